What follows belongs to an exercise in optimizing a design on an open flow for small area, a short achievable clock period and few clock cycles; a production flow would make more cautious choices.
RTL that was checked went through simulation tests only; none was proved equivalent to the original.
Order is by start time. A run may have started before the one above it ended, and the first run may already hold edits.
Some runs may be left out. An edit can pass the tests and still lose a function that they never use.
Function not checked in runs 1 to 4: the RTL went through the layout flow alone.

==> config.mk <==
export PLATFORM = sky130hd
export DESIGN_NAME = sha256
export DESIGN_NICKNAME = sha256
export VERILOG_FILES = /design/flow/design.v
export SDC_FILE = /design/flow/constraint.sdc
export NUM_CORES = 4
export LEC_CHECK = 0
export CAP_MARGIN = 20
export CORE_MARGIN = 2
export CORE_UTILIZATION = 40
export SETUP_SLACK_MARGIN = 4.5
export SLEW_MARGIN = 20
export TNS_END_PERCENT = 100
==> design.v <==
module sha256(
    input clk,
    input reset_n,
    input cs,
    input we,
    input [7:0] address,
    input [31:0] write_data,
    output [31:0] read_data
);
localparam ADDR_CTRL   = 8'h08;
localparam ADDR_STATUS = 8'h09;
localparam [31:0] IV0 = 32'h6a09e667;
localparam [31:0] IV1 = 32'hbb67ae85;
localparam [31:0] IV2 = 32'h3c6ef372;
localparam [31:0] IV3 = 32'ha54ff53a;
localparam [31:0] IV4 = 32'h510e527f;
localparam [31:0] IV5 = 32'h9b05688c;
localparam [31:0] IV6 = 32'h1f83d9ab;
localparam [31:0] IV7 = 32'h5be0cd19;
function [31:0] kfun(input [5:0] i);
    case (i)
        6'd00: kfun = 32'h428a2f98;
        6'd01: kfun = 32'h71374491;
        6'd02: kfun = 32'hb5c0fbcf;
        6'd03: kfun = 32'he9b5dba5;
        6'd04: kfun = 32'h3956c25b;
        6'd05: kfun = 32'h59f111f1;
        6'd06: kfun = 32'h923f82a4;
        6'd07: kfun = 32'hab1c5ed5;
        6'd08: kfun = 32'hd807aa98;
        6'd09: kfun = 32'h12835b01;
        6'd10: kfun = 32'h243185be;
        6'd11: kfun = 32'h550c7dc3;
        6'd12: kfun = 32'h72be5d74;
        6'd13: kfun = 32'h80deb1fe;
        6'd14: kfun = 32'h9bdc06a7;
        6'd15: kfun = 32'hc19bf174;
        6'd16: kfun = 32'he49b69c1;
        6'd17: kfun = 32'hefbe4786;
        6'd18: kfun = 32'h0fc19dc6;
        6'd19: kfun = 32'h240ca1cc;
        6'd20: kfun = 32'h2de92c6f;
        6'd21: kfun = 32'h4a7484aa;
        6'd22: kfun = 32'h5cb0a9dc;
        6'd23: kfun = 32'h76f988da;
        6'd24: kfun = 32'h983e5152;
        6'd25: kfun = 32'ha831c66d;
        6'd26: kfun = 32'hb00327c8;
        6'd27: kfun = 32'hbf597fc7;
        6'd28: kfun = 32'hc6e00bf3;
        6'd29: kfun = 32'hd5a79147;
        6'd30: kfun = 32'h06ca6351;
        6'd31: kfun = 32'h14292967;
        6'd32: kfun = 32'h27b70a85;
        6'd33: kfun = 32'h2e1b2138;
        6'd34: kfun = 32'h4d2c6dfc;
        6'd35: kfun = 32'h53380d13;
        6'd36: kfun = 32'h650a7354;
        6'd37: kfun = 32'h766a0abb;
        6'd38: kfun = 32'h81c2c92e;
        6'd39: kfun = 32'h92722c85;
        6'd40: kfun = 32'ha2bfe8a1;
        6'd41: kfun = 32'ha81a664b;
        6'd42: kfun = 32'hc24b8b70;
        6'd43: kfun = 32'hc76c51a3;
        6'd44: kfun = 32'hd192e819;
        6'd45: kfun = 32'hd6990624;
        6'd46: kfun = 32'hf40e3585;
        6'd47: kfun = 32'h106aa070;
        6'd48: kfun = 32'h19a4c116;
        6'd49: kfun = 32'h1e376c08;
        6'd50: kfun = 32'h2748774c;
        6'd51: kfun = 32'h34b0bcb5;
        6'd52: kfun = 32'h391c0cb3;
        6'd53: kfun = 32'h4ed8aa4a;
        6'd54: kfun = 32'h5b9cca4f;
        6'd55: kfun = 32'h682e6ff3;
        6'd56: kfun = 32'h748f82ee;
        6'd57: kfun = 32'h78a5636f;
        6'd58: kfun = 32'h84c87814;
        6'd59: kfun = 32'h8cc70208;
        6'd60: kfun = 32'h90befffa;
        6'd61: kfun = 32'ha4506ceb;
        6'd62: kfun = 32'hbef9a3f7;
        default: kfun = 32'hc67178f2;
    endcase
endfunction
function [31:0] ch(input [31:0] x, input [31:0] y, input [31:0] z);
    ch = (x & y) ^ ((~x) & z);
endfunction
function [31:0] maj(input [31:0] x, input [31:0] y, input [31:0] z);
    maj = (x & y) | (x & z) | (y & z);
endfunction
function [31:0] sum0(input [31:0] x);
    sum0 = {x[1:0], x[31:2]} ^ {x[12:0], x[31:13]} ^ {x[21:0], x[31:22]};
endfunction
function [31:0] sum1(input [31:0] x);
    sum1 = {x[5:0], x[31:6]} ^ {x[10:0], x[31:11]} ^ {x[24:0], x[31:25]};
endfunction
function [31:0] sig0(input [31:0] x);
    sig0 = {x[6:0], x[31:7]} ^ {x[17:0], x[31:18]} ^ {3'h0, x[31:3]};
endfunction
function [31:0] sig1(input [31:0] x);
    sig1 = {x[16:0], x[31:17]} ^ {x[18:0], x[31:19]} ^ {10'h0, x[31:10]};
endfunction
reg        busy;        
reg [5:0]  u;           
reg [31:0] w [0:15];    
reg [31:0] H [0:7];     
reg [31:0] a, b, c, d, e, f, g, h;
reg [31:0] pkw;         
reg        load_iv;     
wire wr       = cs && we;
wire ctrl_wr  = wr && (address == ADDR_CTRL) && !busy;
wire start    = ctrl_wr && (write_data[0] || write_data[1]);
wire init     = write_data[0];
wire blk_wr   = wr && (address[7:4] == 4'h1);
wire last     = (u == 6'd0);
wire [31:0] hsel = H[address[2:0]];
assign read_data =
    (address == ADDR_STATUS)      ? {31'h0, !busy || last} :
    (address[7:3] == 5'b00100)    ? hsel :
    32'h0;
function [63:0] csa(input [31:0] x, input [31:0] y, input [31:0] z);
    csa = {((x & y) | (x & z) | (y & z)) << 1, x ^ y ^ z};
endfunction
wire [63:0] x1  = csa(pkw, sum1(e), ch(e, f, g));               
wire [63:0] xe  = csa(x1[31:0], x1[63:32], d);                  
wire [63:0] x2  = csa(sum0(a), maj(a, b, c), x1[31:0]);
wire [63:0] xa  = csa(x2[31:0], x2[63:32], x1[63:32]);          
wire [31:0] an  = xa[31:0] + xa[63:32];
wire [31:0] en  = xe[31:0] + xe[63:32];
wire [63:0] ya  = csa(xa[31:0], xa[63:32], H[3]);
wire [63:0] ye  = csa(xe[31:0], xe[63:32], H[7]);
wire [31:0] han = ya[31:0] + ya[63:32];
wire [31:0] hen = ye[31:0] + ye[63:32];
wire [63:0] m0  = csa(sig1(w[14]), w[9], sig0(w[1]));
wire [63:0] m1  = csa(m0[31:0], m0[63:32], w[0]);
wire [31:0] wn  = m1[31:0] + m1[63:32];
wire [31:0] s7  = init ? IV7 : H[7];
wire [63:0] q   = csa(busy ? g : s7, busy ? w[1] : w[0], kfun(u));
wire [31:0] pn  = q[31:0] + q[63:32];
wire [31:0] wdg = {32{!busy}} & write_data;
integer i;
always @(posedge clk) begin
    if (!reset_n)
        busy <= 1'b0;
    else if (start)
        busy <= 1'b1;
    else if (last)
        busy <= 1'b0;
    if (!reset_n)
        u <= 6'd0;
    else if (start)
        u <= 6'd1;
    else if (busy && !last)
        u <= u + 6'd1;
    pkw <= pn;
    for (i = 0; i < 15; i = i + 1)
        if (busy || (blk_wr && address[3:0] == i))
            w[i] <= ({32{busy}} & w[i + 1]) | wdg;
    if (busy || (blk_wr && address[3:0] == 4'd15))
        w[15] <= ({32{busy}} & wn) | wdg;
    if (start) begin
        if (init) begin
            a <= IV0; b <= IV1; c <= IV2; d <= IV3;
            e <= IV4; f <= IV5; g <= IV6; h <= IV7;
        end else begin
            a <= H[0]; b <= H[1]; c <= H[2]; d <= H[3];
            e <= H[4]; f <= H[5]; g <= H[6]; h <= H[7];
        end
    end else begin
        a <= an; b <= a; c <= b; d <= c;
        e <= en; f <= e; g <= f; h <= g;
    end
    load_iv <= start && init;
    if (load_iv) begin
        H[0] <= IV0; H[1] <= IV1; H[2] <= IV2; H[3] <= IV3;
        H[4] <= IV4; H[5] <= IV5; H[6] <= IV6; H[7] <= IV7;
    end else if (busy && (u[5:0] > 6'd60 || last)) begin
        H[0] <= han; H[1] <= H[0]; H[2] <= H[1]; H[3] <= H[2];
        H[4] <= hen; H[5] <= H[4]; H[6] <= H[5]; H[7] <= H[6];
    end
end
endmodule
==> run.sh <==
#!/bin/bash
# synth_recipe.tcl (not shown) runs the flow's synth.tcl, then flattens the netlist and writes it again
# the make line also repeats each setting of config.mk as NAME=value (left out here)
make -C /OpenROAD-flow-scripts/flow DESIGN_CONFIG=/design/flow/config.mk WORK_HOME=/design/flow/orfs CLKGATE_MAP_FILE= SYNTH_SCRIPT=/design/flow/synth_recipe.tcl finish
==> constraint.sdc <==
create_clock -name core_clock -period 10.0 [get_ports {clk}]
set_input_delay 2.0000 -clock core_clock [delete_from_list [all_inputs] [get_ports {clk}]]
set_output_delay 2.0000 -clock core_clock [all_outputs]
set_load 0.01 [all_outputs]
==> reports/metrics.cfg, run 1 <==
[clocking]
h-tree-depth=3
clk_latency_ns=0.77
holdBufCountCts=0
path_clk_slew_ns=0.06
cts.sinks=1032
cts_root_buffer=clkbuf_16
clk_path_buf_depth=3
cts_buffers=114
cts_tree=built

[global_route]
grt_use_total=0.271
grt_pass1_wl_mm=313
antenna_found_initial=2
grt_pass1_vias=46800
grt_overflow=0
grt_max_degree=168

[routing]
drtPass1Iterations=7
wl_mm=213
vias_per_cell=5.72
ant_nets=0
drtIter0Drc=5762
wl_per_cell_um=24.5
drc=0
route.vias.total=49800

[flow_run]
maxCapViolCount=0

[critical_path]
crit_fanout=3
critical_path_required_ns=8.00
timing.reg2reg.setup_slack_ns=4.60
endpoint_kind=output pin
path_class=input port to output pin
critPathArrivalTime_ns=3.52
start_kind=input port

[logic_synthesis]
ys_seq_area_frac=0.425
yosys_most_used_dff=dfxtp_1
synth.area.top_cells=edfxtp_1 25%, dfxtp_1 17%, nand2_1 11%
syn_nets=7250
synth.most_common_cell=nand2_1
synth.distinct_cells=92
ys_ff_latch=1032
synth_top_area_share=0.254
syn-cell-area_um2=60600
yosysWarnings=3
yosys.area.top_type=edfxtp_1
yosys-top-cells-count=1796 x nand2_1, 520 x dfxtp_1, 512 x edfxtp_1
synth_edf_count=512
syn_area_per_cell_um2=9.02
synthCells=6717
async_flop_share=0

[sta]
slew_headroom=0.257
drv_slew=0
finalHoldViolCount=0
finalCriticalPeriod_ns=5.52
finalWorstSetupSlack_ns=4.48
finalSetupTns_ns=0
rsz0062_at_grt=true
finalSetupViolations=0
finalCritPeriodShare=0.552
worst_pin_slew_ns=1.11
fmax_ghz=0.181
fin_worst_skew_ns=0.0885

[floorplan]
die-height_um=393
pin_count=76
rows=142
core_um2=150000
start_util=0.404
dieWidth_um=393
fp.dieArea_um2=155000

[placement]
io_buffers=75
post_dp_cell_area_um2=62900
gp_congestion=0.983
place_ws_ns=2.98
hpwlAfterDp_mm=151

[status]
status=no timing/DRC/antenna violations

[final_layout]
n_fill_cell=14300
layout-drive-gt1-share=0.0883
synthToLayoutAreaGrowth_pct=13.0
fin_util=0.456
final_nets=7130
final_area_um2=68500

[min_path]
hold_class=flop to flop

## kinds of logic after synthesis
group | after synthesis | share of synthesized area
and+or+nand+nor | 2719 | 0.185
buffers and inverters | 684 | 0.0432
muxes | 65 | 0.0134
DFF | 1032 | 0.425
AOI/OAI and AO/OA | 1296 | 0.135
adders and majority gates | 517 | 0.140
xor gates and xnor gates | 404 | 0.0584
## layout make-up
type	count	area (µm²)	share of cell area
antenna	1	2.50	0.0000365
clock buffer	159	3220	0.0471
clock inverter	50	688	0.0101
inverter	236	910	0.0133
multi-input combinational	5001	33100	0.483
sequential	1032	25800	0.377
tap	2016	2520	0.0368
timing repair buffer	212	2190	0.0320
## worst max-delay path: stages
cell             delay [ns]
clkdlybuf4s15_1        0.22
or4_4                  0.55
o31ai_4                0.51
buf_2                  0.22
## cells in the final DEF (no fill, tap or decap), types with 95 or more instances in the layout
cell       netlist  routed
o21ai_0        347     319
xnor2_1        298     291
edfxtp_1       512     512
nor2_1         385     377
dfxtp_1        520     494
nand3_1        184     184
clkbuf_16        0     119
nor3_1         159     158
fa_1           279     274
nand2_1       1796    1781
a21oi_1        381     373
inv_1          234     224
buf_4            0      95
ha_1           210     201
xor2_1         106     104
## worst paths after layout
| path | depth (start not counted) | end | from |
|---|---|---|---|
| worst max-delay path | 4 | read_data[0] | address[6] |
| worst min register to register | 2 | g[19] | f[19] |
| worst min-delay path | 2 | g[19] | f[19] |
| worst max register to register | 19 | H[4][27] | e[1] |
## what timing repair did
action / 4_1_cts / 5_1_grt
endpoints found under the setup margin: 85 / 61
pin swaps: 27 / 35
buffers inserted: 27 / 15
gates cloned: 9 / 3
gates resized for setup: 313 / 106
## routing by layer
layer  global-route usage  wire [µm]  share of wire  vias up
met3               0.0479      18900          0.089      399
met1                0.394      94200           0.44    24500
met4                0.108       8960          0.042        0
met5                    0          0              0        -
li1                     -          -              -    22600
met2                0.399      91100           0.43     2380
## registers in the layout, indices dropped and copies added, names as in the netlist, 6 cells and up
signal and cells:
a 32, u 6, d 32, H 256
b 32, pkw 32, e 32, c 32
w 512, g 32, f 32
## metrics by stage
stage | std cells | hold slack [ns]
final | 8707 | 0.380
after global routing | 8706 | 0.442
after detailed placement | 8443 | 0.442
after global placement | 8443 | 0.433
after CTS | 8688 | 0.382
after floorplan | 6717 | 0.420
Power of run 1 is not shown: default switching activity piles up to over one toggle a cycle in this logic, so the estimate is an artifact.
==> run 2, diff against run 1 <==
--- a/design.v
+++ b/design.v
@@ -104,10 +104,30 @@
     sig1 = {x[16:0], x[31:17]} ^ {x[18:0], x[31:19]} ^ {10'h0, x[31:10]};
 endfunction
+function [31:0] addbk(input [31:0] x, input [31:0] y);
+    reg [31:0] gg, pp;
+    integer i, l;
+    begin
+        gg = x & y;
+        pp = x ^ y;
+        for (l = 1; l < 32; l = l * 2)
+            for (i = 2 * l - 1; i < 32; i = i + 2 * l) begin
+                gg[i] = gg[i] | (pp[i] & gg[i - l]);
+                pp[i] = pp[i] & pp[i - l];
+            end
+        for (l = 8; l >= 1; l = l / 2)
+            for (i = 3 * l - 1; i < 32; i = i + 2 * l) begin
+                gg[i] = gg[i] | (pp[i] & gg[i - l]);
+                pp[i] = pp[i] & pp[i - l];
+            end
+        addbk = x ^ y ^ {gg[30:0], 1'b0};
+    end
+endfunction
 reg        busy;        
+reg        fin;         
 reg [5:0]  u;           
 reg [31:0] w [0:15];    
 reg [31:0] H [0:7];     
 reg [31:0] a, b, c, d, e, f, g, h;
-reg [31:0] pkw;         
+reg [31:0] kr;           
 reg        load_iv;     
 wire wr       = cs && we;
@@ -119,5 +139,5 @@
 wire [31:0] hsel = H[address[2:0]];
 assign read_data =
-    (address == ADDR_STATUS)      ? {31'h0, !busy || last} :
+    (address == ADDR_STATUS)      ? {31'h0, !busy} :
     (address[7:3] == 5'b00100)    ? hsel :
     32'h0;
@@ -125,23 +145,24 @@
     csa = {((x & y) | (x & z) | (y & z)) << 1, x ^ y ^ z};
 endfunction
-wire [63:0] x1  = csa(pkw, sum1(e), ch(e, f, g));               
-wire [63:0] xe  = csa(x1[31:0], x1[63:32], d);                  
-wire [63:0] x2  = csa(sum0(a), maj(a, b, c), x1[31:0]);
-wire [63:0] xa  = csa(x2[31:0], x2[63:32], x1[63:32]);          
+wire [31:0] s1e = sum1(e);
+wire [31:0] che = ch(e, f, g);
+wire [63:0] x0  = csa(h, w[0], kr);                             
+wire [63:0] x1  = csa(s1e, che, x0[31:0]);                      
+wire [63:0] xe  = csa(x1[31:0], x1[63:32], x0[63:32]);
+wire [63:0] ye  = csa(xe[31:0], xe[63:32], d);                  
+wire [63:0] x2  = csa(sum0(a), maj(a, b, c), x0[63:32]);
+wire [63:0] x3  = csa(x1[31:0], x1[63:32], x2[31:0]);
+wire [63:0] xa  = csa(x3[31:0], x3[63:32], x2[63:32]);          
 wire [31:0] an  = xa[31:0] + xa[63:32];
-wire [31:0] en  = xe[31:0] + xe[63:32];
-wire [63:0] ya  = csa(xa[31:0], xa[63:32], H[3]);
-wire [63:0] ye  = csa(xe[31:0], xe[63:32], H[7]);
-wire [31:0] han = ya[31:0] + ya[63:32];
-wire [31:0] hen = ye[31:0] + ye[63:32];
+wire [31:0] en  = ye[31:0] + ye[63:32];
+wire [31:0] han = addbk(H[3], a);
+wire [31:0] hen = addbk(H[7], e);
 wire [63:0] m0  = csa(sig1(w[14]), w[9], sig0(w[1]));
 wire [63:0] m1  = csa(m0[31:0], m0[63:32], w[0]);
-wire [31:0] wn  = m1[31:0] + m1[63:32];
-wire [31:0] s7  = init ? IV7 : H[7];
-wire [63:0] q   = csa(busy ? g : s7, busy ? w[1] : w[0], kfun(u));
-wire [31:0] pn  = q[31:0] + q[63:32];
+wire [31:0] wn  = addbk(m1[31:0], m1[63:32]);
 wire [31:0] wdg = {32{!busy}} & write_data;
 integer i;
 always @(posedge clk) begin
+    fin <= reset_n && busy && last;
     if (!reset_n)
         busy <= 1'b0;
@@ -156,5 +177,5 @@
     else if (busy && !last)
         u <= u + 6'd1;
-    pkw <= pn;
+    kr  <= busy && !last ? kfun(u) : kfun(6'd0);
     for (i = 0; i < 15; i = i + 1)
         if (busy || (blk_wr && address[3:0] == i))
@@ -178,5 +199,5 @@
         H[0] <= IV0; H[1] <= IV1; H[2] <= IV2; H[3] <= IV3;
         H[4] <= IV4; H[5] <= IV5; H[6] <= IV6; H[7] <= IV7;
-    end else if (busy && (u[5:0] > 6'd60 || last)) begin
+    end else if ((busy && (u[5:0] > 6'd61 || last)) || fin) begin
         H[0] <= han; H[1] <= H[0]; H[2] <= H[1]; H[3] <= H[2];
         H[4] <= hen; H[5] <= H[4]; H[6] <= H[5]; H[7] <= H[6];
--- a/config.mk
+++ b/config.mk
@@ -9,5 +9,5 @@
 export CORE_MARGIN = 2
 export CORE_UTILIZATION = 40
-export SETUP_SLACK_MARGIN = 4.5
+export SETUP_SLACK_MARGIN = 5
 export SLEW_MARGIN = 20
 export TNS_END_PERCENT = 100
==> reports/metrics.cfg, run 2 <==
[logic_synthesis]
yosys-top-cells-count=1976 x nand2_1, 553 x dfxtp_1, 512 x edfxtp_1
synth.most_common_cell=nand2_1
async_flop_share=0
synth_top_area_share=0.261
synth.area.top_cells=edfxtp_1 26%, dfxtp_1 19%, nand2_1 13%
yosys_most_used_dff=dfxtp_1
synth_edf_count=512
syn-cell-area_um2=58800
syn_area_per_cell_um2=9.25
yosys.area.top_type=edfxtp_1
synthCells=6358
ys_ff_latch=1065
synth.distinct_cells=83
yosysWarnings=3
syn_nets=6891
ys_seq_area_frac=0.450

[global_route]
grt_overflow=0
antenna_found_initial=3
grt_pass1_vias=45400
grt_use_total=0.281
use_met2=0.425
use_met3=0.0566
grt_max_degree=213
grtUsageMet1=0.380
grt_pass1_wl_mm=312
grt_busiest_layer=met2

[sta]
rsz0062_at_grt=true
finalSetupViolations=0
worst_pin_slew_ns=1.33
finalSetupTns_ns=0
finalCritPeriodShare=0.566
finalCriticalPeriod_ns=5.66
slew_headroom=0.111
fin_worst_skew_ns=0.0546
fmax_ghz=0.177
drv_slew=0
finalHoldViolCount=0

[floorplan]
fp.dieArea_um2=150000
rows=140
dieWidth_um=387
core_um2=146000
start_util=0.404
die-height_um=387
pin_count=76

[routing]
drtPass1Iterations=7
drtIter0Drc=5698
route.vias.total=47500
wl_mm=216
vias_per_cell=5.70
ant_nets=0
wl_per_cell_um=25.9
drc=0

[critical_path]
crit_fanout=5
endpoint_kind=output pin
start_kind=input port
critPathArrivalTime_ns=3.66
critical_path_required_ns=8.00
path_class=input port to output pin

[final_layout]
largestRegisters=w x512, H x256
layout-drive-gt1-share=0.121
final_nets=6862
final_common_cell=nand2_1
layout_common_cells=1958 x nand2_1, 512 x edfxtp_1, 506 x dfxtp_1
synthToLayoutAreaGrowth_pct=15.5
largest_reg_flops=512
n_fill_cell=13600
top_register=w

[flow_run]
maxCapViolCount=0

[clocking]
cts_tree=built
clk_path_buf_depth=3
cts_root_buffer=clkbuf_16
cts.sinks=1065
path_clk_slew_ns=0.06
h-tree-depth=3
cts_buffers=111
clk_latency_ns=0.76

[placement]
hpwlAfterDp_mm=151
io_buffers=75
gp_congestion=0.988

[min_path]
hold_class=flop to flop

[status]
status=no timing/DRC/antenna violations

==> run 2: changes by cell type after synthesis, moves of 20 or more <==
cell / before / now
a21oi_1: 381 / 330
ha_1: 210 / 168
dfxtp_1: 520 / 553
fa_1: 279 / 321
o211ai_1: 45 / 65
nand2_1: 1796 / 1976
xor2_1: 106 / 74
o22a_1: 26 / 0
nor2_1: 385 / 182
o21bai_1: 30 / 7
nor3_1: 159 / 48
nand3_1: 184 / 247
nor2b_1: 54 / 19
==> run 2: metrics by stage <==
step | util | hold WS [ns] | setup slack (ns) | cell area, µm² | cells
after floorplan | - | 0.410 | 4.91 | 59000 | 6358
after global placement | 0.418 | 0.422 | 2.79 | 60900 | 7968
after detailed placement | 0.418 | 0.430 | 2.73 | 60900 | 7968
after CTS | 0.460 | 0.412 | 4.45 | 67000 | 8298
after global routing | 0.466 | 0.420 | 4.31 | 67900 | 8341
final | 0.466 | 0.407 | 4.34 | 67900 | 8342
==> run 2: area by class of cell <==
type / instances / area, µm² / area share
Multi-Input combinational cell: 4617 / 31300 / 0.461
Sequential cell: 1065 / 26500 / 0.390
Clock buffer: 147 / 3170 / 0.0466
Timing Repair Buffer: 288 / 2870 / 0.0423
Tap cell: 1917 / 2400 / 0.0353
Inverter: 246 / 945 / 0.0139
Clock inverter: 60 / 744 / 0.0110
Antenna cell: 2 / 5.00 / 0.0000737
==> run 2: timing repair <==
action	in CTS	in global routing
setup buffers	110	39
setup endpoints to repair	100	149
cloned	13	2
pin swaps	155	98
gates resized for setup	432	121
hold buffers	0	0
==> run 2: cells by family (layout without fill, tap and decap cells) <==
group,Yosys count,after routing,share of synthesized area
compound gates,1104,1104,0.114
xor+xnor,361,361,0.0538
fa+ha+maj,519,519,0.150
buf+inv,680,741,0.0443
flops,1065,1065,0.450
mux,69,69,0.0137
other cells,0,2,0
simple gates,2560,2564,0.175
==> run 2: final timing paths <==
check | cells past startpoint | slack (ns) | endpoint | start
min reg2reg | 2 | 0.41 | h[29] | g[29]
max reg2reg | 21 | 4.60 | w[15][31] | w[14][18]
max | 13 | 4.34 | read_data[28] | address[0]
min | 2 | 0.41 | h[29] | g[29]
==> run 2: metal layers <==
layer  up-vias  wire [µm]
met5         -         58
met4         2      12900
met3       491      18900
met2      2111      94900
met1     23600      89400
li1      21300          -
==> run 2: worst max-delay path, stage by stage <==
cell and delay, ns:
buf_8 0.08, buf_12 0.12, clkinvlp_4 0.11, buf_4 0.15
buf_6 0.11, buf_6 0.11, buf_12 0.14, buf_16 0.15
a21oi_1 0.15, o22ai_1 0.11, a21oi_1 0.18, nor2_2 0.10
buf_2 0.15
Power of run 2 is left out for the same reason.
==> run 3, diff against run 2 <==
--- a/design.v
+++ b/design.v
@@ -123,4 +123,24 @@
     end
 endfunction
+function [31:0] addsk(input [31:0] x, input [31:0] y);
+    reg [31:0] gg, pp, g2, p2;
+    integer i, l;
+    begin
+        gg = x & y;
+        pp = x ^ y;
+        for (l = 1; l < 32; l = l * 2) begin
+            g2 = gg;
+            p2 = pp;
+            for (i = 0; i < 32; i = i + 1)
+                if (i % (2 * l) >= l) begin
+                    g2[i] = gg[i] | (pp[i] & gg[(i / (2 * l)) * (2 * l) + l - 1]);
+                    p2[i] = pp[i] & pp[(i / (2 * l)) * (2 * l) + l - 1];
+                end
+            gg = g2;
+            pp = p2;
+        end
+        addsk = x ^ y ^ {gg[30:0], 1'b0};
+    end
+endfunction
 reg        busy;        
 reg        fin;         
@@ -129,43 +149,51 @@
 reg [31:0] H [0:7];     
 reg [31:0] a, b, c, d, e, f, g, h;
-reg [31:0] kr;           
-reg        load_iv;     
+reg [31:0] pkw;         
+reg [31:0] kr;          
+reg        pre;         
 wire wr       = cs && we;
-wire ctrl_wr  = wr && (address == ADDR_CTRL) && !busy;
+wire ctrl_wr  = wr && (address == ADDR_CTRL) && !busy && !pre;
 wire start    = ctrl_wr && (write_data[0] || write_data[1]);
 wire init     = write_data[0];
+wire go       = (start && !init) || pre;    
 wire blk_wr   = wr && (address[7:4] == 4'h1);
 wire last     = (u == 6'd0);
-wire [31:0] hsel = H[address[2:0]];
-assign read_data =
-    (address == ADDR_STATUS)      ? {31'h0, !busy} :
-    (address[7:3] == 5'b00100)    ? hsel :
-    32'h0;
+wire        hit_h = (address[7:3] == 5'b00100);
+wire [7:0]  sel_h;
+genvar gi;
+generate
+    for (gi = 0; gi < 8; gi = gi + 1) begin : g_sel
+        assign sel_h[gi] = hit_h && (address[2:0] == gi);
+    end
+endgenerate
+wire [31:0] hsel = ({32{sel_h[0]}} & H[0]) | ({32{sel_h[1]}} & H[1]) |
+                   ({32{sel_h[2]}} & H[2]) | ({32{sel_h[3]}} & H[3]) |
+                   ({32{sel_h[4]}} & H[4]) | ({32{sel_h[5]}} & H[5]) |
+                   ({32{sel_h[6]}} & H[6]) | ({32{sel_h[7]}} & H[7]);
+assign read_data = hsel | {31'h0, (address == ADDR_STATUS) && !busy && !pre};
 function [63:0] csa(input [31:0] x, input [31:0] y, input [31:0] z);
     csa = {((x & y) | (x & z) | (y & z)) << 1, x ^ y ^ z};
 endfunction
-wire [31:0] s1e = sum1(e);
-wire [31:0] che = ch(e, f, g);
-wire [63:0] x0  = csa(h, w[0], kr);                             
-wire [63:0] x1  = csa(s1e, che, x0[31:0]);                      
-wire [63:0] xe  = csa(x1[31:0], x1[63:32], x0[63:32]);
-wire [63:0] ye  = csa(xe[31:0], xe[63:32], d);                  
-wire [63:0] x2  = csa(sum0(a), maj(a, b, c), x0[63:32]);
-wire [63:0] x3  = csa(x1[31:0], x1[63:32], x2[31:0]);
-wire [63:0] xa  = csa(x3[31:0], x3[63:32], x2[63:32]);          
+wire [63:0] x1  = csa(pkw, sum1(e), ch(e, f, g));               
+wire [63:0] xe  = csa(x1[31:0], x1[63:32], d);                  
+wire [63:0] x2  = csa(sum0(a), maj(a, b, c), x1[31:0]);
+wire [63:0] xa  = csa(x2[31:0], x2[63:32], x1[63:32]);          
 wire [31:0] an  = xa[31:0] + xa[63:32];
-wire [31:0] en  = ye[31:0] + ye[63:32];
+wire [31:0] en  = xe[31:0] + xe[63:32];
 wire [31:0] han = addbk(H[3], a);
 wire [31:0] hen = addbk(H[7], e);
 wire [63:0] m0  = csa(sig1(w[14]), w[9], sig0(w[1]));
 wire [63:0] m1  = csa(m0[31:0], m0[63:32], w[0]);
-wire [31:0] wn  = addbk(m1[31:0], m1[63:32]);
+wire [31:0] wn  = addsk(m1[31:0], m1[63:32]);
+wire [63:0] q   = csa(busy ? g : H[7], busy ? w[1] : w[0], kr);
+wire [31:0] pn  = q[31:0] + q[63:32];
 wire [31:0] wdg = {32{!busy}} & write_data;
 integer i;
 always @(posedge clk) begin
     fin <= reset_n && busy && last;
+    pre <= reset_n && start && init;
     if (!reset_n)
         busy <= 1'b0;
-    else if (start)
+    else if (go)
         busy <= 1'b1;
     else if (last)
@@ -173,9 +201,10 @@
     if (!reset_n)
         u <= 6'd0;
-    else if (start)
+    else if (go)
         u <= 6'd1;
     else if (busy && !last)
         u <= u + 6'd1;
-    kr  <= busy && !last ? kfun(u) : kfun(6'd0);
+    pkw <= pn;
+    kr  <= (go || (busy && !last)) ? kfun(u + 6'd1) : kfun(6'd0);
     for (i = 0; i < 15; i = i + 1)
         if (busy || (blk_wr && address[3:0] == i))
@@ -183,18 +212,12 @@
     if (busy || (blk_wr && address[3:0] == 4'd15))
         w[15] <= ({32{busy}} & wn) | wdg;
-    if (start) begin
-        if (init) begin
-            a <= IV0; b <= IV1; c <= IV2; d <= IV3;
-            e <= IV4; f <= IV5; g <= IV6; h <= IV7;
-        end else begin
-            a <= H[0]; b <= H[1]; c <= H[2]; d <= H[3];
-            e <= H[4]; f <= H[5]; g <= H[6]; h <= H[7];
-        end
-    end else begin
+    if (busy) begin
         a <= an; b <= a; c <= b; d <= c;
         e <= en; f <= e; g <= f; h <= g;
-    end
-    load_iv <= start && init;
-    if (load_iv) begin
+    end else begin
+        a <= H[0]; b <= H[1]; c <= H[2]; d <= H[3];
+        e <= H[4]; f <= H[5]; g <= H[6]; h <= H[7];
+    end
+    if (start && init) begin
         H[0] <= IV0; H[1] <= IV1; H[2] <= IV2; H[3] <= IV3;
         H[4] <= IV4; H[5] <= IV5; H[6] <= IV6; H[7] <= IV7;
==> reports/metrics.cfg, run 3 <==
[final_layout]
seq_area_um2=26500
largestRegisters=w x512, H x256
layout_common_cells=1637 x nand2_1, 527 x dfxtp_1, 512 x edfxtp_1
multiInputGateArea_um2=30400
synthToLayoutAreaGrowth_pct=14.0
final_common_cell=nand2_1
n_fill_cell=13400
final_nets=6401
top_register=w
largest_reg_flops=512
layout-drive-gt1-share=0.129

[sta]
finalHoldViolCount=0
finalSetupTns_ns=0
worst_pin_slew_ns=1.21
slew_headroom=0.186
rsz0062_at_grt=true
finalCritPeriodShare=0.566
fin_worst_skew_ns=0.0454
fmax_ghz=0.177
drv_slew=0
finalWorstSetupSlack_ns=4.34
finalSetupViolations=0
finalCriticalPeriod_ns=5.66

[routing]
vias_per_cell=5.67
route.vias.total=44900
drc=0
drt-met1-wl_mm=84.0
dr_wl_met3_mm=15.0
drtIter0Drc=4550
wl_mm=195
top_layer_used=met5
drtPass1Iterations=6
dr_wl_met2_mm=87.7
wl_per_cell_um=24.6
ant_nets=0

[logic_synthesis]
yosys_most_used_dff=dfxtp_1
synth-simple-area-share=0.153
yosys.area.top_type=edfxtp_1
synth.area.top_cells=edfxtp_1 27%, dfxtp_1 19%, nand2_1 11%
syn_nets=6431
yosys-top-cells-count=1639 x nand2_1, 553 x dfxtp_1, 512 x edfxtp_1
synth.most_common_cell=nand2_1
synth_xor_area_frac=0.0589
synth_edf_count=512
synthCells=5935
synth_compound_area_frac=0.110
synth_top_family_by_area=simple AND/OR/NAND/NOR gates
ys_ff_latch=1065
async_flop_share=0
synth_top_area_share=0.265
ys_seq_area_frac=0.456
synth.distinct_cells=82
synthMuxAreaShare=0.0511
syn_area_per_cell_um2=9.77
synthAdderAreaFrac=0.135
syn-cell-area_um2=58000
yosysWarnings=3

[critical_path]
start_kind=input port
crit_chain=buf_8, nor2_4, nand4b_1, buf_6, buf_12, nor2_4, clkbuf_16, a222oi_1, nand3_1, buf_2
crit_fanout=8
r2r_end=w[15][31]
path_common_cell=nor2_4
cp-startpoint=address[6]
path_class=input port to output pin
cp_slowest_cell=clkbuf_16
r2r_cells=15
critPathArrivalTime_ns=3.66
endpoint_kind=output pin
cp_slowest_stage_delay_ns=0.24
timing.reg2reg.setup_slack_ns=5.06
critical_path_required_ns=8.00
r2r-start=w[1][21]

[floorplan]
pin_count=76
core_um2=144000
start_util=0.403
die-height_um=385
fp.dieArea_um2=148000
dieWidth_um=385
rows=139

[clocking]
path_clk_slew_ns=0.06
clk_path_buf_depth=3
clk_latency_ns=0.78
h-tree-depth=3
cts.sinks=1065
cts_root_buffer=clkbuf_16
holdBufCountCts=0
cts_buffers=115
cts_tree=built

[min_path]
min_to=H[5][0]
min_path_cells=2
hold_class=flop to flop
min-delay-start=H[5][0]

[global_route]
antenna_found_initial=6
grt_max_degree=167
grt_pass1_wl_mm=285
grt_overflow=0
grt_pass1_vias=42700
grt_use_total=0.258

[placement]
io_buffers=75
place_ws_ns=2.51
hpwlAfterDp_mm=133
gp_congestion=0.985

[status]
status=no timing/DRC/antenna violations

[flow_run]
maxCapViolCount=0

==> run 3: cell count changes after synthesis, sizes merged, moves of 31 or more <==
cell	previous run	this run
o211ai	65	28
nand3	247	185
ha	168	199
a22oi	54	118
inv	240	162
mux2	33	237
buf	69	30
o21ai	344	207
nand2	1976	1639
a31oi	59	20
a21oi	330	293
fa	321	253
==> run 3: cell families (layout without fill, tap and decap cells) <==
group | after synthesis | in the layout
AO/OA/AOI/OAI | 995 | 995
XOR/XNOR | 389 | 389
adder cells (fa/ha/maj) | 481 | 481
buffers and inverters | 545 | 607
flip-flops | 1065 | 1065
multiplexers | 264 | 264
other | 0 | 2
AND/OR/NAND/NOR | 2196 | 2204
==> run 3: cell type report <==
type                    instances  share of cell area
flip-flops and latches       1065               0.401
repair buffers                228              0.0344
clock buffers                 140              0.0460
multi-input cells            4333               0.460
diodes                          2           0.0000757
well taps                    1903              0.0360
clock inverters                77              0.0135
inverters                     162             0.00924
==> run 3: worst max-delay path: cells and delay by family <==
family                 cells  cell delay, ns
buffers and inverters      5            0.79
AOI/OAI and AO/OA          1            0.10
and+or+nand+nor            4            0.75
==> run 3: routing by layer <==
metal	GRT usage	up-vias
met4	0.0943	4
met5	0	-
met3	0.0455	376
li1	-	20300
met2	0.402	1954
met1	0.358	22200
==> run 3: worst max path at each step <==
| stage | end | cells past startpoint |
|---|---|---|
| after floorplan | w[12][0] | 4 |
| after global placement | read_data[0] | 8 |
| after detailed placement | read_data[0] | 7 |
| after CTS | read_data[0] | 10 |
| after global routing | read_data[13] | 10 |
| final | read_data[0] | 10 |
==> run 3: timing repair <==
item,CTS,global route
gates resized for setup,266,85
setup endpoints to repair,162,62
pin swaps,47,51
setup buffers,57,30
cloned,10,2
==> run 3: through the flow <==
stage	hold slack [ns]	std cells	cell area [µm²]	utilization
final	0.458	7910	66100	0.459
after global routing	0.494	7909	66100	0.459
after CTS	0.454	7876	65500	0.455
after detailed placement	0.454	7592	60500	0.421
after global placement	0.443	7592	60500	0.421
after floorplan	0.432	5935	58000	-
Power of run 3 is not shown: the default activity estimate is doubtful for this run.
==> run 4, diff against run 3 <==
--- a/config.mk
+++ b/config.mk
@@ -9,5 +9,6 @@
 export CORE_MARGIN = 2
 export CORE_UTILIZATION = 40
-export SETUP_SLACK_MARGIN = 5
+export CTS_BUF_LIST = sky130_fd_sc_hd__clkbuf_4 sky130_fd_sc_hd__clkbuf_8
+export SETUP_SLACK_MARGIN = 4.6
 export SLEW_MARGIN = 20
 export TNS_END_PERCENT = 100
==> reports/metrics.cfg, run 4 <==
[status]
status=no timing/DRC/antenna violations

[global_route]
grt_use_total=0.260
grt_max_degree=174
grt_pass1_wl_mm=287
grt_pass1_vias=43300
antenna_found_initial=7
grt_overflow=0

[routing]
route.vias.total=44800
vias_per_cell=5.60
drc=0
wl_mm=194
drtIter0Drc=5116
ant_nets=0
drtPass1Iterations=8
wl_per_cell_um=24.3

[placement]
io_buffers=75
gp_congestion=0.966
place_ws_ns=2.35
dpl.cell_count=7592
hpwlAfterDp_mm=133

[logic_synthesis]
syn-cell-area_um2=58000
yosysWarnings=3
yosys-top-cells-count=1639 x nand2_1, 553 x dfxtp_1, 512 x edfxtp_1
synth_top_area_share=0.265
yosys.area.top_type=edfxtp_1
syn_area_per_cell_um2=9.77
synthCells=5935
synth.distinct_cells=82
ys_ff_latch=1065
async_flop_share=0
ys_seq_area_frac=0.456
syn_nets=6431
synth.area.top_cells=edfxtp_1 27%, dfxtp_1 19%, nand2_1 11%
synth_edf_count=512
synth.most_common_cell=nand2_1
yosys_most_used_dff=dfxtp_1

[final_layout]
seq_area_um2=26500
final_common_cell=nand2_1
top_register=w
multiInputGateArea_um2=30200
fin_cells=8000
layout-drive-gt1-share=0.139
final_nets=6446
synthToLayoutAreaGrowth_pct=13.2
largestRegisters=w x512, H x256
n_fill_cell=13500
layout_common_cells=1637 x nand2_1, 541 x dfxtp_1, 512 x edfxtp_1
largest_reg_flops=512

[sta]
finalSetupViolations=0
worst_pin_slew_ns=1.07
drv_slew=0
fmax_ghz=0.174
fin_worst_skew_ns=0.0743
finalSetupTns_ns=0
finalCritPeriodShare=0.576
rsz0062_at_grt=true
finalWorstSetupSlack_ns=4.24
finalCriticalPeriod_ns=5.76
finalHoldViolCount=0
slew_headroom=0.277

[critical_path]
timing.reg2reg.setup_slack_ns=4.73
path_class=input port to output pin
crit_fanout=5
endpoint_kind=output pin
critical_path_required_ns=8.00
start_kind=input port
critPathArrivalTime_ns=3.76

[clocking]
cts_tree=built
clk_path_buf_depth=3
cts_buffers=183
h-tree-depth=4
clk_latency_ns=0.97
cts.sinks=1065
holdBufCountCts=0
cts_root_buffer=clkbuf_8
path_clk_slew_ns=0.06

[floorplan]
rows=139
dieWidth_um=385
fp.dieArea_um2=148000
core_um2=144000
pin_count=76
start_util=0.403
die-height_um=385

[min_path]
hold_class=flop to flop

[flow_run]
maxCapViolCount=0

==> run 4: logic make-up (layout without fill, tap and decap cells) <==
family                     Yosys count  count (layout)  share of synthesized area
adders and majority gates          481             481                      0.135
other                                0               2                          0
DFF                               1065            1065                      0.456
muxes                              264             264                     0.0511
buffers and inverters              545             696                     0.0354
AOI/OAI and AO/OA                  995             996                      0.110
and+or+nand+nor                   2196            2204                      0.153
xor gates and xnor gates           389             389                     0.0589
==> run 4: final timing paths <==
path                            cells past startpoint        from             to
worst max-delay path                               11  address[7]  read_data[12]
worst min-delay path                                1        b[1]           c[1]
worst max register to register                     15        e[5]          a[31]
worst min register to register                      1        b[1]           c[1]
==> run 4: critical path, stage by stage <==
cell and delay, ns:
buf_8 0.10, nor2_4 0.21, nand4_1 0.19, buf_6 0.17
buf_6 0.13, nor2_4 0.20, buf_6 0.14, buf_8 0.13
a22oi_1 0.09, nand4_1 0.21, buf_2 0.18
==> run 4: through the flow <==
| step | instance area [µm²] | utilization | hold WS (ns) |
|---|---|---|---|
| after floorplan | 58000 | - | 0.432 |
| after global placement | 60500 | 0.420 | 0.440 |
| after detailed placement | 60500 | 0.421 | 0.449 |
| after CTS | 65400 | 0.454 | 0.456 |
| after global routing | 65600 | 0.456 | 0.492 |
| final | 65600 | 0.456 | 0.449 |
==> run 4: repair_timing <==
item,CTS,global route
gates cloned,9,2
buffers inserted,60,4
gates resized for setup,237,53
pin swaps,56,21
endpoints found under the hold margin,0,0
setup endpoints to repair,48,113
==> run 4: per-layer routing <==
layer | part of all wire | up-vias | track usage
li1 | - | 20400 | -
met1 | 0.43 | 22000 | 0.358
met2 | 0.45 | 1986 | 0.399
met3 | 0.080 | 390 | 0.0512
met4 | 0.042 | 6 | 0.107
met5 | 0.00021 | - | 0
==> run 4: cell type report <==
class                   count  area share
diodes                      2   0.0000762
clock buffers             274      0.0514
clock inverters            56     0.00835
inverters                 162     0.00930
multi-input cells        4334       0.460
flip-flops and latches   1065       0.403
well taps                1903      0.0363
repair buffers            204      0.0315
Power of run 4 is not shown: the default activity estimate is doubtful for this run.
==> run 5, diff against run 4 <==
--- a/design.v
+++ b/design.v
@@ -151,25 +151,16 @@
 reg [31:0] pkw;         
 reg [31:0] kr;          
-reg        pre;         
+reg        load_iv;     
 wire wr       = cs && we;
-wire ctrl_wr  = wr && (address == ADDR_CTRL) && !busy && !pre;
+wire ctrl_wr  = wr && (address == ADDR_CTRL) && !busy;
 wire start    = ctrl_wr && (write_data[0] || write_data[1]);
 wire init     = write_data[0];
-wire go       = (start && !init) || pre;    
 wire blk_wr   = wr && (address[7:4] == 4'h1);
 wire last     = (u == 6'd0);
-wire        hit_h = (address[7:3] == 5'b00100);
-wire [7:0]  sel_h;
-genvar gi;
-generate
-    for (gi = 0; gi < 8; gi = gi + 1) begin : g_sel
-        assign sel_h[gi] = hit_h && (address[2:0] == gi);
-    end
-endgenerate
-wire [31:0] hsel = ({32{sel_h[0]}} & H[0]) | ({32{sel_h[1]}} & H[1]) |
-                   ({32{sel_h[2]}} & H[2]) | ({32{sel_h[3]}} & H[3]) |
-                   ({32{sel_h[4]}} & H[4]) | ({32{sel_h[5]}} & H[5]) |
-                   ({32{sel_h[6]}} & H[6]) | ({32{sel_h[7]}} & H[7]);
-assign read_data = hsel | {31'h0, (address == ADDR_STATUS) && !busy && !pre};
+wire [31:0] hsel = H[address[2:0]];
+assign read_data =
+    (address == ADDR_STATUS)      ? {31'h0, !busy} :
+    (address[7:3] == 5'b00100)    ? hsel :
+    32'h0;
 function [63:0] csa(input [31:0] x, input [31:0] y, input [31:0] z);
     csa = {((x & y) | (x & z) | (y & z)) << 1, x ^ y ^ z};
@@ -186,5 +177,6 @@
 wire [63:0] m1  = csa(m0[31:0], m0[63:32], w[0]);
 wire [31:0] wn  = addsk(m1[31:0], m1[63:32]);
-wire [63:0] q   = csa(busy ? g : H[7], busy ? w[1] : w[0], kr);
+wire [31:0] s7  = init ? IV7 : H[7];
+wire [63:0] q   = csa(busy ? g : s7, busy ? w[1] : w[0], kr);
 wire [31:0] pn  = q[31:0] + q[63:32];
 wire [31:0] wdg = {32{!busy}} & write_data;
@@ -192,8 +184,7 @@
 always @(posedge clk) begin
     fin <= reset_n && busy && last;
-    pre <= reset_n && start && init;
     if (!reset_n)
         busy <= 1'b0;
-    else if (go)
+    else if (start)
         busy <= 1'b1;
     else if (last)
@@ -201,10 +192,10 @@
     if (!reset_n)
         u <= 6'd0;
-    else if (go)
+    else if (start)
         u <= 6'd1;
     else if (busy && !last)
         u <= u + 6'd1;
     pkw <= pn;
-    kr  <= (go || (busy && !last)) ? kfun(u + 6'd1) : kfun(6'd0);
+    kr  <= (start || (busy && !last)) ? kfun(u + 6'd1) : kfun(6'd0);
     for (i = 0; i < 15; i = i + 1)
         if (busy || (blk_wr && address[3:0] == i))
@@ -212,12 +203,18 @@
     if (busy || (blk_wr && address[3:0] == 4'd15))
         w[15] <= ({32{busy}} & wn) | wdg;
-    if (busy) begin
+    if (start) begin
+        if (init) begin
+            a <= IV0; b <= IV1; c <= IV2; d <= IV3;
+            e <= IV4; f <= IV5; g <= IV6; h <= IV7;
+        end else begin
+            a <= H[0]; b <= H[1]; c <= H[2]; d <= H[3];
+            e <= H[4]; f <= H[5]; g <= H[6]; h <= H[7];
+        end
+    end else begin
         a <= an; b <= a; c <= b; d <= c;
         e <= en; f <= e; g <= f; h <= g;
-    end else begin
-        a <= H[0]; b <= H[1]; c <= H[2]; d <= H[3];
-        e <= H[4]; f <= H[5]; g <= H[6]; h <= H[7];
-    end
-    if (start && init) begin
+    end
+    load_iv <= start && init;
+    if (load_iv) begin
         H[0] <= IV0; H[1] <= IV1; H[2] <= IV2; H[3] <= IV3;
         H[4] <= IV4; H[5] <= IV5; H[6] <= IV6; H[7] <= IV7;
--- a/config.mk
+++ b/config.mk
@@ -9,6 +9,5 @@
 export CORE_MARGIN = 2
 export CORE_UTILIZATION = 40
-export CTS_BUF_LIST = sky130_fd_sc_hd__clkbuf_4 sky130_fd_sc_hd__clkbuf_8
-export SETUP_SLACK_MARGIN = 4.6
+export SETUP_SLACK_MARGIN = 5
 export SLEW_MARGIN = 20
 export TNS_END_PERCENT = 100
==> reports/metrics.cfg, run 5 <==
[placement]
hpwlAfterDp_mm=155
gp_congestion=0.997
io_buffers=75

[sta]
finalHoldViolCount=0
finalCriticalPeriod_ns=5.36
slew_headroom=0.0957
finalCritPeriodShare=0.536
finalSetupTns_ns=0
finalSetupViolations=0
fin_worst_skew_ns=0.0523
rsz0062_at_grt=true
fmax_ghz=0.186
worst_pin_slew_ns=1.36
drv_slew=0

[flow_run]
maxCapViolCount=0

[final_layout]
largest_reg_flops=512
final_nets=6926
synthToLayoutAreaGrowth_pct=14.9
top_register=w
n_fill_cell=13800
largestRegisters=w x512, H x256
final_common_cell=nand2_1
layout-drive-gt1-share=0.108
layout_common_cells=1972 x nand2_1, 521 x dfxtp_1, 512 x edfxtp_1

[critical_path]
start_kind=input port
r2r_cells=19
timing.reg2reg.setup_slack_ns=5.01
crit_fanout=10
path_class=input port to output pin
crit_chain=buf_12, buf_16, mux4_2, a21oi_1, nor2_2, buf_6
r2r_end=a[31]
cp_slowest_stage_delay_ns=0.52
endpoint_kind=output pin
r2r-start=e[30]
cp_slowest_cell=mux4_2
critPathArrivalTime_ns=3.36
cp-startpoint=address[2]
critical_path_required_ns=8.00

[global_route]
grt_max_degree=219
grt_pass1_wl_mm=318
grt_use_total=0.285
grt_overflow=0
antenna_found_initial=5
grt_pass1_vias=45300

[clocking]
cts_root_buffer=clkbuf_16
cts.sinks=1065
path_clk_slew_ns=0.06
h-tree-depth=3
clk_path_buf_depth=3
cts_tree=built
clk_latency_ns=0.77
holdBufCountCts=0
cts_buffers=114

[floorplan]
fp.dieArea_um2=152000
core_um2=148000
rows=141
start_util=0.402
dieWidth_um=389
pin_count=76
die-height_um=389

[logic_synthesis]
synth.most_common_cell=nand2_1
yosys_most_used_dff=dfxtp_1
yosys.area.top_type=edfxtp_1
synthCells=6471
yosysWarnings=3
synth.distinct_cells=93
ys_ff_latch=1065
syn-cell-area_um2=59400
syn_nets=6967
yosys-top-cells-count=1987 x nand2_1, 553 x dfxtp_1, 512 x edfxtp_1
async_flop_share=0
synth.area.top_cells=edfxtp_1 26%, dfxtp_1 19%, nand2_1 13%
ys_seq_area_frac=0.445
synth_top_area_share=0.259
synth_edf_count=512
syn_area_per_cell_um2=9.18

[routing]
drtPass1Iterations=6
ant_nets=0
wl_per_cell_um=26.1
wl_mm=221
drtIter0Drc=6092
route.vias.total=48400
vias_per_cell=5.72
drc=0

[min_path]
min_path_cells=2
min_to=g[1]
min-delay-start=f[1]
hold_class=flop to flop

[status]
status=no timing/DRC/antenna violations

## run 5: cell count changes in the layout (fill, tap and decap cells not counted), sizes merged, moves of 42 or more
cell / previous run / this run
a22oi: 118 / 52
buf: 164 / 237
clkbuf: 276 / 161
mux2: 237 / 13
nand2: 1639 / 1987
nand3: 185 / 143
nand3b: 3 / 127
o21ai: 207 / 345
## run 5: worst max-delay path, delay by kind of cell
family / cells / cell delay (ns)
AOI/OAI and AO/OA: 1 / 0.30
buffers and inverters: 3 / 0.41
muxes: 1 / 0.52
and+or+nand+nor: 1 / 0.11
## run 5: worst max-delay path by stage
stage,end,cells after the start
6_report,read_data[25],6
5_1_grt,read_data[0],10
4_1_cts,read_data[1],9
3_5_place_dp,read_data[25],8
3_3_place_gp,read_data[25],8
2_1_floorplan,pkw[28],17
## run 5: metrics by stage
stage          cells  cell area (µm²)  hold WS, ns  worst slack, ns   util
2_1_floorplan   6471            59900        0.410             4.92      -
3_3_place_gp    8102            61900        0.422             3.10  0.419
3_5_place_dp    8102            61900        0.427             3.03  0.419
4_1_cts         8391            67100        0.436             4.66  0.455
5_1_grt         8456            68300        0.454             4.58  0.463
6_report        8459            68300        0.435             4.64  0.463
## run 5: logic make-up after synthesis
logic type	synth area share
simple gates	0.185
compound gates	0.125
flops	0.445
buf+inv	0.0399
fa+ha+maj	0.132
xor+xnor	0.0586
mux	0.0145
## run 5: cell type report
| type | count | area, µm² | share of cell area |
|---|---|---|---|
| diodes | 4 | 10.0 | 0.000147 |
| multi-input cells | 4782 | 31800 | 0.466 |
| well taps | 1930 | 2410 | 0.0354 |
| repair buffers | 279 | 3050 | 0.0447 |
| flip-flops and latches | 1065 | 26500 | 0.388 |
| clock inverters | 52 | 498 | 0.00729 |
| inverters | 186 | 743 | 0.0109 |
| clock buffers | 159 | 3220 | 0.0472 |
| repair inverters | 2 | 20.0 | 0.000293 |
## run 5: repair_timing
item | CTS | global route
pin swaps | 89 | 69
resized for setup | 336 | 142
buffers inserted | 60 | 61
endpoints found under the hold margin | 0 | 0
setup endpoints to repair | 67 | 64
cloned | 18 | 2
## run 5: layer usage
layer  vias to the layer above  part of all wire  global-route usage
met5                         -                 0                   0
met4                         0             0.050               0.129
met3                       401             0.091              0.0484
met2                      2317              0.43               0.426
met1                     23800              0.42               0.404
li1                      21900                 -                   -
Testbench counts for the RTL of run 5, summed over its fixed seeds: cycles 80,808.
Power of run 5 is left out: the tool's default activity adds up to more than one toggle a clock period on the data nets, which glitch-free logic cannot reach.
==> run 6, diff against run 5 <==
--- a/design.v
+++ b/design.v
@@ -151,14 +151,15 @@
 reg [31:0] pkw;         
 reg [31:0] kr;          
-reg        load_iv;     
+reg        pre;         
 wire wr       = cs && we;
-wire ctrl_wr  = wr && (address == ADDR_CTRL) && !busy;
+wire ctrl_wr  = wr && (address == ADDR_CTRL) && !busy && !pre;
 wire start    = ctrl_wr && (write_data[0] || write_data[1]);
 wire init     = write_data[0];
+wire go       = (start && !init) || pre;    
 wire blk_wr   = wr && (address[7:4] == 4'h1);
 wire last     = (u == 6'd0);
 wire [31:0] hsel = H[address[2:0]];
 assign read_data =
-    (address == ADDR_STATUS)      ? {31'h0, !busy} :
+    (address == ADDR_STATUS)      ? {31'h0, !busy && !pre} :
     (address[7:3] == 5'b00100)    ? hsel :
     32'h0;
@@ -170,6 +171,6 @@
 wire [63:0] x2  = csa(sum0(a), maj(a, b, c), x1[31:0]);
 wire [63:0] xa  = csa(x2[31:0], x2[63:32], x1[63:32]);          
-wire [31:0] an  = xa[31:0] + xa[63:32];
-wire [31:0] en  = xe[31:0] + xe[63:32];
+wire [31:0] an  = addsk(xa[31:0], xa[63:32]);
+wire [31:0] en  = addsk(xe[31:0], xe[63:32]);
 wire [31:0] han = addbk(H[3], a);
 wire [31:0] hen = addbk(H[7], e);
@@ -177,14 +178,14 @@
 wire [63:0] m1  = csa(m0[31:0], m0[63:32], w[0]);
 wire [31:0] wn  = addsk(m1[31:0], m1[63:32]);
-wire [31:0] s7  = init ? IV7 : H[7];
-wire [63:0] q   = csa(busy ? g : s7, busy ? w[1] : w[0], kr);
-wire [31:0] pn  = q[31:0] + q[63:32];
+wire [63:0] q   = csa(busy ? g : H[7], busy ? w[1] : w[0], kr);
+wire [31:0] pn  = addsk(q[31:0], q[63:32]);
 wire [31:0] wdg = {32{!busy}} & write_data;
 integer i;
 always @(posedge clk) begin
     fin <= reset_n && busy && last;
+    pre <= reset_n && start && init;
     if (!reset_n)
         busy <= 1'b0;
-    else if (start)
+    else if (go)
         busy <= 1'b1;
     else if (last)
@@ -192,10 +193,10 @@
     if (!reset_n)
         u <= 6'd0;
-    else if (start)
+    else if (go)
         u <= 6'd1;
     else if (busy && !last)
         u <= u + 6'd1;
     pkw <= pn;
-    kr  <= (start || (busy && !last)) ? kfun(u + 6'd1) : kfun(6'd0);
+    kr  <= (go || (busy && !last)) ? kfun(u + 6'd1) : kfun(6'd0);
     for (i = 0; i < 15; i = i + 1)
         if (busy || (blk_wr && address[3:0] == i))
@@ -203,18 +204,12 @@
     if (busy || (blk_wr && address[3:0] == 4'd15))
         w[15] <= ({32{busy}} & wn) | wdg;
-    if (start) begin
-        if (init) begin
-            a <= IV0; b <= IV1; c <= IV2; d <= IV3;
-            e <= IV4; f <= IV5; g <= IV6; h <= IV7;
-        end else begin
-            a <= H[0]; b <= H[1]; c <= H[2]; d <= H[3];
-            e <= H[4]; f <= H[5]; g <= H[6]; h <= H[7];
-        end
-    end else begin
+    if (busy) begin
         a <= an; b <= a; c <= b; d <= c;
         e <= en; f <= e; g <= f; h <= g;
-    end
-    load_iv <= start && init;
-    if (load_iv) begin
+    end else begin
+        a <= H[0]; b <= H[1]; c <= H[2]; d <= H[3];
+        e <= H[4]; f <= H[5]; g <= H[6]; h <= H[7];
+    end
+    if (start && init) begin
         H[0] <= IV0; H[1] <= IV1; H[2] <= IV2; H[3] <= IV3;
         H[4] <= IV4; H[5] <= IV5; H[6] <= IV6; H[7] <= IV7;
--- a/config.mk
+++ b/config.mk
@@ -9,5 +9,7 @@
 export CORE_MARGIN = 2
 export CORE_UTILIZATION = 40
-export SETUP_SLACK_MARGIN = 5
+export CTS_CLUSTER_DIAMETER = 100
+export CTS_CLUSTER_SIZE = 20
+export SETUP_SLACK_MARGIN = 4.8
 export SLEW_MARGIN = 20
 export TNS_END_PERCENT = 100
==> reports/metrics.cfg, run 6 <==
[status]
status=no timing/DRC/antenna violations

[final_layout]
multiInputGateArea_um2=30000
seq_area_um2=26500
n_fill_cell=13500
layout-drive-gt1-share=0.113
largestRegisters=w x512, H x256
top_register=w
num_antenna_cells=0
layout_common_cells=1608 x nand2_1, 532 x dfxtp_1, 512 x edfxtp_1
final_nets=6349
final_common_cell=nand2_1
synthToLayoutAreaGrowth_pct=10.3
largest_reg_flops=512

[sta]
finalHoldViolCount=0
finalSetupTns_ns=0
rsz0062_at_grt=true
worst_pin_slew_ns=1.14
slew_headroom=0.235
finalCriticalPeriod_ns=5.41
fin_worst_skew_ns=0.0882
drv_slew=0
finalSetupViolations=0
finalCritPeriodShare=0.541
fmax_ghz=0.185

[logic_synthesis]
yosys_most_used_dff=dfxtp_1
syn_nets=6440
ys_ff_latch=1065
synth.distinct_cells=79
yosys-top-cells-count=1621 x nand2_1, 553 x dfxtp_1, 512 x edfxtp_1
yosysWarnings=3
ys_seq_area_frac=0.455
synth.area.top_cells=edfxtp_1 26%, dfxtp_1 19%, nand2_1 10%
syn-cell-area_um2=58100
synth.most_common_cell=nand2_1
synthCells=5938
async_flop_share=0
syn_area_per_cell_um2=9.78
synth_edf_count=512
yosys.area.top_type=edfxtp_1
synth_top_area_share=0.265

[global_route]
use_met3=0.0295
grt_max_degree=200
grt_pass1_vias=41000
grt_overflow=0
grt_pass1_wl_mm=276
grt_busiest_layer=met2
use_met2=0.380
grtUsageMet1=0.362
grt_use_total=0.248
antenna_found_initial=1

[flow_run]
maxCapViolCount=0

[routing]
wl_per_cell_um=23.9
drtIter0Drc=4593
drc=0
route.vias.total=43300
wl_mm=186
vias_per_cell=5.56
drtPass1Iterations=6
ant_nets=0

[critical_path]
cp_slowest_cell=mux4_2
path_delay_family=buffers and inverters
critical_path_buf_inv_count=4
endpoint_kind=output pin
start_kind=input port
crit_fanout=7
path_common_cell=buf_16
critical_path_required_ns=8.00
critPathArrivalTime_ns=3.41
crit_chain=buf_16, buf_16, buf_12, mux4_2, a21oi_2, a21oi_1, buf_2
path_class=input port to output pin
cp_slowest_stage_delay_ns=0.51

[clocking]
h-tree-depth=2
clk_path_buf_depth=3
clk_latency_ns=0.74
cts.sinks=1065
cts_buffers=61
path_clk_slew_ns=0.09
cts_root_buffer=clkbuf_16
cts_tree=built

[placement]
hpwlAfterDp_mm=127
io_buffers=75
gp_congestion=0.938

[floorplan]
pin_count=76
fp.dieArea_um2=148000
die-height_um=385
start_util=0.404
rows=139
dieWidth_um=385
core_um2=144000

[min_path]
hold_class=flop to flop

-- run 6: worst register-to-register path: stages (launching register included) --
cell and delay (ns):
dfxtp_1 0.31, buf_4 0.19, xor2_1 0.20, xnor2_2 0.30, fa_2 0.58, fa_1 0.61, fa_1 0.42, inv_1 0.08
fa_2 0.27, a211oi_2 0.10, o211ai_1 0.36, nand4_1 0.34, a21oi_2 0.30, o21ai_2 0.11, o21ai_1 0.23, o22ai_1 0.14
xnor2_1 0.13, mux2_2 0.25
-- run 6: kinds of logic (layout without fill, tap and decap cells) --
| group | after synthesis | in the layout | share of synthesized area |
|---|---|---|---|
| multiplexers | 300 | 300 | 0.0630 |
| XOR/XNOR | 394 | 394 | 0.0594 |
| flip-flops | 1065 | 1065 | 0.455 |
| buffers and inverters | 629 | 571 | 0.0411 |
| AO/OA/AOI/OAI | 964 | 965 | 0.102 |
| adder cells (fa/ha/maj) | 461 | 461 | 0.133 |
| AND/OR/NAND/NOR | 2125 | 2127 | 0.146 |
-- run 6: layout make-up --
class,count,share of cell area
clock buffer,90,0.0258
multi-input combinational,4247,0.468
tap,1903,0.0371
sequential,1065,0.413
clock inverter,9,0.00279
inverter,256,0.0152
timing repair buffer,216,0.0378
-- run 6: what timing repair did --
item	in CTS	in global routing
pin swaps	39	24
resized for setup	322	68
setup endpoints to repair	199	204
hold buffers	0	0
setup buffers	63	3
cloned	19	0
-- run 6: layer usage --
layer / part of all wire / up-vias / routed length (µm)
li1: - / 19900 / -
met1: 0.45 / 21500 / 83100
met2: 0.44 / 1700 / 82500
met3: 0.072 / 263 / 13500
met4: 0.040 / 0 / 7450
met5: 0 / - / 0
-- run 6: path summary, 6_finish.rpt --
check	slack (ns)	depth (start not counted)	endpoint	from
setup reg to reg	4.95	17	a[29]	e[28]
hold / removal	0.43	2	e[2]	H[4][2]
setup / recovery	4.59	7	read_data[22]	address[0]
hold reg to reg	0.43	2	e[2]	H[4][2]
-- run 6: stage by stage --
stage | cell area (µm²) | utilization | hold WS, ns | worst slack [ns] | instances
after floorplan | 58100 | - | 0.430 | 4.77 | 5938
after global placement | 60400 | 0.420 | 0.438 | 3.08 | 7602
after detailed placement | 60400 | 0.420 | 0.445 | 3.04 | 7602
after CTS | 63800 | 0.444 | 0.444 | 4.56 | 7783
after global routing | 64100 | 0.446 | 0.476 | 4.57 | 7786
final | 64100 | 0.446 | 0.434 | 4.59 | 7786
Testbench counts for the RTL of run 6, summed over its fixed seeds: cycles 81,192.
Power of run 6 is not shown: the default activity estimate is doubtful for this run.
==> run 7, diff against run 6 <==
--- a/config.mk
+++ b/config.mk
@@ -10,6 +10,6 @@
 export CORE_UTILIZATION = 40
 export CTS_CLUSTER_DIAMETER = 100
-export CTS_CLUSTER_SIZE = 20
-export SETUP_SLACK_MARGIN = 4.8
+export CTS_CLUSTER_SIZE = 24
+export SETUP_SLACK_MARGIN = 4.6
 export SLEW_MARGIN = 20
 export TNS_END_PERCENT = 100
==> reports/metrics.cfg, run 7 <==
[status]
status=no timing/DRC/antenna violations

[sta]
slew_headroom=0.231
finalSetupViolations=0
finalCritPeriodShare=0.549
finalHoldViolCount=0
rsz0062_at_grt=true
worst_pin_slew_ns=1.15
drv_slew=0
finalSetupTns_ns=0
fmax_ghz=0.182
finalCriticalPeriod_ns=5.49
fin_worst_skew_ns=0.101

[global_route]
antenna_found_initial=1
grt_pass1_vias=41000
grt_max_degree=165
grt_pass1_wl_mm=273
grt_use_total=0.245
grt_overflow=0

[min_path]
hold_class=flop to flop
min_path_cells=2

[logic_synthesis]
async_flop_share=0
ys_ff_latch=1065
synth.area.top_cells=edfxtp_1 26%, dfxtp_1 19%, nand2_1 10%
syn_nets=6440
synth_top_area_share=0.265
yosysWarnings=3
synth_edf_count=512
yosys_most_used_dff=dfxtp_1
yosys.area.top_type=edfxtp_1
synthCells=5938
yosys-top-cells-count=1621 x nand2_1, 553 x dfxtp_1, 512 x edfxtp_1
syn_area_per_cell_um2=9.78
synth.distinct_cells=79
ys_seq_area_frac=0.455
synth.most_common_cell=nand2_1
syn-cell-area_um2=58100

[critical_path]
crit_fanout=8
path_class=input port to output pin
critical_path_buf_inv_count=4
cp_slowest_stage_delay_ns=0.53
critPathArrivalTime_ns=3.49
cp_slowest_cell=mux4_2
crit_chain=buf_16, buf_16, buf_4, mux4_2, mux2i_2, o22ai_2, buf_2
start_kind=input port
critical_path_required_ns=8.00
worstSetupPathDepth=7
r2r_cells=15
path_delay_family=multiplexers
path_common_cell=buf_16
endpoint_kind=output pin

[floorplan]
die-height_um=385
dieWidth_um=385
rows=139
pin_count=76
start_util=0.404
fp.dieArea_um2=148000
core_um2=144000

[placement]
hpwlAfterDp_mm=125
io_buffers=75
gp_congestion=0.937

[clocking]
path_clk_slew_ns=0.10
cts.sinks=1065
cts_buffers=54
clk_latency_ns=0.73
clk_path_buf_depth=3
holdBufCountCts=0
cts_tree=built
h-tree-depth=2
cts_root_buffer=clkbuf_16

[flow_run]
maxCapViolCount=0

[routing]
dr_wl_met2_mm=83.7
top_layer_used=met4
drc=0
vias_per_cell=5.60
drtIter0Drc=4855
drtPass1Iterations=5
wl_mm=186
dr_wl_met3_mm=13.6
drt-met1-wl_mm=82.6
wl_per_cell_um=24.0
route.vias.total=43500
ant_nets=0

[final_layout]
final_common_cell=nand2_1
top_register=w
largestRegisters=w x512, H x256
layout-drive-gt1-share=0.103
synthToLayoutAreaGrowth_pct=9.12
final_nets=6336
layout_common_cells=1609 x nand2_1, 535 x dfxtp_1, 512 x edfxtp_1
num_antenna_cells=0
largest_reg_flops=512

==> run 7: layout make-up <==
cell class | count | area, µm²
Multi-Input combinational cell | 4249 | 29700
Clock inverter | 13 | 218
Tap cell | 1903 | 2380
Inverter | 256 | 980
Sequential cell | 1065 | 26500
Clock buffer | 80 | 1460
Timing Repair Buffer | 208 | 2170
Fill cell | 13700 | 80400
==> run 7: cell families after synthesis <==
kind of cell | after synthesis | share of synthesized area
AOI/OAI and AO/OA | 964 | 0.102
xor gates and xnor gates | 394 | 0.0594
adders and majority gates | 461 | 0.133
buffers and inverters | 629 | 0.0411
DFF | 1065 | 0.455
muxes | 300 | 0.0630
and+or+nand+nor | 2125 | 0.146
==> run 7: metal layers <==
metal / vias to the layer above / GRT usage
li1: 19900 / -
met1: 21700 / 0.358
met2: 1712 / 0.381
met3: 248 / 0.0251
met4: 0 / 0.0776
met5: - / 0
==> run 7: worst paths after layout <==
check	from	endpoint	slack, ns
max	address[0]	read_data[0]	4.51
min	H[1][12]	H[1][12]	0.46
max reg2reg	e[19]	a[29]	4.66
min reg2reg	H[1][12]	H[1][12]	0.46
==> run 7: repair_timing <==
action / CTS / global route
resized for setup: 196 / 89
cloned: 12 / 5
buffers inserted: 44 / 13
endpoints found under the setup margin: 49 / 45
pin swaps: 15 / 23
==> run 7: through the flow <==
step                area, µm²  hold WS [ns]  std cells  setup slack, ns  utilization
floorplan               58100         0.430       5938             4.60            -
global placement        60400         0.440       7604             3.11        0.420
detailed placement      60500         0.444       7607             3.01        0.420
CTS                     63000         0.427       7756             4.45        0.438
global route            63400         0.464       7774             4.51        0.441
finish                  63400         0.458       7774             4.51        0.441
==> run 7: worst reg2reg max path, delay by kind of cell, from the launching register on <==
family	cells	cell delay [ns]
AOI/OAI and AO/OA	5	1.50
xor gates and xnor gates	1	0.08
adders and majority gates	4	1.93
buffers and inverters	1	0.04
DFF	1	0.59
muxes	2	0.68
and+or+nand+nor	2	0.42
Power of run 7 is not shown: the default activity estimate is doubtful for this run.
==> run 8, diff against run 7 <==
--- a/config.mk
+++ b/config.mk
@@ -8,8 +8,9 @@
 export CAP_MARGIN = 20
 export CORE_MARGIN = 2
-export CORE_UTILIZATION = 40
+export CORE_UTILIZATION = 70
 export CTS_CLUSTER_DIAMETER = 100
-export CTS_CLUSTER_SIZE = 24
-export SETUP_SLACK_MARGIN = 4.6
+export CTS_CLUSTER_SIZE = 20
+export PLACE_DENSITY = 0.8
+export SETUP_SLACK_MARGIN = 4.8
 export SLEW_MARGIN = 20
 export TNS_END_PERCENT = 100
==> reports/metrics.cfg, run 8 <==
[status]
status=no timing/DRC/antenna violations

[floorplan]
fp.dieArea_um2=85300
die-height_um=292
start_util=0.707
pin_count=76
dieWidth_um=292
rows=105
core_um2=82100

[clocking]
h-tree-depth=2
clk_path_buf_depth=3
clk_latency_ns=0.70
cts_buffers=59
path_clk_slew_ns=0.09
cts_tree=built
holdBufCountCts=0
cts_root_buffer=clkbuf_16
cts.sinks=1065

[logic_synthesis]
ys_seq_area_frac=0.455
synth.area.top_cells=edfxtp_1 26%, dfxtp_1 19%, nand2_1 10%
ys_ff_latch=1065
synth_top_area_share=0.265
synth_edf_count=512
yosysWarnings=3
synth.most_common_cell=nand2_1
synthCells=5938
syn_area_per_cell_um2=9.78
yosys_most_used_dff=dfxtp_1
syn_nets=6440
yosys.area.top_type=edfxtp_1
syn-cell-area_um2=58100
synth.distinct_cells=79
yosys-top-cells-count=1621 x nand2_1, 553 x dfxtp_1, 512 x edfxtp_1
async_flop_share=0

[final_layout]
top_register=w
fin_util=0.768
layout_common_cells=1612 x nand2_1, 528 x dfxtp_1, 512 x edfxtp_1
largest_reg_flops=512
largestRegisters=w x512, H x256
synthToLayoutAreaGrowth_pct=8.50
layout-drive-gt1-share=0.115
n_fill_cell=5443
final_common_cell=nand2_1
final_nets=6364

[global_route]
antenna_found_initial=3
grt_use_total=0.432
grt_max_degree=198
grt_pass1_wl_mm=275
grt_overflow=0
grt_pass1_vias=44100

[placement]
hpwlAfterDp_mm=124
gp_congestion=0.997
io_buffers=75

[critical_path]
crit_chain=buf_16, buf_16, buf_4, mux4_2, a21oi_4, a21oi_2, buf_2
path_class=input port to output pin
cp-startpoint=address[0]
cp_slowest_stage_delay_ns=0.56
r2r-start=a[0]
endpoint_kind=output pin
critPathArrivalTime_ns=3.50
path_delay_family=multiplexers
path_common_cell=buf_16
cp_slowest_cell=mux4_2
critical_path_required_ns=8.00
start_kind=input port
critical_path_buf_inv_count=4
crit_fanout=7

[flow_run]
maxCapViolCount=0

[min_path]
min-delay-start=b[13]
hold_class=flop to flop

[routing]
drc=0
vias_per_cell=6.50
ant_nets=0
route.vias.total=45300
drtPass1Iterations=10
drtIter0Drc=5427
wl_per_cell_um=26.9
wl_mm=187

[sta]
slew_headroom=0.217
rsz0062_at_grt=true
fin_worst_skew_ns=0.0250
fmax_ghz=0.182
finalSetupViolations=0
finalSetupTns_ns=0
drv_slew=0
finalCritPeriodShare=0.550
worst_pin_slew_ns=1.16
finalHoldViolCount=0
finalCriticalPeriod_ns=5.50

## run 8: worst paths after layout
| path | to | slack [ns] | cells past startpoint |
|---|---|---|---|
| setup / recovery | read_data[3] | 4.50 | 7 |
| hold / removal | c[13] | 0.46 | 2 |
| setup reg to reg | H[0][31] | 4.76 | 17 |
| hold reg to reg | c[13] | 0.46 | 2 |
## run 8: final cells by class
cell class	count	area, µm²	share of cell area
Clock inverter	6	86.3	0.00137
Multi-Input combinational cell	4247	30000	0.476
Timing Repair Buffer	233	2500	0.0397
Tap cell	1070	1340	0.0212
Clock buffer	86	1600	0.0254
Sequential cell	1065	26500	0.420
Antenna cell	2	5.00	0.0000794
Inverter	256	982	0.0156
## run 8: per-layer routing
metal,wire [µm],GRT usage
met1,65400,0.531
met2,84300,0.679
met3,21000,0.104
met4,16300,0.296
met5,32,0
## run 8: worst reg2reg max path, delay by kind of cell (launching register included)
family | cells | cell delay, ns
and+or+nand+nor | 1 | 0.07
adders and majority gates | 3 | 1.31
xor gates and xnor gates | 2 | 0.44
AOI/OAI and AO/OA | 10 | 2.73
buffers and inverters | 1 | 0.18
DFF | 1 | 0.46
## run 8: stage by stage
step	area, µm²	hold WS, ns	cells	setup slack, ns
after global placement	59400	0.437	6773	2.56
after detailed placement	59400	0.449	6773	2.55
after floorplan	58100	0.430	5938	4.77
final	63000	0.462	6965	4.50
after CTS	62500	0.463	6942	4.55
after global routing	63000	0.480	6963	4.50
## run 8: kinds of logic after synthesis
group / count (synthesis) / share of synthesized area
AND/OR/NAND/NOR: 2125 / 0.146
flip-flops: 1065 / 0.455
AO/OA/AOI/OAI: 964 / 0.102
buffers and inverters: 629 / 0.0411
adder cells (fa/ha/maj): 461 / 0.133
XOR/XNOR: 394 / 0.0594
multiplexers: 300 / 0.0630
## run 8: what timing repair did
action,in CTS,in global routing
pin swaps,39,30
resized for setup,326,67
setup buffers,66,19
setup endpoints to repair,77,58
gates cloned,11,2
endpoints found under the hold margin,0,0
Power of run 8 is not shown: the default activity estimate is doubtful for this run.
==> run 9, diff against run 8 <==
--- a/config.mk
+++ b/config.mk
@@ -8,8 +8,8 @@
 export CAP_MARGIN = 20
 export CORE_MARGIN = 2
-export CORE_UTILIZATION = 70
+export CORE_UTILIZATION = 60
 export CTS_CLUSTER_DIAMETER = 100
-export CTS_CLUSTER_SIZE = 20
-export PLACE_DENSITY = 0.8
+export CTS_CLUSTER_SIZE = 24
+export PLACE_DENSITY = 0.7
 export SETUP_SLACK_MARGIN = 4.8
 export SLEW_MARGIN = 20
==> reports/metrics.cfg, run 9 <==
[sta]
finalCritPeriodShare=0.543
slew_headroom=0.166
finalSetupTns_ns=0
whs_ns=0.459
finalHoldViolCount=0
worst_pin_slew_ns=1.24
fin_worst_skew_ns=0.0413
fmax_ghz=0.184
drv_slew=0
rsz0062_at_grt=true
finalCriticalPeriod_ns=5.43
finalSetupViolations=0

[placement]
io_buffers=75
hpwlAfterDp_mm=126
gp_congestion=0.994

[critical_path]
cp_slowest_stage_delay_ns=0.38
endpoint_kind=output pin
cp_slowest_cell=bufbuf_16
critPathArrivalTime_ns=3.43
start_kind=input port
crit_chain=buf_16, bufbuf_16, mux4_2, nand2_1, o21a_1, a21oi_4, buf_2
path_class=input port to output pin
crit_fanout=22
critical_path_required_ns=8.00

[final_layout]
num_antenna_cells=0
final_common_cell=nand2_1
layout_common_cells=1612 x nand2_1, 534 x dfxtp_1, 512 x edfxtp_1
top_register=w
seq_area_um2=26500
final_nets=6336
n_fill_cell=7709
largest_reg_flops=512
largestRegisters=w x512, H x256
layout-drive-gt1-share=0.111
multiInputGateArea_um2=30100
synthToLayoutAreaGrowth_pct=8.48

[logic_synthesis]
syn_area_per_cell_um2=9.78
synth_edf_count=512
syn_nets=6440
synthCells=5938
syn-cell-area_um2=58100
async_flop_share=0
ys_seq_area_frac=0.455
synth_top_area_share=0.265
yosys.area.top_type=edfxtp_1
synth.distinct_cells=79
synth.most_common_cell=nand2_1
ys_ff_latch=1065
synth.area.top_cells=edfxtp_1 26%, dfxtp_1 19%, nand2_1 10%
yosys_most_used_dff=dfxtp_1
yosys-top-cells-count=1621 x nand2_1, 553 x dfxtp_1, 512 x edfxtp_1
yosysWarnings=3

[global_route]
grt_max_degree=246
grt_overflow=0
grt_use_total=0.373
grt_pass1_wl_mm=274
antenna_found_initial=0
grt_pass1_vias=42000

[routing]
drtPass1Iterations=7
drc=0
vias_per_cell=6.16
wl_per_cell_um=26.1
ant_nets=0
route.vias.total=44000
wl_mm=186
drtIter0Drc=4496

[clocking]
cts.sinks=1065
clk_path_buf_depth=3
path_clk_slew_ns=0.10
cts_tree=built
cts_buffers=51
clk_latency_ns=0.71
cts_root_buffer=clkbuf_16
holdBufCountCts=0
h-tree-depth=2

[floorplan]
fp.dieArea_um2=99300
rows=114
pin_count=76
dieWidth_um=315
start_util=0.603
die-height_um=315
core_um2=96300

[status]
status=no timing/DRC/antenna violations

[min_path]
hold_class=flop to flop

[flow_run]
maxCapViolCount=0

==> run 9: cell counts after synthesis <==
Identical to the previous run, type by type.
==> run 9: final timing paths <==
path,to,slack [ns],start,depth (start not counted)
hold reg to reg,H[2][24],0.46,H[2][24],2
setup / recovery,read_data[25],4.57,address[1],7
setup reg to reg,a[29],4.90,e[18],16
hold / removal,H[2][24],0.46,H[2][24],2
==> run 9: timing repair <==
item / in CTS / in global routing
buffers inserted: 50 / 3
pin swaps: 28 / 25
endpoints found under the setup margin: 83 / 143
resized for setup: 318 / 91
gates cloned: 19 / 0
==> run 9: logic make-up (layout without fill, tap and decap cells) <==
| kind of cell | after synthesis | in the layout | synth area share |
|---|---|---|---|
| buffers and inverters | 629 | 546 | 0.0411 |
| xor gates and xnor gates | 394 | 394 | 0.0594 |
| DFF | 1065 | 1065 | 0.455 |
| AOI/OAI and AO/OA | 964 | 964 | 0.102 |
| muxes | 300 | 300 | 0.0630 |
| adders and majority gates | 461 | 461 | 0.133 |
| and+or+nand+nor | 2125 | 2129 | 0.146 |
==> run 9: routing by layer <==
| layer | GRT usage | vias to the layer above | wire length [µm] |
|---|---|---|---|
| met2 | 0.593 | 2034 | 85400 |
| met1 | 0.488 | 21600 | 73200 |
| met4 | 0.211 | 0 | 12800 |
| met5 | 0 | - | 0 |
| met3 | 0.0600 | 484 | 14500 |
| li1 | - | 19800 | - |
==> run 9: stage by stage <==
step           cell area (µm²)  instances  utilization  worst slack (ns)
2_1_floorplan            58100       5938            -              4.77
3_3_place_gp             59700       6984        0.620              2.94
3_5_place_dp             59700       6984        0.620              2.95
4_1_cts                  62600       7131        0.650              4.63
5_1_grt                  63000       7135        0.655              4.57
6_report                 63000       7135        0.655              4.57
==> run 9: layout make-up <==
type / instances / area share
clock inverter: 5 / 0.00121
inverter: 256 / 0.0154
tap: 1276 / 0.0253
timing repair buffer: 212 / 0.0385
clock buffer: 73 / 0.0216
sequential: 1065 / 0.420
multi-input combinational: 4248 / 0.478
==> run 9: critical path: cells and delay by family <==
family                 cells  cell delay, ns
AO/OA/AOI/OAI              2            0.30
buffers and inverters      3            0.67
multiplexers               1            0.36
AND/OR/NAND/NOR            1            0.09
Power of run 9 is not shown: the default activity estimate is doubtful for this run.
==> run 10, diff against run 9 <==
--- a/config.mk
+++ b/config.mk
@@ -10,5 +10,5 @@
 export CORE_UTILIZATION = 60
 export CTS_CLUSTER_DIAMETER = 100
-export CTS_CLUSTER_SIZE = 24
+export CTS_CLUSTER_SIZE = 20
 export PLACE_DENSITY = 0.7
 export SETUP_SLACK_MARGIN = 4.8
==> reports/metrics.cfg, run 10 <==
[global_route]
grt_max_degree=246
use_met2=0.589
use_met3=0.0510
grt_busiest_layer=met2
grt_use_total=0.373
antenna_found_initial=0
grt_pass1_wl_mm=274
grt_pass1_vias=42100
grt_overflow=0
grtUsageMet1=0.493

[sta]
finalSetupViolations=0
finalSetupTns_ns=0
fin_worst_skew_ns=0.0378
worst_pin_slew_ns=1.22
drv_slew=0
rsz0062_at_grt=true
fmax_ghz=0.187
slew_headroom=0.183
finalHoldViolCount=0
finalCriticalPeriod_ns=5.35
finalCritPeriodShare=0.535

[logic_synthesis]
synth_top_area_share=0.265
synth_xor_area_frac=0.0594
syn_area_per_cell_um2=9.78
synthMuxAreaShare=0.0630
ys_seq_area_frac=0.455
yosys.area.top_type=edfxtp_1
ys_ff_latch=1065
synthAdderAreaFrac=0.133
synthCells=5938
synth_compound_area_frac=0.102
syn_nets=6440
synth-simple-area-share=0.146
yosys-top-cells-count=1621 x nand2_1, 553 x dfxtp_1, 512 x edfxtp_1
async_flop_share=0
synth.most_common_cell=nand2_1
synth_top_family_by_area=simple AND/OR/NAND/NOR gates
synth_edf_count=512
yosys_most_used_dff=dfxtp_1
synth.distinct_cells=79
synth.area.top_cells=edfxtp_1 26%, dfxtp_1 19%, nand2_1 10%
syn-cell-area_um2=58100
yosysWarnings=3

[clocking]
holdBufCountCts=0
h-tree-depth=2
cts.sinks=1065
cts_buffers=60
path_clk_slew_ns=0.09
clk_path_buf_depth=3
cts_tree=built
cts_root_buffer=clkbuf_16
clk_latency_ns=0.73

[critical_path]
critical_path_required_ns=8.00
path_class=input port to output pin
critPathArrivalTime_ns=3.35
start_kind=input port
endpoint_kind=output pin
crit_fanout=7

[final_layout]
top_register=w
layout-drive-gt1-share=0.113
largest_reg_flops=512
final_common_cell=nand2_1
largestRegisters=w x512, H x256
layout_common_cells=1611 x nand2_1, 536 x dfxtp_1, 512 x edfxtp_1
num_antenna_cells=0
final_nets=6359
synthToLayoutAreaGrowth_pct=9.06

[routing]
drc=0
route.vias.total=44300
wl_mm=186
drtIter0Drc=4865
drtPass1Iterations=6
wl_per_cell_um=26.0
ant_nets=0
vias_per_cell=6.18

[floorplan]
rows=114
die-height_um=315
pin_count=76
dieWidth_um=315
core_um2=96300
start_util=0.603
fp.dieArea_um2=99300

[placement]
io_buffers=75
hpwlAfterDp_mm=126
gp_congestion=0.994

[status]
status=no timing/DRC/antenna violations

[min_path]
hold_class=flop to flop

[flow_run]
maxCapViolCount=0

## run 10: cell families after synthesis
kind of cell	after synthesis
AOI/OAI and AO/OA	964
xor gates and xnor gates	394
adders and majority gates	461
buffers and inverters	629
DFF	1065
muxes	300
and+or+nand+nor	2125
## run 10: critical path: stages
cell     delay [ns]
buf_16         0.14
buf_16         0.16
buf_4          0.15
mux2_4         0.29
a22o_1         0.19
a21oi_2        0.19
nor2_1         0.07
buf_2          0.14
## run 10: layer usage
layer | part of all wire | wire, µm | up-vias
met5 | 0 | 0 | -
met4 | 0.070 | 13000 | 0
met3 | 0.082 | 15300 | 489
met2 | 0.46 | 85300 | 2164
met1 | 0.39 | 72800 | 21700
li1 | - | - | 19900
## run 10: repair_timing
| action | 4_1_cts | 5_1_grt |
|---|---|---|
| gates cloned | 17 | 2 |
| endpoints found under the setup margin | 81 | 137 |
| setup buffers | 59 | 8 |
| pin swaps | 31 | 21 |
| resized for setup | 325 | 79 |
## run 10: path summary, 6_finish.rpt
kind	from	end	slack, ns	cells past startpoint
max	address[1]	read_data[28]	4.65	8
min reg2reg	H[2][10]	H[2][10]	0.46	2
max reg2reg	e[17]	a[29]	4.89	16
min	H[2][10]	H[2][10]	0.46	2
## run 10: cell type report
cell class	count	area [µm²]
well taps	1276	1600
inverters	256	968
fillers	7700	32900
multi-input cells	4247	30000
repair buffers	227	2620
clock inverters	6	66.3
flip-flops and latches	1065	26500
clock buffers	88	1630
## run 10: per-stage QoR
stage           util  setup slack [ns]  instance area, µm²  hold WS, ns  cells
3_3_place_gp   0.620              2.94               59700        0.438   6984
5_1_grt        0.658              4.62               63400        0.466   7165
6_report       0.658              4.65               63400        0.456   7165
3_5_place_dp   0.620              2.95               59700        0.445   6984
4_1_cts        0.653              4.65               62900        0.455   7154
2_1_floorplan      -              4.77               58100        0.430   5938
Power of run 10 is not shown: the default activity estimate is doubtful for this run.
==> run 11, diff against run 10 <==
--- a/config.mk
+++ b/config.mk
@@ -12,5 +12,5 @@
 export CTS_CLUSTER_SIZE = 20
 export PLACE_DENSITY = 0.7
-export SETUP_SLACK_MARGIN = 4.8
+export SETUP_SLACK_MARGIN = 5
 export SLEW_MARGIN = 20
 export TNS_END_PERCENT = 100
==> reports/metrics.cfg, run 11 <==
[status]
status=no timing/DRC/antenna violations

[global_route]
antenna_found_initial=1
grt_overflow=0
grt_max_degree=246
grt_use_total=0.378
grt_pass1_vias=42900
grt_pass1_wl_mm=278

[routing]
vias_per_cell=6.18
route.vias.total=44300
wl_mm=188
wl_per_cell_um=26.2
drc=0
ant_nets=0
drtPass1Iterations=6
drtIter0Drc=5069

[critical_path]
start_kind=input port
critical_path_required_ns=8.00
path_delay_family=buffers and inverters
critical_path_buf_inv_count=5
r2r_cells=18
cp_slowest_cell=and3b_2
critPathArrivalTime_ns=3.53
r2r-start=e[7]
path_common_cell=buf_6
timing.reg2reg.setup_slack_ns=5.03
crit_fanout=6
cp_slowest_stage_delay_ns=0.33
endpoint_kind=output pin
r2r_end=a[19]
path_class=input port to output pin
crit_chain=buf_6, nor3_4, and3b_2, buf_6, buf_12, buf_16, o21ai_2, a21oi_2, buf_2

[final_layout]
top_register=w
final_nets=6367
largestRegisters=w x512, H x256
fin_cells=7178
largest_reg_flops=512
seq_area_um2=26500
layout-drive-gt1-share=0.120
synthToLayoutAreaGrowth_pct=9.83
n_fill_cell=7681
final_common_cell=nand2_1
multiInputGateArea_um2=30100
layout_common_cells=1613 x nand2_1, 526 x dfxtp_1, 512 x edfxtp_1

[logic_synthesis]
ys_ff_latch=1065
synth.area.top_cells=edfxtp_1 26%, dfxtp_1 19%, nand2_1 10%
ys_seq_area_frac=0.455
async_flop_share=0
yosysWarnings=3
synth_edf_count=512
yosys-top-cells-count=1621 x nand2_1, 553 x dfxtp_1, 512 x edfxtp_1
syn_nets=6440
syn-cell-area_um2=58100
synth.distinct_cells=79
yosys_most_used_dff=dfxtp_1
synth_top_area_share=0.265
syn_area_per_cell_um2=9.78
synth.most_common_cell=nand2_1
yosys.area.top_type=edfxtp_1
synthCells=5938

[clocking]
clk_latency_ns=0.74
cts.sinks=1065
cts_tree=built
clk_path_buf_depth=3
path_clk_slew_ns=0.08
cts_root_buffer=clkbuf_16
cts_buffers=61
h-tree-depth=2

[sta]
finalHoldViolCount=0
finalSetupTns_ns=0
finalCriticalPeriod_ns=5.53
finalSetupViolations=0
worst_pin_slew_ns=1.13
slew_headroom=0.244
fin_worst_skew_ns=0.0241
drv_slew=0
finalCritPeriodShare=0.553
rsz0062_at_grt=true
fmax_ghz=0.181

[placement]
dpl.cell_count=6979
hpwlAfterDp_mm=127
gp_congestion=1.01
io_buffers=75

[floorplan]
dieWidth_um=315
die-height_um=315
rows=114
pin_count=76
start_util=0.603
fp.dieArea_um2=99300
core_um2=96300

[min_path]
min_path_cells=2
hold_class=flop to flop
min-delay-start=H[2][24]
min_to=H[2][24]

[flow_run]
maxCapViolCount=0

==> run 11: cell counts after synthesis <==
Identical to the previous run, type by type.
==> run 11: cells by family (layout without fill, tap and decap cells) <==
group / count (synthesis) / after routing / share of synthesized area
XOR/XNOR: 394 / 394 / 0.0594
flip-flops: 1065 / 1065 / 0.455
multiplexers: 300 / 300 / 0.0630
other: 0 / 1 / 0
AO/OA/AOI/OAI: 964 / 964 / 0.102
adder cells (fa/ha/maj): 461 / 461 / 0.133
AND/OR/NAND/NOR: 2125 / 2127 / 0.146
buffers and inverters: 629 / 590 / 0.0411
==> run 11: timing repair <==
item | in CTS | in global routing
buffers inserted | 66 | 15
endpoints found under the setup margin | 189 | 103
hold buffers | 0 | 0
pin swaps | 31 | 35
gates resized for setup | 317 | 77
cloned | 17 | 0
==> run 11: area by class of cell <==
type / count / area share
diodes: 1 / 0.0000392
clock buffers: 90 / 0.0258
clock inverters: 9 / 0.00277
inverters: 256 / 0.0154
multi-input cells: 4246 / 0.472
flip-flops and latches: 1065 / 0.416
well taps: 1276 / 0.0250
repair buffers: 235 / 0.0431
==> run 11: worst max-delay path by stage <==
stage | start | endpoint | slack [ns] | depth (start not counted)
2_1_floorplan | address[0] | read_data[22] | 5.00 | 5
3_3_place_gp | address[0] | read_data[25] | 2.93 | 7
3_5_place_dp | address[0] | read_data[25] | 2.85 | 7
4_1_cts | address[0] | read_data[25] | 4.51 | 8
5_1_grt | address[6] | read_data[24] | 4.47 | 9
6_report | address[6] | read_data[24] | 4.47 | 9
==> run 11: worst reg2reg max path, stage by stage (launching register included) <==
cell	delay (ns)
dfxtp_4	0.40
xor2_2	0.20
xnor2_2	0.29
fa_1	0.53
fa_2	0.58
inv_1	0.05
fa_2	0.34
ha_2	0.21
fa_2	0.36
a211oi_2	0.28
o211ai_1	0.13
buf_4	0.22
a31oi_4	0.25
o21bai_2	0.11
a21o_1	0.18
a21o_1	0.21
a21oi_2	0.16
xnor2_1	0.08
mux2_2	0.26
==> run 11: through the flow <==
| step | hold WS, ns | worst slack [ns] | instance area [µm²] | utilization |
|---|---|---|---|---|
| 5_1_grt | 0.483 | 4.47 | 63800 | 0.663 |
| 3_3_place_gp | 0.440 | 2.93 | 59800 | 0.621 |
| 2_1_floorplan | 0.430 | 5.00 | 58400 | - |
| 4_1_cts | 0.457 | 4.51 | 63300 | 0.658 |
| 6_report | 0.453 | 4.47 | 63800 | 0.663 |
| 3_5_place_dp | 0.445 | 2.85 | 59800 | 0.621 |
==> run 11: metal layers <==
layer,global-route usage,vias up,part of all wire
met3,0.0579,538,0.082
met2,0.603,2165,0.46
li1,-,19900,-
met1,0.488,21700,0.39
met5,0,-,0
met4,0.233,0,0.072
Power of run 11 is not shown: the default activity estimate is doubtful for this run.

==> afterwards: timing with drivers on the ports <==
In the flow no input, the clock included, has a driving cell. The finished layouts below were timed again as built, in two steps.
Step 1: set_driving_cell puts a clkbuf_16 on clk and a buf_2 on each other input, an assumption about the parent block.
Step 2 times the ports against the registers' clock, not the clock port: input delays grow and output delays shrink by t, the midpoint of the rising clock arrivals with the driver on.
a / b / c = ideal ports / drivers / drivers and shift; a / b = the first two.
run | t (ns) | setup WS [ns] | cell pins on the clock port's net
run 1 | 0.810 | 4.477 / 4.310 / 3.939 | 1
run 2 | 0.823 | 4.341 / 4.291 / 4.291 | 1
run 3 | 0.831 | 4.340 / 4.225 / 4.225 | 1
run 4 | 1.001 | 4.244 / 4.116 / 4.116 | 1
run 5 | 0.831 | 4.636 / 4.569 / 4.414 | 1
run 6 | 0.786 | 4.587 / 4.306 / 4.306 | 1
run 7 | 0.763 | 4.507 / 4.191 / 4.191 | 1
run 8 | 0.758 | 4.504 / 4.174 / 4.174 | 1
run 9 | 0.762 | 4.574 / 4.268 / 4.268 | 1
run 10 | 0.782 | 4.649 / 4.228 / 4.228 | 1
run 11 | 0.798 | 4.473 / 4.202 / 4.202 | 1
After both steps every run listed still meets setup and hold. For run 1, which loses most, drivers alone change the setup slack by -0.167 ns; drivers and shift together by -0.538 ns.
